From an optimization exercise on the open Yosys and OpenROAD flow, aimed at small area; shortcuts taken in it are not production practice.
Where RTL was checked, it was by simulation tests only, not by an equivalence proof against the original.
The runs stand in the order in which they began. Some may have run side by side, so a run need not build on the results above it, and the first need not be the original design.
Not every run is shown, and edits may drop behaviour that the tests do not exercise.
The RTL of runs 2 and 3 was laid out without a check of its function.
No activity file was given, so power comes from the tool's default toggle rates.

**design.v**
```verilog
`timescale 1ns / 1ps
module hvsync_generator(clk, reset, vga_h_sync, vga_v_sync, inDisplayArea, CounterX, CounterY);
input clk;
input reset;
output vga_h_sync;
output vga_v_sync;
output inDisplayArea;
output [9:0] CounterX;
output [8:0] CounterY;
reg [9:0] CounterX;
reg [8:0] CounterY;
wire CounterXmaxed = (CounterX==10'h2FF);
reg[1:0] pxclk;
always @ (posedge clk) if (reset) pxclk <= 2'd0; else pxclk <= pxclk + 1;
wire pce;
assign pce = (pxclk == 2'b01);
always @(posedge clk)
if (reset)
	CounterX <= 0;
else if (pce) begin
if(CounterXmaxed)
	CounterX <= 0;
else
	CounterX <= CounterX + 1;
end
always @(posedge clk)
if (reset)
	CounterY <= 0;
else if (pce) begin
if(CounterXmaxed) CounterY <= CounterY + 1;
end
reg	vga_HS, vga_VS;
always @(posedge clk)
if (reset) begin
	vga_HS <= 1'b0;
	vga_VS <= 1'b0;
end
else if (pce)
begin
	vga_HS <= (CounterX[9:4]==6'h2D);  
	vga_VS <= (CounterY==500);  
end
reg inDisplayArea;
always @(posedge clk)
if (reset)
	inDisplayArea <= 1'b0;
else if (pce) begin
if(inDisplayArea==0)
	inDisplayArea <= (CounterXmaxed) && (CounterY<480);
else
	inDisplayArea <= !(CounterX==639);
end
assign vga_h_sync = ~vga_HS;
assign vga_v_sync = ~vga_VS;
endmodule 
module pong(
output vga_h_sync, vga_v_sync, 
output reg [3:0] vga_R, vga_G, vga_B,
input clk,
input btnL,
input btnR,
input reset,  
input [9:0] start_x,      
input [8:0] start_y,
input start_dir_x,
input start_dir_y,
input [8:0] start_paddle  
);
wire inDisplayArea;
wire [9:0] CounterX;
wire [8:0] CounterY;
hvsync_generator syncgen(.clk(clk), .reset(reset), .vga_h_sync(vga_h_sync), .vga_v_sync(vga_v_sync), 
  .inDisplayArea(inDisplayArea), .CounterX(CounterX), .CounterY(CounterY));
integer left;
integer right;
reg [8:0] PaddlePosition ; 
    always @(posedge clk)
    begin
            if (reset)
            begin
                left = 0;
                right = 0;
                PaddlePosition <= start_paddle;
            end
            else
            begin
                if(btnR==1) 
                begin
                right=right+1;
                        if(right>200000)
                        begin
                            PaddlePosition <= PaddlePosition + 1; 
                            right=0;
                        end
                end
                if(btnL==1) 
                begin
                left=left+1;
                        if(left>200000)
                        begin
                            PaddlePosition <= PaddlePosition - 1;
                            left=0;
                        end
                 end
            end
        end    
reg [9:0] ballX;
reg [8:0] ballY;
reg ball_inX, ball_inY;
always @(posedge clk)
if(reset) ball_inX <= 1'b0; else
if(ball_inX==0) ball_inX <= (CounterX==ballX) & ball_inY; else ball_inX <= !(CounterX==ballX+16);
always @(posedge clk)
if(reset) ball_inY <= 1'b0; else
if(ball_inY==0) ball_inY <= (CounterY==ballY); else ball_inY <= !(CounterY==ballY+16);
wire ball = ball_inX & ball_inY;
wire border = (CounterX[9:3]==0) || (CounterX[9:3]==79) || (CounterY[8:3]==0) || (CounterY[8:3]==59);
wire paddle = (CounterX>=PaddlePosition+8) && (CounterX<=PaddlePosition+120) && (CounterY[8:4]==27);
wire BouncingObject = border | paddle;  
reg ResetCollision;
always @(posedge clk) if(reset) ResetCollision <= 1'b0; else ResetCollision <= (CounterY==500) & (CounterX==0);   
reg CollisionX1, CollisionX2, CollisionY1, CollisionY2;
always @(posedge clk) if(reset | ResetCollision) CollisionX1<=0; else if(BouncingObject & (CounterX==ballX   ) & (CounterY==ballY+ 8)) CollisionX1<=1;
always @(posedge clk) if(reset | ResetCollision) CollisionX2<=0; else if(BouncingObject & (CounterX==ballX+16) & (CounterY==ballY+ 8)) CollisionX2<=1;
always @(posedge clk) if(reset | ResetCollision) CollisionY1<=0; else if(BouncingObject & (CounterX==ballX+ 8) & (CounterY==ballY   )) CollisionY1<=1;
always @(posedge clk) if(reset | ResetCollision) CollisionY2<=0; else if(BouncingObject & (CounterX==ballX+ 8) & (CounterY==ballY+16)) CollisionY2<=1;
wire UpdateBallPosition = ResetCollision;   
reg ball_dirX, ball_dirY;
always @(posedge clk)
if(reset)
begin
	ballX <= start_x;
	ballY <= start_y;
	ball_dirX <= start_dir_x;
	ball_dirY <= start_dir_y;
end
else if(UpdateBallPosition)
begin
	if(~(CollisionX1 & CollisionX2))         
	begin
		ballX <= ballX + (ball_dirX ? -1 : 1);
		if(CollisionX2) ball_dirX <= 1; else if(CollisionX1) ball_dirX <= 0;
	end
	if(~(CollisionY1 & CollisionY2))         
	begin
		ballY <= ballY + (ball_dirY ? -1 : 1);
		if(CollisionY2) ball_dirY <= 1; else if(CollisionY1) ball_dirY <= 0;
	end
end 
wire R = BouncingObject | ball | (CounterX[3] ^ CounterY[3]);
wire G = BouncingObject | ball;
wire B = BouncingObject | ball;
always @(posedge clk)
begin
	if (reset)
	begin
		vga_R <= 4'd0;
		vga_G <= 4'd0;
		vga_B <= 4'd0;
	end
	else
	begin
		vga_R [3:0] <= R & inDisplayArea;
		vga_G [3:0] <= G & inDisplayArea;
		vga_B [3:0] <= B & inDisplayArea;
	end
end
endmodule
```
**run.sh**
```bash
#!/bin/bash
# synth_recipe.tcl (not shown) runs the flow's synth.tcl, then flattens the netlist and writes it again
# the make line also repeats each setting of config.mk as NAME=value (left out here)
make -C /OpenROAD-flow-scripts/flow DESIGN_CONFIG=/design/flow/config.mk WORK_HOME=/design/flow/orfs CLKGATE_MAP_FILE= SYNTH_SCRIPT=/design/flow/synth_recipe.tcl finish
```
**config.mk**
```make
export PLATFORM = sky130hd
export DESIGN_NAME = pong
export DESIGN_NICKNAME = pong
export VERILOG_FILES = /design/flow/design.v
export SDC_FILE = /design/flow/constraint.sdc
export NUM_CORES = 4
export LEC_CHECK = 0
export CAP_MARGIN = 20
export CORE_MARGIN = 2
export CORE_UTILIZATION = 40
export SLEW_MARGIN = 20
```
**constraint.sdc**
```tcl
create_clock -name core_clock -period 10.0 [get_ports {clk}]
set_input_delay 2.0000 -clock core_clock [delete_from_list [all_inputs] [get_ports {clk}]]
set_output_delay 2.0000 -clock core_clock [all_outputs]
set_load 0.01 [all_outputs]
```
==> out/results.ini, run 1 <==
[outcome]
status = timing/DRC/antenna clean

[critical_path]
critPathCaptureType = register
crit_path_start_kind = input pin
crit_fanout = 34
critPathLaunch = btnR
crit_required_ps = 10340
r2r_start = right[0]
crit_type = in2reg
arrival_ps = 4440

[power_and_ir_drop]
pwr_density_cell_nw_per_um2 = 135
leakage_nw = 3.61
irDropWorstVdd_v = 0.000106

[die]
start_util_pct = 40.6
dieHeight_microns = 158
die_width_microns = 158
io-pin-count = 48
rows = 56
dieArea_sq_um = 25100
core_sq_um = 23500

[timing]
setup_violations = 0
period_share_pct = 41.0
slew_headroom_pct = 34.3
worst_slack_ps = 5900
holdWs_ps = 420
hold_viol_final = 0
fin_crit_ps = 4100
finalClockSkew_ps = 11.2
rsz0062_at_grt = no
setup-tns-final_ps = 0
timing.fmax_ghz = 0.244
drv_slew = 0
worst_pin_slew_ps = 982

[routing]
routed-via-count = 8901
first_iter_violations = 663
vias_per_cell = 5.76
dr.pass1.iters = 6
wl_per_cell_microns = 15.7
wl_microns = 24300
drc = 0
ant_nets = 0

[global_route]
overflow = 0
grt_antenna_before_repair = 0
grt_usage_pct = 20.0
grt_first_pass_wirelength_microns = 41000
grt_pass1_vias = 8149
grt_max_degree = 85

[clock_tree]
hold_buffers = 0
cts_tree = done
cts_made_buffers = 17
root_buffer = clkbuf_16
cts.sinks = 127
cts_setup_buffers = 0
htree_num_levels = 4
cts_buffer_depth = 2
clock_latency_ps = 430
post_cts_resized = 0
clkTransAtPathRegs_ps = 60

[job]
cap_violations = 0

[logic_synthesis]
synthFlopType = dfxtp_1
yosysWarningCount = 2
async_reset_ff_share_pct = 0
synth_top_area_cell = dfxtp_1
synth_cell_types = 83
synth-seq-cells = 127
ys_seq_area_share_pct = 28.9
synth_area_sq_um = 9540
avgSynthCellArea_sq_um = 7.70
netlist.area_leader.share_pct = 22.2
synth_area_leaders = dfxtp_1 (22%), edfxtp_1 (6.6%), ha_1 (6.0%)
syn_inst = 1238
synth_edf_count = 21

[placement]
dp.cells = 1514
dp_slack_ps = 5470
dp_hpwl_microns = 16700
gp_congestion = 0.848
io_buffers = 38

[final_layout]
area_growth_pct = 10.6
final_util_pct = 44.9
drive_gt1_share_pct = 5.22
final_nets = 1296
antennaDiodeCount = 0
stdcell_count = 1546

[min_path]
hold_class = reg2reg
min_from = syncgen.pxclk[0]

[power by group]
| part | internal [mW] | total (mW) | switching (mW) |
|---|---|---|---|
| Clock | 0.397 | 0.651 | 0.254 |
| Combinational | 0.0922 | 0.200 | 0.107 |
| Sequential | 0.542 | 0.575 | 0.0330 |
| Total | 1.03 | 1.43 | 0.395 |
[metal layers]
metal  global-route usage (%)  vias up  wire length [microns]
met5                        0        -                      0
met1                     28.3     4213                  12000
met2                     32.1      218                  10900
li1                         -     4453                      -
met4                     4.63        0                    184
met3                     3.29       17                   1190
[cell type report]
class | instances | area, sq um
timing repair buffer | 45 | 430
sequential | 127 | 2750
clock inverter | 14 | 181
inverter | 44 | 165
clock buffer | 18 | 429
tap | 319 | 399
fill | 2350 | 12900
multi-input combinational | 979 | 6190
[state kept, by name, summed over array words and instances (netlist names), 2 cells and up]
name              count
PaddlePosition        9
syncgen.CounterY      9
left                 32
ballY                 9
syncgen.pxclk         2
ballX                10
syncgen.CounterX     10
right                32
[worst max-delay path: stages]
cell,delay [ps]
clkdlybuf4s50_1,450
buf_4,310
inv_1,280
nor2_1,760
buf_4,350
nand4b_1,120
a21oi_1,160
[worst paths after layout]
kind	endpoint	slack, ps	depth (start not counted)
hold reg to reg	syncgen.pxclk[0]	420	1
setup reg to reg	right[8]	5980	12
setup / recovery	right[8]	5900	7
hold / removal	syncgen.pxclk[0]	420	1
[cell usage in the layout (no fill, tap or decap), types with 37 or more instances in the layout]
cell             count
nand2_1            135
o21ai_0             92
nand4_1             42
nor3_1              49
a21oi_1             71
inv_1               43
ha_1                46
nand3_1             47
dfxtp_1            106
nor2_1             101
clkdlybuf4s50_1     37
xnor2_1             54
[per-stage QoR]
stage / power [mW] / instance area [sq um]
after floorplan: 0.732 / 9570
after global placement: 0.781 / 9940
after detailed placement: 0.785 / 9940
after CTS: 1.44 / 10500
after global routing: 1.49 / 10500
final: 1.43 / 10500
[synth_stat cells, drive strengths merged (6+ instances only)]
cell      n
nand2   135
dfxtp   106
nor2    102
o21ai    94
a21oi    72
clkbuf   60
xnor2    54
nor3     49
nand3    47
ha       46
nand4    44
inv      43
buf      36
xor2     33
nor4     29
and3     25
nand3b   23
edfxtp   21
or3      17
a22oi    14
and2     14
a32o     12
and4     11
nand2b   11
o21a     10
or4      10
a21o      8
a31oi     8
mux2i     8
mux2      7
o211ai    7
o31ai     7
a32oi     6
nand4b    6
[logic make-up (layout without fill, tap and decap cells)]
family | count (synthesis) | after routing | share of synthesized area [%]
AO/OA/AOI/OAI | 283 | 283 | 18.8
XOR/XNOR | 87 | 87 | 7.99
adder cells (fa/ha/maj) | 48 | 48 | 6.45
buffers and inverters | 140 | 121 | 6.57
flip-flops | 127 | 127 | 28.9
multiplexers | 15 | 15 | 1.67
other | 1 | 9 | 0.0393
AND/OR/NAND/NOR | 537 | 537 | 29.6
==> run 2, diff against run 1 <==
==> design.v (replaced) <==
module hvsync_generator(clk, reset, vga_h_sync, vga_v_sync, inDisplayArea, CounterX, CounterY, pce);
input clk;
input reset;
output vga_h_sync;
output vga_v_sync;
output inDisplayArea;
output [9:0] CounterX;
output [8:0] CounterY;
output pce;
reg [9:0] CounterX;
reg [8:0] CounterY;
wire CounterXmaxed = (CounterX==10'h2FF);
reg [1:0] pxclk;
always @(posedge clk) if (reset) pxclk <= 2'd0; else pxclk <= pxclk + 2'd1;
assign pce = (pxclk == 2'b01);
always @(posedge clk)
if (reset)
	CounterX <= 10'd0;
else if (pce)
	CounterX <= CounterXmaxed ? 10'd0 : CounterX + 10'd1;
always @(posedge clk)
if (reset)
	CounterY <= 9'd0;
else if (pce & CounterXmaxed)
	CounterY <= CounterY + 9'd1;
reg vga_HS, vga_VS;
always @(posedge clk)
if (reset) begin
	vga_HS <= 1'b0;
	vga_VS <= 1'b0;
end else if (pce) begin
	vga_HS <= (CounterX[9:4]==6'h2D);
	vga_VS <= (CounterY==9'd500);
end
reg inDisplayArea;
always @(posedge clk)
if (reset)
	inDisplayArea <= 1'b0;
else if (pce) begin
	if (inDisplayArea==1'b0)
		inDisplayArea <= CounterXmaxed && (CounterY<9'd480);
	else
		inDisplayArea <= !(CounterX==10'd639);
end
assign vga_h_sync = ~vga_HS;
assign vga_v_sync = ~vga_VS;
endmodule
module pong(
output vga_h_sync, vga_v_sync,
output [3:0] vga_R, vga_G, vga_B,
input clk,
input btnL,
input btnR,
input reset,
input [9:0] start_x,      
input [8:0] start_y,
input start_dir_x,
input start_dir_y,
input [8:0] start_paddle  
);
wire inDisplayArea;
wire [9:0] CounterX;
wire [8:0] CounterY;
wire pce;
hvsync_generator syncgen(.clk(clk), .reset(reset), .vga_h_sync(vga_h_sync), .vga_v_sync(vga_v_sync),
  .inDisplayArea(inDisplayArea), .CounterX(CounterX), .CounterY(CounterY), .pce(pce));
wire moveL, moveR;
btn_counter cntL(.clk(clk), .reset(reset), .btn(btnL), .move(moveL));
btn_counter cntR(.clk(clk), .reset(reset), .btn(btnR), .move(moveR));
reg [8:0] PaddlePosition;
wire [8:0] tp;
assign tp[0] = 1'b1;
genvar gi;
generate
for (gi = 1; gi < 9; gi = gi + 1) begin : gtp
	assign tp[gi] = tp[gi-1] & (PaddlePosition[gi-1] ^ moveL);
end
endgenerate
always @(posedge clk)
if (reset)
	PaddlePosition <= start_paddle;
else if (moveL | moveR)
	PaddlePosition <= PaddlePosition ^ tp;    
reg [9:0] ballX;
reg [8:0] ballY;
reg ball_inX, ball_inY;
wire xlo = (CounterX[2:0] == ballX[2:0]);
wire ylo = (CounterY[2:0] == ballY[2:0]);
wire [7:0] ux = {1'b0, CounterX[9:3]} - {1'b0, ballX[9:3]};
wire [6:0] uy = {1'b0, CounterY[8:3]} - {1'b0, ballY[8:3]};
wire dx0  = xlo & (ux == 8'd0);
wire dx8  = xlo & (ux == 8'd1);
wire dx16 = xlo & (ux == 8'd2);
wire dy0  = ylo & (uy == 7'd0);
wire dy8  = ylo & (uy == 7'd1);
wire dy16 = ylo & (uy == 7'd2);
always @(posedge clk)
if (reset) ball_inX <= 1'b0;
else if (!ball_inX) ball_inX <= dx0 & ball_inY;
else ball_inX <= !dx16;
always @(posedge clk)
if (reset) ball_inY <= 1'b0;
else if (!ball_inY) ball_inY <= dy0;
else ball_inY <= !dy16;
wire ball = ball_inX & ball_inY;
wire border = (CounterX[9:3]==7'd0) || (CounterX[9:3]==7'd79) || (CounterY[8:3]==6'd0) || (CounterY[8:3]==6'd59);
wire [10:0] dp = {1'b0, CounterX} - {2'b0, PaddlePosition};
wire paddle = (dp[10:7] == 4'd0) && (dp[6:3] != 4'd0) && !((dp[6:3] == 4'hF) && (dp[2:0] != 3'd0)) && (CounterY[8:4]==5'd27);
wire BouncingObject = border | paddle;
reg ResetCollision;
always @(posedge clk) if (reset) ResetCollision <= 1'b0; else ResetCollision <= (CounterY==9'd500) & (CounterX==10'd0);
reg CollisionX1, CollisionX2, CollisionY1, CollisionY2;
always @(posedge clk) if (reset | ResetCollision) CollisionX1 <= 1'b0; else if (BouncingObject & dx0  & dy8 ) CollisionX1 <= 1'b1;
always @(posedge clk) if (reset | ResetCollision) CollisionX2 <= 1'b0; else if (BouncingObject & dx16 & dy8 ) CollisionX2 <= 1'b1;
always @(posedge clk) if (reset | ResetCollision) CollisionY1 <= 1'b0; else if (BouncingObject & dx8  & dy0 ) CollisionY1 <= 1'b1;
always @(posedge clk) if (reset | ResetCollision) CollisionY2 <= 1'b0; else if (BouncingObject & dx8  & dy16) CollisionY2 <= 1'b1;
reg ball_dirX, ball_dirY;
wire [9:0] tx;
wire [8:0] ty;
assign tx[0] = 1'b1;
assign ty[0] = 1'b1;
generate
for (gi = 1; gi < 10; gi = gi + 1) begin : gtx
	assign tx[gi] = tx[gi-1] & (ballX[gi-1] ^ ball_dirX);
end
for (gi = 1; gi < 9; gi = gi + 1) begin : gty
	assign ty[gi] = ty[gi-1] & (ballY[gi-1] ^ ball_dirY);
end
endgenerate
always @(posedge clk)
if (reset) begin
	ballX <= start_x;
	ballY <= start_y;
	ball_dirX <= start_dir_x;
	ball_dirY <= start_dir_y;
end else if (ResetCollision) begin
	if (~(CollisionX1 & CollisionX2)) begin
		ballX <= ballX ^ tx;
		if (CollisionX2) ball_dirX <= 1'b1; else if (CollisionX1) ball_dirX <= 1'b0;
	end
	if (~(CollisionY1 & CollisionY2)) begin
		ballY <= ballY ^ ty;
		if (CollisionY2) ball_dirY <= 1'b1; else if (CollisionY1) ball_dirY <= 1'b0;
	end
end
wire G = BouncingObject | ball;
wire R = G | (CounterX[3] ^ CounterY[3]);
reg red, grn;
always @(posedge clk)
if (reset) begin
	red <= 1'b0;
	grn <= 1'b0;
end else begin
	red <= R & inDisplayArea;
	grn <= G & inDisplayArea;
end
assign vga_R = {3'b000, red};
assign vga_G = {3'b000, grn};
assign vga_B = {3'b000, grn};
endmodule
module btn_counter(input clk, input reset, input btn, output move);
localparam [17:0] LFSR_HIT  = 18'h111c6;
localparam [17:0] LFSR_MASK = 18'h3ffdd;
reg [17:0] cnt;
assign move = btn & ((cnt & LFSR_MASK) == (LFSR_HIT & LFSR_MASK));
always @(posedge clk)
if (reset | move)
	cnt <= 18'd0;
else if (btn)
	cnt <= {cnt[16:0], ~(cnt[17] ^ cnt[10])};
endmodule
--- a/config.mk
+++ b/config.mk
@@ -7,5 +7,6 @@
 export LEC_CHECK = 0
 export CAP_MARGIN = 20
 export CORE_MARGIN = 2
-export CORE_UTILIZATION = 40
+export CORE_UTILIZATION = 60
+export CTS_BUF_LIST = sky130_fd_sc_hd__clkbuf_8
 export SLEW_MARGIN = 20
==> run 2 against run 1 <==
Fmax shrank 13%. Highest routed layer unchanged. Core utilization grew 23 points. Still clean. Combinational power shrank 42%. Synthesized area shrank 37%. Flip-flop and latch count shrank 28. Sequential share of layout area grew 8.4 points. Cell area shrank 37%. Clock-buffer cell count shrank 9. Cell count shrank 46%. Critical path depth shrank 1.
==> out/results.ini, run 2 <==
[routing]
ant_nets = 0  ; unchanged
wl_microns = 12000  ; -51%
dr.pass1.iters = 5  ; -1
routed-via-count = 4713  ; -47%
wl_per_cell_microns = 14.4  ; -8.7%
drc = 0  ; unchanged
vias_per_cell = 5.62  ; -2.3%
first_iter_violations = 216  ; -67%

[critical_path]
crit_required_ps = 10050  ; -290 ps
crit_path_start_kind = input pin
crit_fanout = 20  ; -41%
arrival_ps = 4750  ; +310 ps
critPathCaptureType = register
crit_type = in2reg

[logic_synthesis]
synth_edf_count = 30  ; +43%
async_reset_ff_share_pct = 0  ; unchanged
synthTopCellsByCount = nor2_1 (85), dfxtp_1 (69), nand2_1 (62)
synth-seq-cells = 99  ; -22%
synth_cell_types = 61  ; -27%
synth_area_leaders = dfxtp_1 (23%), edfxtp_1 (15%), mux2i_1 (7.0%)
avgSynthCellArea_sq_um = 8.84  ; +15%
yosysWarningCount = 3  ; +1
yosysMostFrequentCell = nor2_1
syn_inst = 679  ; -45%
synth_area_sq_um = 6000  ; -37%
synthFlopType = dfxtp_1
ys_seq_area_share_pct = 38.0  ; +9.2 points
netlist.area_leader.share_pct = 23.0  ; +0.76 points
synth_top_area_cell = dfxtp_1

[power_and_ir_drop]
seq_power_share_pct = 52.5  ; +12 points
power.share.switching_pct = 25.9  ; -1.7 points
p_sw_mw = 0.220  ; -44%
p_int_mw = 0.627  ; -39%
finalPower_mw = 0.847  ; -41%
clkPwrFrac_pct = 33.6  ; -12 points
comb_power_share_pct = 13.8  ; -0.2 points
pwr_density_cell_nw_per_um2 = 128  ; -5.3%
irDropWorstVdd_v = 0.000134  ; +27%
leakage_nw = 2.62  ; -28%

[min_path]
hold_class = reg2reg

[global_route]
overflow = 0  ; unchanged
grt_max_degree = 46  ; -46%
grt_usage_pct = 23.2  ; +3.1 points
met1_usage_pct = 29.0  ; +0.69 points
grt_first_pass_wirelength_microns = 20500  ; -50%
grt_antenna_before_repair = 0  ; unchanged
met3_usage_pct = 5.08  ; +1.8 points
grt_use_met2_pct = 39.6  ; +7.5 points
gr-max-usage-layer = met2
grt_pass1_vias = 4480  ; -45%

[clock_tree]
cts_setup_buffers = 0  ; unchanged
cts_buffer_depth = 2  ; unchanged
htree_num_levels = 3  ; -1
cts_tree = done
hold_buffers = 0  ; unchanged
clkTransAtPathRegs_ps = 100  ; +40 ps
cts.sinks = 99  ; -22%
cts_made_buffers = 9  ; -8
root_buffer = clkbuf_8
clock_latency_ps = 390  ; -40 ps
post_cts_resized = 0  ; unchanged

[die]
die_width_microns = 104  ; -34%
io-pin-count = 48  ; unchanged
rows = 36  ; -36%
core_sq_um = 9730  ; -59%
dieHeight_microns = 104  ; -34%
start_util_pct = 61.7  ; +21 points
dieArea_sq_um = 10800  ; -57%

[timing]
worst_pin_slew_ps = 1010  ; +25.1 ps
period_share_pct = 47.0  ; +6.0 points
fin_crit_ps = 4700  ; +598 ps
setup-tns-final_ps = 0  ; unchanged
hold_viol_final = 0  ; unchanged
slew_headroom_pct = 32.6  ; -1.6 points
drv_slew = 0  ; unchanged
setup_violations = 0  ; unchanged
rsz0062_at_grt = no
finalClockSkew_ps = 15.0  ; +3.81 ps
timing.fmax_ghz = 0.213  ; -13%

[job]
cap_violations = 0  ; unchanged

[final_layout]
final_cell_mix = nor2_1 (85), dfxtp_1 (69), nand2_1 (62)
final_nets = 764  ; -41%
antennaDiodeCount = 0  ; unchanged
layout.cells.most_common = nor2_1
drive_gt1_share_pct = 4.82  ; -0.39 points
area_growth_pct = 10.2

[placement]
io_buffers = 38  ; unchanged
dp_hpwl_microns = 8910  ; -46%
gp_congestion = 0.885  ; +4.4%

[outcome]
status = timing/DRC/antenna clean

run 2: changes by cell type in the layout (fill, tap and decap cells not counted), sizes merged, moves of 33 or more:
cell / delta
mux2i: +34
nor3: -39
nand3: -33
dfxtp: -37
o21ai: -55
nand2: -73
a21oi: -49
run 2: final timing paths:
check / startpoint / to / slack (ps) / depth (start not counted)
hold reg to reg: syncgen.pxclk[0] / syncgen.pxclk[0] / 420 / 1
setup / recovery: btnL / PaddlePosition[7] / 5300 / 6
hold / removal: syncgen.pxclk[0] / syncgen.pxclk[0] / 420 / 1
setup reg to reg: PaddlePosition[0] / CollisionX1 / 6930 / 10
run 2: layout make-up:
type | instances | area [sq um]
repair buffers | 40 | 390
clock buffers | 9 | 124
well taps | 133 | 166
clock inverters | 7 | 92.6
fillers | 817 | 3110
multi-input cells | 511 | 3410
inverters | 39 | 146
flip-flops and latches | 99 | 2280
run 2: kinds of logic after synthesis:
kind of cell             count (synthesis)  synth area share [%]
buffers and inverters                   77                  5.63
AND/OR/NAND/NOR                        255                  21.1
multiplexers                            48                  8.13
flip-flops                              99                  38.0
XOR/XNOR                                67                  9.78
AO/OA/AOI/OAI                          102                  10.7
adder cells (fa/ha/maj)                 30                  6.63
other                                    1                0.0625
run 2: critical path, stage by stage:
cell	delay, ps
clkdlybuf4s50_1	1140
nand4b_1	220
nor2_1	210
nand3_1	180
nand2b_1	520
nand2b_1	470
run 2: through the flow:
step           worst slack, ps  instance area [sq um]  utilization (%)  hold slack (ps)  instances
6_report                  5300                   6620             68.0              423        838
5_1_grt                   5070                   6620             68.0              465        838
4_1_cts                   5330                   6620             68.0              428        838
3_5_place_dp              4890                   6400             65.8              408        822
3_3_place_gp              4990                   6400             65.8              400        822
2_1_floorplan             6300                   6030                -              390        687
run 2: power groups by stage:
stage / Sequential (mW) / Combinational [mW] / Clock, mW
floorplan: 0.447 / 0.0928 / 0
global placement: 0.454 / 0.113 / 0
detailed placement: 0.454 / 0.117 / 0
CTS: 0.445 / 0.118 / 0.293
global route: 0.448 / 0.131 / 0.307
finish: 0.445 / 0.117 / 0.285
run 2: routing by layer:
metal	wire [microns]	share of wire, %
met5	0	0
met4	219	1.8
met3	503	4.2
met2	5930	49
met1	5380	45
==> run 3, diff against run 2 <==
--- a/design.v
+++ b/design.v
@@ -1,4 +1,4 @@
-module hvsync_generator(clk, reset, vga_h_sync, vga_v_sync, inDisplayArea, CounterX, CounterY, pce);
+module hvsync_generator(clk, reset, vga_h_sync, vga_v_sync, inDisplayArea, CounterX, CounterY, ResetCollision);
 input clk;
 input reset;
 output vga_h_sync;
@@ -6,44 +6,34 @@
 output inDisplayArea;
 output [9:0] CounterX;
 output [8:0] CounterY;
-output pce;
+output ResetCollision;
 reg [9:0] CounterX;
 reg [8:0] CounterY;
-wire CounterXmaxed = (CounterX==10'h2FF);
-reg [1:0] pxclk;
-always @(posedge clk) if (reset) pxclk <= 2'd0; else pxclk <= pxclk + 2'd1;
-assign pce = (pxclk == 2'b01);
+reg [1:0] ph;
+wire pce = (ph == 2'b11);
+wire CounterXmaxed = CounterX[9] & (&CounterX[7:0]);
+wire wrap = pce & CounterXmaxed;
 always @(posedge clk)
 if (reset)
-	CounterX <= 10'd0;
-else if (pce)
-	CounterX <= CounterXmaxed ? 10'd0 : CounterX + 10'd1;
+	{CounterX, ph} <= {10'd0, 2'b10};
+else if (wrap)
+	{CounterX, ph} <= 12'd0;
+else
+	{CounterX, ph} <= {CounterX, ph} + 12'd1;
 always @(posedge clk)
 if (reset)
 	CounterY <= 9'd0;
-else if (pce & CounterXmaxed)
+else if (wrap)
 	CounterY <= CounterY + 9'd1;
-reg vga_HS, vga_VS;
-always @(posedge clk)
-if (reset) begin
-	vga_HS <= 1'b0;
-	vga_VS <= 1'b0;
-end else if (pce) begin
-	vga_HS <= (CounterX[9:4]==6'h2D);
-	vga_VS <= (CounterY==9'd500);
-end
-reg inDisplayArea;
-always @(posedge clk)
-if (reset)
-	inDisplayArea <= 1'b0;
-else if (pce) begin
-	if (inDisplayArea==1'b0)
-		inDisplayArea <= CounterXmaxed && (CounterY<9'd480);
-	else
-		inDisplayArea <= !(CounterX==10'd639);
-end
-assign vga_h_sync = ~vga_HS;
-assign vga_v_sync = ~vga_VS;
+wire x0 = (CounterX[9:1] == 9'd0);        
+wire y500 = (CounterY[8:1] == 8'd250);    
+wire hs = (CounterX[9:4] == 6'h2D) ? (CounterX[3:0] != 4'd0) : (CounterX == 10'd736);
+wire vs = y500 & (CounterY[0] == (x0 & ~CounterX[0]));
+assign inDisplayArea = ~(CounterX[9] & (CounterX[8] | CounterX[7])) & (CounterY != 9'd0) &
+	~((&CounterY[8:5]) & (CounterY[4:0] != 5'd0));
+assign ResetCollision = y500 & ~CounterY[0] & x0 & (CounterX[0] ? (ph == 2'b00) : (ph != 2'b00));
+assign vga_h_sync = ~hs;
+assign vga_v_sync = ~vs;
 endmodule
 module pong(
 output vga_h_sync, vga_v_sync,
@@ -61,26 +51,26 @@
 wire inDisplayArea;
 wire [9:0] CounterX;
 wire [8:0] CounterY;
-wire pce;
+wire ResetCollision;
 hvsync_generator syncgen(.clk(clk), .reset(reset), .vga_h_sync(vga_h_sync), .vga_v_sync(vga_v_sync),
-  .inDisplayArea(inDisplayArea), .CounterX(CounterX), .CounterY(CounterY), .pce(pce));
+  .inDisplayArea(inDisplayArea), .CounterX(CounterX), .CounterY(CounterY), .ResetCollision(ResetCollision));
 wire moveL, moveR;
 btn_counter cntL(.clk(clk), .reset(reset), .btn(btnL), .move(moveL));
 btn_counter cntR(.clk(clk), .reset(reset), .btn(btnR), .move(moveR));
 reg [8:0] PaddlePosition;
 wire [8:0] tp;
-assign tp[0] = 1'b1;
+assign tp[0] = moveL | moveR;
 genvar gi;
 generate
 for (gi = 1; gi < 9; gi = gi + 1) begin : gtp
-	assign tp[gi] = tp[gi-1] & (PaddlePosition[gi-1] ^ moveL);
+	assign tp[gi] = tp[gi-1] & (PaddlePosition[gi-1] ^ moveL);    
 end
 endgenerate
 always @(posedge clk)
 if (reset)
 	PaddlePosition <= start_paddle;
-else if (moveL | moveR)
-	PaddlePosition <= PaddlePosition ^ tp;    
+else
+	PaddlePosition <= PaddlePosition ^ tp;
 reg [9:0] ballX;
 reg [8:0] ballY;
 reg ball_inX, ball_inY;
@@ -107,18 +97,18 @@
 wire [10:0] dp = {1'b0, CounterX} - {2'b0, PaddlePosition};
 wire paddle = (dp[10:7] == 4'd0) && (dp[6:3] != 4'd0) && !((dp[6:3] == 4'hF) && (dp[2:0] != 3'd0)) && (CounterY[8:4]==5'd27);
 wire BouncingObject = border | paddle;
-reg ResetCollision;
-always @(posedge clk) if (reset) ResetCollision <= 1'b0; else ResetCollision <= (CounterY==9'd500) & (CounterX==10'd0);
 reg CollisionX1, CollisionX2, CollisionY1, CollisionY2;
 always @(posedge clk) if (reset | ResetCollision) CollisionX1 <= 1'b0; else if (BouncingObject & dx0  & dy8 ) CollisionX1 <= 1'b1;
 always @(posedge clk) if (reset | ResetCollision) CollisionX2 <= 1'b0; else if (BouncingObject & dx16 & dy8 ) CollisionX2 <= 1'b1;
 always @(posedge clk) if (reset | ResetCollision) CollisionY1 <= 1'b0; else if (BouncingObject & dx8  & dy0 ) CollisionY1 <= 1'b1;
 always @(posedge clk) if (reset | ResetCollision) CollisionY2 <= 1'b0; else if (BouncingObject & dx8  & dy16) CollisionY2 <= 1'b1;
 reg ball_dirX, ball_dirY;
+wire stepX = ResetCollision & ~(CollisionX1 & CollisionX2);    
+wire stepY = ResetCollision & ~(CollisionY1 & CollisionY2);
 wire [9:0] tx;
 wire [8:0] ty;
-assign tx[0] = 1'b1;
-assign ty[0] = 1'b1;
+assign tx[0] = stepX;
+assign ty[0] = stepY;
 generate
 for (gi = 1; gi < 10; gi = gi + 1) begin : gtx
 	assign tx[gi] = tx[gi-1] & (ballX[gi-1] ^ ball_dirX);
@@ -131,15 +121,19 @@
 if (reset) begin
 	ballX <= start_x;
 	ballY <= start_y;
+end else begin
+	ballX <= ballX ^ tx;
+	ballY <= ballY ^ ty;
+end
+always @(posedge clk)
+if (reset) begin
 	ball_dirX <= start_dir_x;
 	ball_dirY <= start_dir_y;
-end else if (ResetCollision) begin
-	if (~(CollisionX1 & CollisionX2)) begin
-		ballX <= ballX ^ tx;
+end else begin
+	if (stepX) begin
 		if (CollisionX2) ball_dirX <= 1'b1; else if (CollisionX1) ball_dirX <= 1'b0;
 	end
-	if (~(CollisionY1 & CollisionY2)) begin
-		ballY <= ballY ^ ty;
+	if (stepY) begin
 		if (CollisionY2) ball_dirY <= 1'b1; else if (CollisionY1) ball_dirY <= 1'b0;
 	end
 end
==> flow/run.sh (new file) <==
#!/bin/bash
# The standard layout (standard.sh, its synthesis unchanged), with two
# changes: the port buffers are the smallest buffer, and clock tree synthesis
# adds no dummy loads.
set -euo pipefail
bash standard.sh \
  BUFFER_PORTS_ARGS="-buffer_cell sky130_fd_sc_hd__buf_1" \
  CTS_ARGS="-sink_clustering_enable -repair_clock_nets -buf_list sky130_fd_sc_hd__clkbuf_8 -dont_use_dummy_load" \
  finish > flow_make.log 2>&1
==> standard.sh (new file) <==
#!/bin/bash
# synth_recipe.tcl (not shown) runs the flow's synth.tcl, then flattens the netlist and writes it again
# the make line also repeats each setting of config.mk as NAME=value (left out here)
make -C /OpenROAD-flow-scripts/flow DESIGN_CONFIG=/design/flow/config.mk WORK_HOME=/design/flow/orfs CLKGATE_MAP_FILE= SYNTH_SCRIPT=/design/flow/synth_recipe.tcl "${@:-finish}"
removed: run.sh
==> run 3 against run 2 <==
Combinational power increased by 3%. Still clean. Core utilization shrank 4.8 points. Setup slack gained 600 ps.
==> out/results.ini, run 3 <==
[outcome]
status = timing/DRC/antenna clean

[clock_tree]
root_buffer = clkbuf_8
cts_setup_buffers = 0  ; unchanged
hold_buffers = 0  ; unchanged
cts.sinks = 95  ; -4.0%
cts_buffer_depth = 2  ; unchanged
cts_tree = done
clkTransAtPathRegs_ps = 70  ; -30 ps
post_cts_resized = 0  ; unchanged
clock_latency_ps = 370  ; -20 ps
cts_made_buffers = 9  ; unchanged
htree_num_levels = 3  ; unchanged

[logic_synthesis]
synth_top_area_cell = dfxtp_1
yosysMostFrequentCell = dfxtp_1
synth_area_sq_um = 5840  ; -2.8%
synth_area_leaders = dfxtp_1 (32%), xnor2_1 (8.0%), mux2i_1 (6.7%)
avgSynthCellArea_sq_um = 8.41  ; -4.9%
syn_inst = 694  ; +2.2%
synth_cell_types = 70  ; +15%
yosysWarningCount = 3  ; unchanged
async_reset_ff_share_pct = 0  ; unchanged
ys_seq_area_share_pct = 32.9  ; -5.1 points
synthTopCellsByCount = dfxtp_1 (93), nor2_1 (81), nand2_1 (68)
synth_edf_count = 2  ; -93%
synthFlopType = dfxtp_1
synth-seq-cells = 95  ; -4.0%
netlist.area_leader.share_pct = 31.9  ; +8.9 points

[critical_path]
r2r_end = CollisionX2
arrival_ps = 2100  ; -2650 ps
critPathLaunch = syncgen.CounterX[4]
crit_required_ps = 8000  ; -2050 ps
crit_path_start_kind = register
r2r_start = PaddlePosition[0]
critPathCaptureType = primary output
reg2reg_setup_slack_ps = 6620  ; -310 ps
endpoint = vga_v_sync
crit_type = reg2out
crit_fanout = 10  ; -50%
r2r_cells = 10  ; unchanged

[final_layout]
final_nets = 774  ; +1.3%
area_growth_pct = 3.90
fin_area_sq_um = 6070  ; -8.3%
final_cell_mix = dfxtp_1 (93), nor2_1 (81), nand2_1 (68)
layout.cells.most_common = dfxtp_1
antennaDiodeCount = 0  ; unchanged
drive_gt1_share_pct = 5.36  ; +0.54 points

[placement]
dp_hpwl_microns = 8880  ; -0.32%
postPlaceCellArea_sq_um = 5940  ; -7.1%
gp_congestion = 0.806  ; -8.9%
io_buffers = 38  ; unchanged

[global_route]
grt_first_pass_wirelength_microns = 19600  ; -4.4%
grt_usage_pct = 23.4  ; +0.28 points
overflow = 0  ; unchanged
grt_pass1_vias = 4300  ; -4.0%
grt_max_degree = 79  ; +72%
grt_antenna_before_repair = 0  ; unchanged

[timing]
hold_viol_final = 0  ; unchanged
rsz0062_at_grt = no
drv_slew = 0  ; unchanged
setup_violations = 0  ; unchanged
slew_headroom_pct = 46.0  ; +13 points
timing.fmax_ghz = 0.244  ; +15%
fin_crit_ps = 4100  ; -597 ps
worst_pin_slew_ps = 789  ; -218 ps
period_share_pct = 41.0  ; -6.0 points
finalClockSkew_ps = 20.4  ; +5.42 ps
setup-tns-final_ps = 0  ; unchanged

[power_and_ir_drop]
irDropWorstVdd_v = 0.0000902  ; -33%
pwr_density_cell_nw_per_um2 = 121  ; -5.5%
leakage_nw = 2.39  ; -8.7%

[job]
cap_violations = 0  ; unchanged

[routing]
vias_per_cell = 5.44  ; -3.2%
first_iter_violations = 168  ; -22%
ant_nets = 0  ; unchanged
dr.pass1.iters = 4  ; -1
wl_per_cell_microns = 14.0  ; -2.4%
wl_microns = 11800  ; -1.9%
drc = 0  ; unchanged
routed-via-count = 4584  ; -2.7%

[die]
dieHeight_microns = 103  ; -1.3%
start_util_pct = 60.9  ; -0.85 points
die_width_microns = 103  ; -1.3%
rows = 36  ; unchanged
core_sq_um = 9590  ; -1.4%
dieArea_sq_um = 10500  ; -2.6%
io-pin-count = 48  ; unchanged

[min_path]
hold_class = reg2reg
min_from = ball_inY

-- run 3: changes by cell type after synthesis, moves of 5 or more --
cell and delta:
edfxtp_1 -28, dfxtp_1 +24, nand2b_1 -11, a21o_1 -8
xnor2_1 +7, nand2_1 +6, o21bai_1 +5, o31ai_1 +5
-- run 3: logic make-up after synthesis --
family	after synthesis	synth area share [%]
xor+xnor	76	11.4
other cells	1	0.0642
flops	95	32.9
compound gates	104	11.4
simple gates	263	23.1
mux	44	7.65
fa+ha+maj	29	6.60
buf+inv	82	6.94
-- run 3: layout make-up --
| type | count | area [sq um] |
|---|---|---|
| Timing Repair Buffer | 41 | 166 |
| Sequential cell | 95 | 1920 |
| Clock buffer | 9 | 124 |
| Multi-Input combinational cell | 525 | 3540 |
| Inverter | 39 | 146 |
| Tap cell | 133 | 166 |
| Fill cell | 861 | 3530 |
-- run 3: how the worst min path moves through the flow --
stage	end	slack (ps)	depth (start not counted)
2_1_floorplan	syncgen.ph[0]	450	1
5_1_grt	ball_inY	520	2
3_5_place_dp	ball_inY	470	2
4_1_cts	ball_inY	490	2
3_3_place_gp	ball_inY	460	2
6_report	ball_inY	490	2
-- run 3: power breakdown --
group / switching, mW / leakage, nW / total (mW) / internal [mW]
Sequential: 0.0179 / 0.781 / 0.412 / 0.394
Clock: 0.121 / 0.0647 / 0.202 / 0.0809
Combinational: 0.0676 / 1.54 / 0.121 / 0.0535
Total: 0.206 / 2.39 / 0.734 / 0.528
-- run 3: through the flow --
stage | cells | setup slack, ps | total power, mW | utilization [%] | hold WS [ps]
3_3_place_gp | 833 | 6100 | 0.536 | 61.9 | 459
3_5_place_dp | 833 | 6070 | 0.541 | 61.9 | 474
4_1_cts | 842 | 5920 | 0.740 | 63.2 | 485
5_1_grt | 842 | 5830 | 0.775 | 63.2 | 518
2_1_floorplan | 702 | 6440 | 0.518 | - | 449
6_report | 842 | 5900 | 0.734 | 63.2 | 489
-- run 3: worst max-delay path: stages (launching register included) --
cell	delay, ps
dfxtp_1	460
or4_4	550
nor3_4	230
a21oi_1	100
o21ai_0	230
buf_1	180
-- run 3: per-layer routing --
metal  vias to the layer above  part of all wire, %  track usage, %  wire length (microns)
met2                        76                   50            41.6                   5880
met1                      2098                   45            28.6                   5360
met4                         0                  2.0            9.74                    231
li1                       2394                    -               -                      -
met5                         -                    0               0                      0
met3                        16                  2.8            2.98                    332
==> run 4, diff against run 3 <==
--- a/design.v
+++ b/design.v
@@ -13,18 +13,32 @@
 wire pce = (ph == 2'b11);
 wire CounterXmaxed = CounterX[9] & (&CounterX[7:0]);
 wire wrap = pce & CounterXmaxed;
+wire [11:0] cx = {CounterX, ph};
+wire [11:0] tc;
+wire [8:0] ty;
+assign tc[0] = 1'b1;
+assign ty[0] = wrap;
+genvar gi;
+generate
+for (gi = 1; gi < 12; gi = gi + 1) begin : gtc
+	assign tc[gi] = tc[gi-1] & cx[gi-1];
+end
+for (gi = 1; gi < 9; gi = gi + 1) begin : gty
+	assign ty[gi] = ty[gi-1] & CounterY[gi-1];
+end
+endgenerate
 always @(posedge clk)
 if (reset)
 	{CounterX, ph} <= {10'd0, 2'b10};
 else if (wrap)
 	{CounterX, ph} <= 12'd0;
 else
-	{CounterX, ph} <= {CounterX, ph} + 12'd1;
+	{CounterX, ph} <= cx ^ tc;
 always @(posedge clk)
 if (reset)
 	CounterY <= 9'd0;
-else if (wrap)
-	CounterY <= CounterY + 9'd1;
+else
+	CounterY <= CounterY ^ ty;
 wire x0 = (CounterX[9:1] == 9'd0);        
 wire y500 = (CounterY[8:1] == 8'd250);    
 wire hs = (CounterX[9:4] == 6'h2D) ? (CounterX[3:0] != 4'd0) : (CounterX == 10'd736);
@@ -76,8 +90,10 @@
 reg ball_inX, ball_inY;
 wire xlo = (CounterX[2:0] == ballX[2:0]);
 wire ylo = (CounterY[2:0] == ballY[2:0]);
-wire [7:0] ux = {1'b0, CounterX[9:3]} - {1'b0, ballX[9:3]};
-wire [6:0] uy = {1'b0, CounterY[8:3]} - {1'b0, ballY[8:3]};
+wire [7:0] ux;    
+wire [6:0] uy;    
+ripple_sub #(7) subx(.a(CounterX[9:3]), .b(ballX[9:3]), .d(ux));
+ripple_sub #(6) suby(.a(CounterY[8:3]), .b(ballY[8:3]), .d(uy));
 wire dx0  = xlo & (ux == 8'd0);
 wire dx8  = xlo & (ux == 8'd1);
 wire dx16 = xlo & (ux == 8'd2);
@@ -94,7 +110,8 @@
 else ball_inY <= !dy16;
 wire ball = ball_inX & ball_inY;
 wire border = (CounterX[9:3]==7'd0) || (CounterX[9:3]==7'd79) || (CounterY[8:3]==6'd0) || (CounterY[8:3]==6'd59);
-wire [10:0] dp = {1'b0, CounterX} - {2'b0, PaddlePosition};
+wire [10:0] dp;
+ripple_sub #(10) subp(.a(CounterX), .b({1'b0, PaddlePosition}), .d(dp));
 wire paddle = (dp[10:7] == 4'd0) && (dp[6:3] != 4'd0) && !((dp[6:3] == 4'hF) && (dp[2:0] != 3'd0)) && (CounterY[8:4]==5'd27);
 wire BouncingObject = border | paddle;
 reg CollisionX1, CollisionX2, CollisionY1, CollisionY2;
@@ -163,3 +180,15 @@
 else if (btn)
 	cnt <= {cnt[16:0], ~(cnt[17] ^ cnt[10])};
 endmodule
+module ripple_sub #(parameter N = 8) (input [N-1:0] a, input [N-1:0] b, output [N:0] d);
+wire [N:0] bw;
+assign bw[0] = 1'b0;
+genvar i;
+generate
+for (i = 0; i < N; i = i + 1) begin : g
+	assign d[i] = a[i] ^ b[i] ^ bw[i];
+	assign bw[i+1] = (~a[i] & b[i]) | (~(a[i] ^ b[i]) & bw[i]);
+end
+endgenerate
+assign d[N] = bw[N];
+endmodule
==> run.sh (new file) <==
#!/bin/bash
# synth_recipe.tcl (not shown) runs the flow's synth.tcl, then flattens the netlist and writes it again
# the make line also repeats each setting of config.mk as NAME=value (left out here)
make -C /OpenROAD-flow-scripts/flow DESIGN_CONFIG=/design/flow/config.mk WORK_HOME=/design/flow/orfs CLKGATE_MAP_FILE= SYNTH_SCRIPT=/design/flow/synth_recipe.tcl finish
removed: flow/run.sh
removed: standard.sh
==> run 4 against run 3 <==
Cell count fell by 17%. Setup slack got worse by 930 ps. Worst hold slack got worse by 30 ps. Synthesized area fell by 9.9%. Critical endpoint is now CollisionX2. Largest cell class unchanged. Flip-flop and latch count did not move. Via count fell by 17%.
==> out/results.ini, run 4 <==
[logic_synthesis]
syn_inst = 560  ; -19%
ys_seq_area_share_pct = 36.5  ; +3.6 points
synth_area_leaders = dfxtp_1 (35%), mux2i_1 (7.6%), fa_1 (7.2%)
synth_edf_count = 2  ; unchanged
avgSynthCellArea_sq_um = 9.40  ; +12%
netlist.area_leader.share_pct = 35.4  ; +3.5 points
async_reset_ff_share_pct = 0  ; unchanged
yosysMostFrequentCell = dfxtp_1
synth_area_sq_um = 5260  ; -9.9%
synthTopCellsByCount = dfxtp_1 (93), nor2_1 (64), nand2_1 (44)
yosysWarningCount = 3  ; unchanged
synth_top_area_cell = dfxtp_1
synth-seq-cells = 95  ; unchanged
synthFlopType = dfxtp_1
synth_cell_types = 59  ; -16%

[final_layout]
final_nets = 664  ; -14%
layout.cells.most_common = dfxtp_1
area_growth_pct = 11.5
fin_area_sq_um = 5870  ; -3.3%
drive_gt1_share_pct = 7.24  ; +1.9 points
final_cell_mix = dfxtp_1 (93), nor2_1 (64), nand2_1 (44)
antennaDiodeCount = 0  ; unchanged

[power_and_ir_drop]
pwr_density_cell_nw_per_um2 = 131  ; +8.5%
irDropWorstVdd_v = 0.0000848  ; -6.0%
finalPower_mw = 0.771  ; +5.0%
leakage_nw = 2.32  ; -2.9%

[die]
io-pin-count = 48  ; unchanged
dieHeight_microns = 97.7  ; -4.9%
start_util_pct = 61.2  ; +0.39 points
die_width_microns = 97.7  ; -4.9%
core_sq_um = 8590  ; -10%
dieArea_sq_um = 9540  ; -9.5%
rows = 34  ; -5.6%

[critical_path]
crit_buf_inv = 2  ; +1
arrival_ps = 5320  ; +3220 ps
crit_required_ps = 10290  ; +2290 ps
critPathMostFrequentCell = fa_1
path_cells = inv_1 -> ha_1 -> fa_1 -> fa_1 -> fa_1 -> fa_1 -> fa_1 -> inv_1 -> fa_1 -> and4b_1 -> nand3_1 -> nor4_1 -> nand2_1 -> or4_1 -> o21ai_0
crit_family = adder cells
crit_path_start_kind = register
cpPeakStageDelay_ps = 590  ; +40 ps
critPathCaptureType = register
crit_type = reg2reg
cp_slowest_cell = dfxtp_1
crit_fanout = 8  ; -2

[timing]
timing.fmax_ghz = 0.199  ; -19%
slew_headroom_pct = 30.6  ; -15 points
worst_pin_slew_ps = 1040  ; +249 ps
finalClockSkew_ps = 12.2  ; -8.21 ps
hold_viol_final = 0  ; unchanged
drv_slew = 0  ; unchanged
fin_crit_ps = 5030  ; +931 ps
rsz0062_at_grt = no
setup_violations = 0  ; unchanged
holdWs_ps = 459  ; -29.7 ps
period_share_pct = 50.3  ; +9.3 points
setup-tns-final_ps = 0  ; unchanged

[clock_tree]
hold_buffers = 0  ; unchanged
cts.sinks = 95  ; unchanged
cts_setup_buffers = 0  ; unchanged
cts_tree = done
cts_made_buffers = 9  ; unchanged
clock_latency_ps = 370  ; about the same
clkTransAtPathRegs_ps = 100  ; +30 ps
post_cts_resized = 0  ; unchanged
htree_num_levels = 3  ; unchanged
root_buffer = clkbuf_8
cts_buffer_depth = 2  ; unchanged

[routing]
vias_per_cell = 5.43  ; -0.31%
first_iter_violations = 124  ; -26%
ant_nets = 0  ; unchanged
routed-via-count = 3810  ; -17%
dr.pass1.iters = 7  ; +3
wl_per_cell_microns = 13.8  ; -1.4%
drc = 0  ; unchanged
wl_microns = 9700  ; -18%

[outcome]
status = timing/DRC/antenna clean

[global_route]
grt_antenna_before_repair = 0  ; unchanged
grt_usage_pct = 21.9  ; -1.5 points
grt_first_pass_wirelength_microns = 17300  ; -12%
overflow = 0  ; unchanged
grt_pass1_vias = 3815  ; -11%
grt_max_degree = 68  ; -14%

[min_path]
hold_class = reg2reg

[placement]
gp_congestion = 0.845  ; +4.9%
dp_hpwl_microns = 7060  ; -21%
io_buffers = 38  ; unchanged
postPlaceCellArea_sq_um = 5650  ; -4.9%

[job]
cap_violations = 0  ; unchanged

-- run 4: cell count changes after synthesis, sizes merged, moves of 14 or more --
cell,previous run,this run
nand2,68,44
xnor2,53,39
nor2,81,65
fa,3,19
xor2,23,9
o21ai,44,30
-- run 4: worst paths after layout --
path,from,endpoint,slack (ps),cells past startpoint
min,syncgen.ph[0],syncgen.ph[0],460,1
max,syncgen.CounterX[3],CollisionX2,4970,15
min reg2reg,syncgen.ph[0],syncgen.ph[0],460,1
max reg2reg,syncgen.CounterX[3],CollisionX2,4970,15
-- run 4: worst register-to-register path, stage by stage (launching register included) --
cell and delay, ps:
dfxtp_1 590, inv_1 120, ha_1 240, fa_1 380
fa_1 390, fa_1 390, fa_1 400, fa_1 370
inv_1 70, fa_1 390, and4b_1 250, nand3_1 80
nor4_1 580, nand2_1 90, or4_1 490, o21ai_0 150
-- run 4: cell families after synthesis --
kind of cell / synth area share (%)
and+or+nand+nor: 22.0
DFF: 36.5
AOI/OAI and AO/OA: 6.85
buffers and inverters: 5.16
xor gates and xnor gates: 7.99
muxes: 8.96
adders and majority gates: 12.5
other: 0.0713
-- run 4: metal layers --
metal | wire, microns | track usage (%) | up-vias
met3 | 409 | 5.90 | 10
met4 | 145 | 5.98 | 0
met2 | 4590 | 37.2 | 79
met1 | 4550 | 27.5 | 1769
met5 | 0 | 0 | -
li1 | - | - | 1952
-- run 4: per-stage QoR --
stage          cells  util [%]  setup WS [ps]
5_1_grt          702      68.3           4660
2_1_floorplan    568         -           5390
3_3_place_gp     686      65.8           5120
3_5_place_dp     686      65.8           5020
6_report         702      68.3           4970
4_1_cts          702      68.2           4960
-- run 4: layout make-up --
type / instances / area [sq um]
Timing Repair Buffer: 39 / 383
Tap cell: 108 / 135
Fill cell: 744 / 2730
Inverter: 30 / 113
Sequential cell: 95 / 1920
Multi-Input combinational cell: 414 / 3100
Clock inverter: 6 / 72.6
Clock buffer: 10 / 138
-- run 4: where the power goes --
| part | internal (mW) | switching (mW) | total [mW] |
|---|---|---|---|
| clock network | 0.107 | 0.152 | 0.258 |
| registers | 0.394 | 0.0205 | 0.414 |
| logic | 0.0505 | 0.0476 | 0.0981 |
==> run 5, diff against run 4 <==
==> flow/run.sh (new file) <==
#!/bin/bash
# The standard layout (standard.sh, its synthesis unchanged), with two
# changes: the port buffers are the smallest buffer, and clock tree synthesis
# adds no dummy loads.
set -euo pipefail
bash standard.sh \
  BUFFER_PORTS_ARGS="-buffer_cell sky130_fd_sc_hd__buf_1" \
  CTS_ARGS="-sink_clustering_enable -repair_clock_nets -buf_list sky130_fd_sc_hd__clkbuf_8 -dont_use_dummy_load" \
  finish > flow_make.log 2>&1
==> standard.sh (new file) <==
#!/bin/bash
# synth_recipe.tcl (not shown) runs the flow's synth.tcl, then flattens the netlist and writes it again
# the make line also repeats each setting of config.mk as NAME=value (left out here)
make -C /OpenROAD-flow-scripts/flow DESIGN_CONFIG=/design/flow/config.mk WORK_HOME=/design/flow/orfs CLKGATE_MAP_FILE= SYNTH_SCRIPT=/design/flow/synth_recipe.tcl "${@:-finish}"
removed: run.sh
==> run 5 against run 4 <==
Critical endpoint is now CollisionX1. Register-to-register slack better by 70 ps. Routed wire length is 0.85% higher. Highest routed layer unchanged. Sequential share of layout area is 1.8 points higher. Synthesized area stayed put. First-iteration DRC count is 25% lower. Cell count is 0.85% lower. Synthesized cell count stayed put. Flip-flop and latch count stayed put. Largest power group unchanged. Non-clock buffer count is 1 higher.
==> out/results.ini, run 5 <==
[logic_synthesis]
synthTopCellsByCount = dfxtp_1 (93), nor2_1 (64), nand2_1 (44)
synth-adder-area-share_pct = 12.5  ; unchanged
synthSimpleGateAreaFrac_pct = 22.0  ; unchanged
synth_area_leaders = dfxtp_1 (35%), mux2i_1 (7.6%), fa_1 (7.2%)
ys_seq_area_share_pct = 36.5  ; unchanged
avgSynthCellArea_sq_um = 9.40  ; unchanged
synth_top_area_cell = dfxtp_1
synth_xor_area_share_pct = 7.99  ; unchanged
netlist.area_leader.share_pct = 35.4  ; unchanged
synth_edf_count = 2  ; unchanged
yosysMostFrequentCell = dfxtp_1
synth-seq-cells = 95  ; unchanged
yosysWarningCount = 3  ; unchanged
synth_cell_types = 59  ; unchanged
async_reset_ff_share_pct = 0  ; unchanged
muxShareOfSynthArea_pct = 8.96  ; unchanged
syn_inst = 560  ; unchanged
synth_compound_area_share_pct = 6.85  ; unchanged
synthFlopType = dfxtp_1
synth_top_family_by_area = simple AND/OR/NAND/NOR gates
synth_area_sq_um = 5260  ; unchanged

[critical_path]
crit_type = reg2reg
reg2reg_setup_slack_ps = 5040  ; +70 ps
crit_buf_inv = 2  ; unchanged
r2r_end = CollisionX1
arrival_ps = 5240  ; -80 ps
crit_cells = 15  ; unchanged
crit_path_start_kind = register
crit_family = adder cells
critPathMostFrequentCell = fa_1
critPathCaptureType = register
cp_slowest_cell = dfxtp_1
cpPeakStageDelay_ps = 560  ; -30 ps
crit_required_ps = 10280  ; about the same
r2r_start = syncgen.CounterX[3]
crit_fanout = 8  ; unchanged
path_cells = inv_1 -> ha_1 -> fa_1 -> fa_1 -> fa_1 -> fa_1 -> fa_1 -> inv_1 -> fa_1 -> and4b_1 -> nand3_1 -> nor4_1 -> nand2_1 -> or4_1 -> o21ai_0
r2r_cells = 15  ; unchanged

[timing]
worst_slack_ps = 5040  ; +74.1 ps
worst_pin_slew_ps = 721  ; -317 ps
finalClockSkew_ps = 29.4  ; +17.2 ps
setup_violations = 0  ; unchanged
rsz0062_at_grt = no
drv_slew = 0  ; unchanged
slew_headroom_pct = 51.9  ; +21 points
fin_crit_ps = 4960  ; -74.1 ps
hold_viol_final = 0  ; unchanged
timing.fmax_ghz = 0.202  ; +1.5%
setup-tns-final_ps = 0  ; unchanged
period_share_pct = 49.6  ; -0.74 points

[final_layout]
multiInputGateArea_sq_um = 3100  ; unchanged
stdcell_count = 696  ; -0.85%
final_util_pct = 64.7  ; -3.6 points
layout.cells.most_common = dfxtp_1
final_nets = 665  ; +0.15%
area_growth_pct = 5.59
seq_area_sq_um = 1920  ; unchanged
drive_gt1_share_pct = 6.46  ; -0.78 points
antennaDiodeCount = 0  ; unchanged
final_cell_mix = dfxtp_1 (93), nor2_1 (64), nand2_1 (44)
fillers = 736  ; -1.1%

[min_path]
min_from = syncgen.ph[0]
hold_depth = 1  ; unchanged
hold_class = reg2reg
hold_path_end = syncgen.ph[0]

[outcome]
status = timing/DRC/antenna clean

[global_route]
grt_max_degree = 68  ; unchanged
overflow = 0  ; unchanged
grt_pass1_vias = 3667  ; -3.9%
grt_antenna_before_repair = 0  ; unchanged
grt_usage_pct = 21.6  ; -0.26 points
grt_first_pass_wirelength_microns = 17000  ; -1.3%

[clock_tree]
cts_setup_buffers = 0  ; unchanged
cts_made_buffers = 9  ; unchanged
htree_num_levels = 3  ; unchanged
cts_buffer_depth = 2  ; unchanged
hold_buffers = 0  ; unchanged
root_buffer = clkbuf_8
cts.sinks = 95  ; unchanged
post_cts_resized = 0  ; unchanged
clock_latency_ps = 370  ; about the same
clkTransAtPathRegs_ps = 80  ; -20 ps
cts_tree = done

[die]
dieArea_sq_um = 9540  ; unchanged
start_util_pct = 61.2  ; unchanged
dieHeight_microns = 97.7  ; unchanged
rows = 34  ; unchanged
core_sq_um = 8590  ; unchanged
io-pin-count = 48  ; unchanged
die_width_microns = 97.7  ; unchanged

[routing]
dr.pass1.iters = 4  ; -3
routed-via-count = 3824  ; +0.37%
first_iter_violations = 93  ; -25%
wl_per_cell_microns = 14.1  ; +1.7%
drc = 0  ; unchanged
vias_per_cell = 5.49  ; +1.2%
wl_microns = 9780  ; +0.85%
ant_nets = 0  ; unchanged

[job]
cap_violations = 0  ; unchanged

[power_and_ir_drop]
irDropWorstVdd_v = 0.000109  ; +28%
leakage_nw = 2.18  ; -5.8%
pwr_density_cell_nw_per_um2 = 127  ; -3.6%
finalPower_mw = 0.704  ; -8.7%

[placement]
gp_congestion = 0.865  ; +2.4%
dp_hpwl_microns = 7140  ; +1.2%
io_buffers = 38  ; unchanged
dp.cells = 687  ; +0.15%
dp_slack_ps = 5040  ; +12.6 ps

==> run 5: per-layer routing <==
metal | up-vias | share of wire, % | global-route usage, %
li1 | 1942 | - | -
met1 | 1782 | 48 | 28.9
met2 | 86 | 46 | 35.4
met3 | 14 | 4.5 | 4.75
met4 | 0 | 1.5 | 6.41
met5 | - | 0 | 0
==> run 5: cell type report <==
type / instances / share of cell area, %
Multi-Input combinational cell: 414 / 55.8
Sequential cell: 95 / 34.6
Timing Repair Buffer: 40 / 2.88
Tap cell: 108 / 2.43
Clock buffer: 9 / 2.23
Inverter: 30 / 2.03
==> run 5: worst max-delay path by stage <==
stage,startpoint,endpoint
global placement,syncgen.CounterX[3],CollisionX2
global route,syncgen.CounterX[3],CollisionX2
CTS,syncgen.CounterX[3],CollisionX1
finish,syncgen.CounterX[3],CollisionX1
floorplan,syncgen.CounterX[3],CollisionX1
detailed placement,syncgen.CounterX[3],CollisionX1
==> run 5: logic make-up after synthesis <==
kind of cell	count (synthesis)
AO/OA/AOI/OAI	62
other	1
buffers and inverters	59
multiplexers	46
adder cells (fa/ha/maj)	41
XOR/XNOR	48
flip-flops	95
AND/OR/NAND/NOR	208
==> run 5: through the flow <==
step / cell area, sq um / hold WS (ps)
after floorplan: 5290 / 427
after global placement: 5430 / 438
after detailed placement: 5430 / 452
after CTS: 5550 / 464
after global routing: 5560 / 485
final: 5560 / 459
==> run 5: report_power, final <==
| part | internal (mW) | switching (mW) | total, mW |
|---|---|---|---|
| clock network | 0.0809 | 0.119 | 0.200 |
| registers | 0.394 | 0.0200 | 0.414 |
| logic | 0.0424 | 0.0481 | 0.0905 |
==> run 6, diff against run 5 <==
--- a/design.v
+++ b/design.v
@@ -71,29 +71,24 @@
 wire moveL, moveR;
 btn_counter cntL(.clk(clk), .reset(reset), .btn(btnL), .move(moveL));
 btn_counter cntR(.clk(clk), .reset(reset), .btn(btnR), .move(moveR));
-reg [8:0] PaddlePosition;
-wire [8:0] tp;
-assign tp[0] = moveL | moveR;
-genvar gi;
-generate
-for (gi = 1; gi < 9; gi = gi + 1) begin : gtp
-	assign tp[gi] = tp[gi-1] & (PaddlePosition[gi-1] ^ moveL);    
-end
-endgenerate
+reg [8:0] nPaddle;
+wire [8:0] np;
+wire stepP = moveL | moveR;
+ripple_add #(9) addp(.a(nPaddle), .b({{8{moveR & ~moveL}}, stepP}), .s(np));    
 always @(posedge clk)
 if (reset)
-	PaddlePosition <= start_paddle;
+	nPaddle <= ~start_paddle;
 else
-	PaddlePosition <= PaddlePosition ^ tp;
-reg [9:0] ballX;
-reg [8:0] ballY;
+	nPaddle <= np;
+reg [9:0] nballX;
+reg [8:0] nballY;
 reg ball_inX, ball_inY;
-wire xlo = (CounterX[2:0] == ballX[2:0]);
-wire ylo = (CounterY[2:0] == ballY[2:0]);
+wire xlo = &(CounterX[2:0] ^ nballX[2:0]);
+wire ylo = &(CounterY[2:0] ^ nballY[2:0]);
 wire [7:0] ux;    
 wire [6:0] uy;    
-ripple_sub #(7) subx(.a(CounterX[9:3]), .b(ballX[9:3]), .d(ux));
-ripple_sub #(6) suby(.a(CounterY[8:3]), .b(ballY[8:3]), .d(uy));
+ripple_sub #(7) subx(.a(CounterX[9:3]), .nb(nballX[9:3]), .d(ux));
+ripple_sub #(6) suby(.a(CounterY[8:3]), .nb(nballY[8:3]), .d(uy));
 wire dx0  = xlo & (ux == 8'd0);
 wire dx8  = xlo & (ux == 8'd1);
 wire dx16 = xlo & (ux == 8'd2);
@@ -111,7 +106,7 @@
 wire ball = ball_inX & ball_inY;
 wire border = (CounterX[9:3]==7'd0) || (CounterX[9:3]==7'd79) || (CounterY[8:3]==6'd0) || (CounterY[8:3]==6'd59);
 wire [10:0] dp;
-ripple_sub #(10) subp(.a(CounterX), .b({1'b0, PaddlePosition}), .d(dp));
+ripple_sub #(10) subp(.a(CounterX), .nb({1'b1, nPaddle}), .d(dp));
 wire paddle = (dp[10:7] == 4'd0) && (dp[6:3] != 4'd0) && !((dp[6:3] == 4'hF) && (dp[2:0] != 3'd0)) && (CounterY[8:4]==5'd27);
 wire BouncingObject = border | paddle;
 reg CollisionX1, CollisionX2, CollisionY1, CollisionY2;
@@ -122,25 +117,17 @@
 reg ball_dirX, ball_dirY;
 wire stepX = ResetCollision & ~(CollisionX1 & CollisionX2);    
 wire stepY = ResetCollision & ~(CollisionY1 & CollisionY2);
-wire [9:0] tx;
-wire [8:0] ty;
-assign tx[0] = stepX;
-assign ty[0] = stepY;
-generate
-for (gi = 1; gi < 10; gi = gi + 1) begin : gtx
-	assign tx[gi] = tx[gi-1] & (ballX[gi-1] ^ ball_dirX);
-end
-for (gi = 1; gi < 9; gi = gi + 1) begin : gty
-	assign ty[gi] = ty[gi-1] & (ballY[gi-1] ^ ball_dirY);
-end
-endgenerate
+wire [9:0] nx;
+wire [8:0] ny;
+ripple_add #(10) addx(.a(nballX), .b({{9{stepX & ~ball_dirX}}, stepX}), .s(nx));
+ripple_add #(9)  addy(.a(nballY), .b({{8{stepY & ~ball_dirY}}, stepY}), .s(ny));
 always @(posedge clk)
 if (reset) begin
-	ballX <= start_x;
-	ballY <= start_y;
+	nballX <= ~start_x;
+	nballY <= ~start_y;
 end else begin
-	ballX <= ballX ^ tx;
-	ballY <= ballY ^ ty;
+	nballX <= nx;
+	nballY <= ny;
 end
 always @(posedge clk)
 if (reset) begin
@@ -180,15 +167,26 @@
 else if (btn)
 	cnt <= {cnt[16:0], ~(cnt[17] ^ cnt[10])};
 endmodule
-module ripple_sub #(parameter N = 8) (input [N-1:0] a, input [N-1:0] b, output [N:0] d);
-wire [N:0] bw;
-assign bw[0] = 1'b0;
+module ripple_sub #(parameter N = 8) (input [N-1:0] a, input [N-1:0] nb, output [N:0] d);
+wire [N:0] c;
+assign c[0] = 1'b1;
 genvar i;
 generate
 for (i = 0; i < N; i = i + 1) begin : g
-	assign d[i] = a[i] ^ b[i] ^ bw[i];
-	assign bw[i+1] = (~a[i] & b[i]) | (~(a[i] ^ b[i]) & bw[i]);
+	assign d[i] = a[i] ^ nb[i] ^ c[i];
+	assign c[i+1] = (a[i] & nb[i]) | (c[i] & (a[i] ^ nb[i]));
 end
 endgenerate
-assign d[N] = bw[N];
+assign d[N] = ~c[N];
 endmodule
+module ripple_add #(parameter N = 8) (input [N-1:0] a, input [N-1:0] b, output [N-1:0] s);
+wire [N:0] c;
+assign c[0] = 1'b0;
+genvar i;
+generate
+for (i = 0; i < N; i = i + 1) begin : g
+	assign s[i] = a[i] ^ b[i] ^ c[i];
+	assign c[i+1] = (a[i] & b[i]) | (c[i] & (a[i] ^ b[i]));
+end
+endgenerate
+endmodule
==> run 6 against run 5 <==
Still clean. First-iteration DRC count decreased by 32%. Combinational power fell by 16%. Clock power hardly changed. Register-to-register slack worse by 1100 ps. Synthesized cell count decreased by 12%. Sequential power down 2%. Largest cell class unchanged.
==> out/results.ini, run 6 <==
[die]
core_sq_um = 8220  ; -4.4%
rows = 33  ; -2.9%
dieArea_sq_um = 9200  ; -3.6%
die_width_microns = 95.9  ; -1.8%
dieHeight_microns = 95.9  ; -1.8%
io-pin-count = 48  ; unchanged
start_util_pct = 61.7  ; +0.43 points

[logic_synthesis]
synth_cell_types = 49  ; -17%
synth_area_leaders = dfxtp_1 (37%), fa_1 (16%), mux2i_1 (9.5%)
syn_inst = 492  ; -12%
synth_edf_count = 2  ; unchanged
synth-seq-cells = 95  ; unchanged
yosysWarningCount = 3  ; unchanged
netlist.area_leader.share_pct = 36.7  ; +1.4 points
yosysMostFrequentCell = dfxtp_1
async_reset_ff_share_pct = 0  ; unchanged
synth_area_sq_um = 5070  ; -3.7%
synthTopCellsByCount = dfxtp_1 (93), nor2_1 (51), mux2i_1 (48)
synth_top_area_cell = dfxtp_1
avgSynthCellArea_sq_um = 10.3  ; +9.6%
ys_seq_area_share_pct = 37.9  ; +1.4 points
synthFlopType = dfxtp_1

[power_and_ir_drop]
finalPower_mw = 0.682  ; -3.1%
seq_power_share_pct = 59.6  ; +0.8 points
power.share.switching_pct = 25.2  ; -1.3 points
pwr_density_cell_nw_per_um2 = 127  ; about the same
clkPwrFrac_pct = 29.2  ; +0.8 points
leakage_nw = 2.42  ; +11%
irDropWorstVdd_v = 0.0000838  ; -23%
p_int_mw = 0.510  ; -1.4%
comb_power_share_pct = 11.1  ; -1.8 points
p_sw_mw = 0.172  ; -7.9%

[critical_path]
crit_buf_inv = 5  ; +3
crit_type = in2reg
crit_family = adder cells
critPathMostFrequentCell = fa_1
arrival_ps = 6770  ; +1530 ps
crit_path_start_kind = input pin
cpPeakStageDelay_ps = 500  ; -60 ps
crit_required_ps = 10230  ; -50 ps
cp_slowest_cell = fa_1
path_cells = buf_1 -> buf_4 -> and4b_1 -> nand4_1 -> o211ai_1 -> inv_1 -> fa_1 -> fa_1 -> fa_1 -> fa_1 -> fa_1 -> inv_1 -> fa_1 -> inv_1 -> fa_1 -> xnor2_1 -> xnor2_1 -> mux2i_1
crit_fanout = 19  ; +11
critPathCaptureType = register

[final_layout]
drive_gt1_share_pct = 4.95  ; -1.5 points
area_growth_pct = 6.25
final_cell_mix = dfxtp_1 (93), nor2_1 (51), mux2i_1 (48)
final_nets = 627  ; -5.7%
antennaDiodeCount = 0  ; unchanged
fillers = 714  ; -3.0%
layout.cells.most_common = dfxtp_1

[timing]
fin_crit_ps = 6550  ; +1590 ps
drv_slew = 0  ; unchanged
period_share_pct = 65.5  ; +16 points
setup_violations = 0  ; unchanged
rsz0062_at_grt = no
timing.fmax_ghz = 0.153  ; -24%
slew_headroom_pct = 33.8  ; -18 points
finalClockSkew_ps = 25.4  ; -3.97 ps
setup-tns-final_ps = 0  ; unchanged
hold_viol_final = 0  ; unchanged
worst_pin_slew_ps = 992  ; +271 ps

[placement]
gp_congestion = 0.842  ; -2.7%
io_buffers = 38  ; unchanged
dp_hpwl_microns = 6760  ; -5.3%

[routing]
drc = 0  ; unchanged
routed-via-count = 3326  ; -13%
dr.pass1.iters = 4  ; unchanged
ant_nets = 0  ; unchanged
wl_microns = 8980  ; -8.2%
vias_per_cell = 5.28  ; -3.9%
wl_per_cell_microns = 14.3  ; +1.4%
first_iter_violations = 63  ; -32%

[clock_tree]
cts_setup_buffers = 0  ; unchanged
cts_made_buffers = 9  ; unchanged
cts.sinks = 95  ; unchanged
clock_latency_ps = 360  ; about the same
htree_num_levels = 3  ; unchanged
cts_buffer_depth = 2  ; unchanged
clkTransAtPathRegs_ps = 100  ; +20 ps
cts_tree = done
hold_buffers = 0  ; unchanged
root_buffer = clkbuf_8
post_cts_resized = 0  ; unchanged

[global_route]
grt_pass1_vias = 3132  ; -15%
grt_usage_pct = 20.8  ; -0.82 points
grt_max_degree = 40  ; -41%
overflow = 0  ; unchanged
grt_antenna_before_repair = 0  ; unchanged
grt_first_pass_wirelength_microns = 14500  ; -15%

[job]
cap_violations = 0  ; unchanged

[outcome]
status = timing/DRC/antenna clean

[min_path]
hold_class = reg2reg

==> run 6: changes by cell type after synthesis, moves of 4 or more <==
cell      previous run  this run
a21oi_1             15        10
nor3_1              16         9
clkbuf_1            13         8
xnor2_1             39        14
mux2i_1             40        48
o21ai_0             20        16
fa_1                19        41
nand2_1             44        28
nand2b_1             6         1
o21ai_1             10         1
inv_1               29        44
nor2_1              64        51
==> run 6: power by group through the flow <==
stage                     registers, mW  logic, mW  clock network [mW]
after global placement            0.415     0.0732                   0
final                             0.407     0.0759               0.199
after CTS                         0.407     0.0770               0.204
after global routing              0.409     0.0871               0.217
after detailed placement          0.415     0.0764                   0
after floorplan                   0.412     0.0616                   0
==> run 6: path summary, 6_finish.rpt <==
kind                                           from            end  slack [ps]  cells after the start
worst max-delay path                           btnL     nPaddle[8]        3450                     18
worst min register to register        syncgen.ph[0]  syncgen.ph[0]         450                      1
worst min-delay path                  syncgen.ph[0]  syncgen.ph[0]         450                      1
worst max register to register  syncgen.CounterY[3]      nballX[9]        3990                     17
==> run 6: per-stage QoR <==
step / worst slack (ps) / instances / util, % / hold slack [ps] / instance area, sq um
after CTS: 3470 / 630 / 65.5 / 453 / 5380
after global routing: 3150 / 630 / 65.5 / 467 / 5380
after detailed placement: 3050 / 621 / 64.0 / 443 / 5260
final: 3450 / 630 / 65.5 / 451 / 5380
after global placement: 3210 / 621 / 64.0 / 442 / 5260
after floorplan: 3310 / 500 / - / 427 / 5100
==> run 6: cell type report <==
type | count | area, sq um | share of cell area [%]
Multi-Input combinational cell | 335 | 2870 | 53.3
Sequential cell | 95 | 1920 | 35.7
Inverter | 45 | 169 | 3.14
Timing Repair Buffer | 41 | 166 | 3.09
Tap cell | 105 | 131 | 2.44
Clock buffer | 9 | 124 | 2.30
==> run 6: routing by layer <==
layer,track usage (%),vias to the layer above,part of all wire (%)
met5,0,-,0
met4,6.43,0,1.4
met3,4.23,10,3.6
met2,34.5,61,47
met1,27.6,1576,48
li1,-,1679,-
==> run 6: cell families (layout without fill, tap and decap cells) <==
kind of cell | Yosys count | after routing | synth area share, %
fa+ha+maj | 66 | 66 | 22.4
buf+inv | 70 | 95 | 6.07
simple gates | 152 | 152 | 15.7
compound gates | 36 | 36 | 4.10
xor+xnor | 22 | 22 | 3.80
flops | 95 | 95 | 37.9
other cells | 1 | 9 | 0.0740
mux | 50 | 50 | 9.93
==> run 7, diff against run 6 <==
--- a/flow/run.sh
+++ b/flow/run.sh
@@ -5,5 +5,5 @@
 set -euo pipefail
 bash standard.sh \
   BUFFER_PORTS_ARGS="-buffer_cell sky130_fd_sc_hd__buf_1" \
-  CTS_ARGS="-sink_clustering_enable -repair_clock_nets -buf_list sky130_fd_sc_hd__clkbuf_8 -dont_use_dummy_load" \
+  CTS_ARGS="-sink_clustering_enable -repair_clock_nets -buf_list sky130_fd_sc_hd__clkbuf_16 -dont_use_dummy_load" \
   finish > flow_make.log 2>&1
==> run 7 against run 6 <==
Flip-flop and latch count is the same. Worst hold slack gained 8.6 ps. Clock power grew 43%. Routed wire length shrank 0.67%.
==> out/results.ini, run 7 <==
[global_route]
grt_max_degree = 40  ; unchanged
grt_pass1_vias = 3131  ; -0.032%
gr-max-usage-layer = met2
grt_usage_pct = 20.6  ; -0.21 points
grt_antenna_before_repair = 0  ; unchanged
met1_usage_pct = 27.2  ; -0.43 points
overflow = 0  ; unchanged
grt_use_met2_pct = 34.7  ; +0.17 points
grt_first_pass_wirelength_microns = 14400  ; -0.43%
met3_usage_pct = 5.01  ; +0.78 points

[final_layout]
area_growth_pct = 8.25
final_cell_mix = dfxtp_1 (93), nor2_1 (51), mux2i_1 (48)
final_util_pct = 66.8  ; +1.2 points
layout.cells.most_common = dfxtp_1
drive_gt1_share_pct = 4.95  ; unchanged
fillers = 702  ; -1.7%
final_nets = 627  ; unchanged
antennaDiodeCount = 0  ; unchanged

[timing]
slew_headroom_pct = 33.6  ; -0.19 points
hold_viol_final = 0  ; unchanged
period_share_pct = 65.9  ; +0.42 points
timing.fmax_ghz = 0.152  ; -0.64%
finalClockSkew_ps = 17.6  ; -7.79 ps
setup-tns-final_ps = 0  ; unchanged
fin_crit_ps = 6590  ; +42.2 ps
setup_violations = 0  ; unchanged
drv_slew = 0  ; unchanged
holdWs_ps = 460  ; +8.58 ps
worst_pin_slew_ps = 995  ; +2.84 ps
rsz0062_at_grt = no

[clock_tree]
cts_buffer_depth = 2  ; unchanged
cts.sinks = 95  ; unchanged
root_buffer = clkbuf_16
cts_tree = done
post_cts_resized = 0  ; unchanged
cts_setup_buffers = 0  ; unchanged
cts_made_buffers = 9  ; unchanged
clkTransAtPathRegs_ps = 70  ; -30 ps
hold_buffers = 0  ; unchanged
clock_latency_ps = 340  ; -20 ps
htree_num_levels = 3  ; unchanged

[logic_synthesis]
yosysWarningCount = 3  ; unchanged
synth_top_area_cell = dfxtp_1
synth_area_sq_um = 5070  ; unchanged
synthTopCellsByCount = dfxtp_1 (93), nor2_1 (51), mux2i_1 (48)
synth_edf_count = 2  ; unchanged
ys_seq_area_share_pct = 37.9  ; unchanged
netlist.area_leader.share_pct = 36.7  ; unchanged
synth-seq-cells = 95  ; unchanged
avgSynthCellArea_sq_um = 10.3  ; unchanged
synth_cell_types = 49  ; unchanged
async_reset_ff_share_pct = 0  ; unchanged
yosysMostFrequentCell = dfxtp_1
synthFlopType = dfxtp_1
syn_inst = 492  ; unchanged
synth_area_leaders = dfxtp_1 (37%), fa_1 (16%), mux2i_1 (9.5%)

[power_and_ir_drop]
pwr_density_cell_nw_per_um2 = 140  ; +11%
finalPower_mw = 0.768  ; +13%
irDropWorstVdd_v = 0.0000856  ; +2.1%
leakage_nw = 2.47  ; +1.9%

[routing]
routed-via-count = 3317  ; -0.27%
dr.pass1.iters = 4  ; unchanged
wl_microns = 8920  ; -0.67%
vias_per_cell = 5.27  ; -0.27%
wl_per_cell_microns = 14.2  ; -0.67%
drc = 0  ; unchanged
ant_nets = 0  ; unchanged
first_iter_violations = 68  ; +7.9%

[job]
cap_violations = 0  ; unchanged

[placement]
gp_congestion = 0.842  ; unchanged
io_buffers = 38  ; unchanged
dp_hpwl_microns = 6760  ; unchanged

[die]
core_sq_um = 8220  ; unchanged
io-pin-count = 48  ; unchanged
dieHeight_microns = 95.9  ; unchanged
start_util_pct = 61.7  ; unchanged
dieArea_sq_um = 9200  ; unchanged
rows = 33  ; unchanged
die_width_microns = 95.9  ; unchanged

[critical_path]
arrival_ps = 6780  ; about the same
crit_type = in2reg
crit_path_start_kind = input pin
critPathCaptureType = register
crit_fanout = 19  ; unchanged
crit_required_ps = 10190  ; -40 ps

[min_path]
hold_class = reg2reg

[outcome]
status = timing/DRC/antenna clean

run 7: cell types whose count changed in the layout (fill, tap and decap cells not counted):
cell / before / now
clkbuf_16: 0 / 9
clkbuf_8: 9 / 0
run 7: critical path, cell delays in order:
cell	delay, ps
buf_1	60
buf_4	290
and4b_1	230
nand4_1	160
o211ai_1	410
inv_1	300
fa_1	500
fa_1	430
fa_1	440
fa_1	430
fa_1	390
inv_1	80
fa_1	170
inv_1	50
fa_1	400
xnor2_1	200
xnor2_1	130
mux2i_1	100
run 7: area by class of cell:
type / count / area [sq um] / area share, %
Tap cell: 105 / 131 / 2.40
Inverter: 45 / 169 / 3.08
Timing Repair Buffer: 41 / 166 / 3.03
Sequential cell: 95 / 1920 / 35.0
Clock buffer: 9 / 225 / 4.11
Multi-Input combinational cell: 335 / 2870 / 52.3
run 7: per-layer routing:
layer	part of all wire (%)	wire [microns]	vias up
met5	0	0	-
met4	0.83	74	0
met3	3.4	307	7
met2	48	4270	55
met1	48	4270	1571
li1	-	-	1684
run 7: path summary, 6_finish.rpt:
check / from / to / slack (ps) / cells past startpoint
max: btnL / nPaddle[8] / 3410 / 18
max reg2reg: syncgen.CounterY[3] / nballX[9] / 3980 / 17
min reg2reg: syncgen.ph[0] / syncgen.ph[0] / 460 / 1
min: syncgen.ph[0] / syncgen.ph[0] / 460 / 1
run 7: cells by family after synthesis:
kind of cell             Yosys count  share of synthesized area (%)
AND/OR/NAND/NOR                  152                           15.7
flip-flops                        95                           37.9
buffers and inverters             70                           6.07
adder cells (fa/ha/maj)           66                           22.4
multiplexers                      50                           9.93
AO/OA/AOI/OAI                     36                           4.10
XOR/XNOR                          22                           3.80
other                              1                         0.0740
run 7: report_power, final:
| part | internal (mW) | switching, mW |
|---|---|---|
| sequential | 0.395 | 0.0125 |
| clock | 0.158 | 0.126 |
| combinational | 0.0349 | 0.0411 |
| total | 0.588 | 0.180 |
run 7: stage by stage:
step,std cells,cell area (sq um),setup WS (ps)
final,630,5490,3410
after global routing,630,5490,3100
after CTS,630,5480,3430
after detailed placement,621,5260,3050
after global placement,621,5260,3210
after floorplan,500,5100,3310
==> run 8, diff against run 7 <==
--- a/design.v
+++ b/design.v
@@ -157,13 +157,14 @@
 assign vga_B = {3'b000, grn};
 endmodule
 module btn_counter(input clk, input reset, input btn, output move);
-localparam [17:0] LFSR_HIT  = 18'h111c6;
-localparam [17:0] LFSR_MASK = 18'h3ffdd;
+localparam [17:0] LFSR_START = 18'h1a85c;
+localparam [17:0] LFSR_HIT   = 18'h001c0;
+localparam [17:0] LFSR_MASK  = 18'h3fff8;
 reg [17:0] cnt;
 assign move = btn & ((cnt & LFSR_MASK) == (LFSR_HIT & LFSR_MASK));
 always @(posedge clk)
 if (reset | move)
-	cnt <= 18'd0;
+	cnt <= LFSR_START;
 else if (btn)
 	cnt <= {cnt[16:0], ~(cnt[17] ^ cnt[10])};
 endmodule
--- a/flow/run.sh
+++ b/flow/run.sh
@@ -5,5 +5,5 @@
 set -euo pipefail
 bash standard.sh \
   BUFFER_PORTS_ARGS="-buffer_cell sky130_fd_sc_hd__buf_1" \
-  CTS_ARGS="-sink_clustering_enable -repair_clock_nets -buf_list sky130_fd_sc_hd__clkbuf_16 -dont_use_dummy_load" \
+  CTS_ARGS="-sink_clustering_enable -repair_clock_nets -buf_list sky130_fd_sc_hd__clkbuf_8 -dont_use_dummy_load" \
   finish > flow_make.log 2>&1
--- a/config.mk
+++ b/config.mk
@@ -5,8 +5,8 @@
 export SDC_FILE = /design/flow/constraint.sdc
 export NUM_CORES = 4
 export LEC_CHECK = 0
-export CAP_MARGIN = 20
+export CAP_MARGIN = 0
 export CORE_MARGIN = 2
 export CORE_UTILIZATION = 60
 export CTS_BUF_LIST = sky130_fd_sc_hd__clkbuf_8
-export SLEW_MARGIN = 20
+export SLEW_MARGIN = 0
==> run 8 against run 7 <==
Critical path depth fell by 1. Sequential power rose by 4%. Register-to-register slack improved by 30 ps. Flip-flop and latch count did not move. Core utilization fell by 1.4 points. Still clean on timing, DRC and antenna.
==> out/results.ini, run 8 <==
[outcome]
status = timing/DRC/antenna clean

[critical_path]
critPathCaptureType = register
reg2reg_setup_slack_ps = 4010  ; +30 ps
crit_required_ps = 10260  ; +70 ps
r2r_start = syncgen.CounterY[3]
crit_type = in2reg
r2r_cells = 17  ; unchanged
arrival_ps = 6560  ; -220 ps
crit_path_start_kind = input pin
crit_fanout = 19  ; unchanged
r2r_end = nballX[9]

[placement]
dp_slack_ps = 3310  ; +263 ps
gp_congestion = 0.823  ; -2.2%
dp_hpwl_microns = 7030  ; +4.0%
io_buffers = 38  ; unchanged

[logic_synthesis]
yosysWarningCount = 3  ; unchanged
synth_cell_types = 42  ; -14%
async_reset_ff_share_pct = 0  ; unchanged
synth-seq-cells = 95  ; unchanged
synth_edf_count = 2  ; unchanged
yosysMostFrequentCell = dfxtp_1
syn_inst = 493  ; +0.20%
synthFlopType = dfxtp_1
netlist.area_leader.share_pct = 36.8  ; about the same
ys_seq_area_share_pct = 38.0  ; about the same
avgSynthCellArea_sq_um = 10.3  ; -0.28%
synth_area_sq_um = 5060  ; about the same
synth_top_area_cell = dfxtp_1
synthTopCellsByCount = dfxtp_1 (93), mux2i_1 (49), nand2_1 (48)
synth_area_leaders = dfxtp_1 (37%), fa_1 (16%), mux2i_1 (9.7%)

[die]
core_sq_um = 8220  ; unchanged
dieArea_sq_um = 9190  ; about the same
io-pin-count = 48  ; unchanged
die_width_microns = 95.9  ; about the same
dieHeight_microns = 95.9  ; about the same
rows = 33  ; unchanged
start_util_pct = 61.6  ; about the same

[global_route]
grt_max_degree = 38  ; -5.0%
grt_usage_pct = 22.6  ; +2.0 points
grt_first_pass_wirelength_microns = 15700  ; +9.1%
grt_pass1_vias = 3337  ; +6.6%
overflow = 0  ; unchanged
grt_antenna_before_repair = 0  ; unchanged

[final_layout]
seq_area_sq_um = 1920  ; unchanged
final_nets = 627  ; unchanged
fillers = 728  ; +3.7%
multiInputGateArea_sq_um = 2860  ; -0.39%
area_growth_pct = 6.10
layout.cells.most_common = dfxtp_1
antennaDiodeCount = 0  ; unchanged
final_util_pct = 65.4  ; -1.4 points
final_cell_mix = dfxtp_1 (93), mux2i_1 (49), nand2_1 (48)
drive_gt1_share_pct = 4.95  ; unchanged

[routing]
wl_met1_microns = 4610  ; +7.9%
routed-via-count = 3330  ; +0.39%
drc = 0  ; unchanged
top_layer_used = met4
first_iter_violations = 104  ; +53%
wl_microns = 9400  ; +5.4%
wl_per_cell_microns = 14.9  ; +5.4%
wl_met2_microns = 4460  ; +4.5%
dr.pass1.iters = 4  ; unchanged
wl_met3_microns = 234  ; -24%
vias_per_cell = 5.29  ; +0.39%
ant_nets = 0  ; unchanged

[min_path]
hold_path_end = syncgen.ph[0]
hold_depth = 1  ; unchanged
min_from = syncgen.ph[0]
hold_class = reg2reg

[timing]
finalClockSkew_ps = 29.6  ; +11.9 ps
slew_headroom_pct = 33.1  ; -0.50 points
period_share_pct = 63.0  ; -2.9 points
drv_slew = 0  ; unchanged
timing.fmax_ghz = 0.159  ; +4.6%
worst_pin_slew_ps = 1000  ; +6.49 ps
setup_violations = 0  ; unchanged
hold_viol_final = 0  ; unchanged
setup-tns-final_ps = 0  ; unchanged
fin_crit_ps = 6300  ; -290 ps
rsz0062_at_grt = no
worst_slack_ps = 3700  ; +290 ps

[power_and_ir_drop]
finalPower_mw = 0.708  ; -7.8%
comb_power_share_pct = 12.1  ; +2.2 points
seq_power_share_pct = 59.6  ; +6.6 points
p_int_mw = 0.524  ; -11%
pwr_density_cell_nw_per_um2 = 132  ; -5.9%
p_sw_mw = 0.184  ; +2.4%
clkPwrFrac_pct = 28.3  ; -8.8 points
power.share.switching_pct = 26.0  ; +2.6 points
leakage_nw = 2.46  ; -0.21%
irDropWorstVdd_v = 0.0000808  ; -5.5%

[clock_tree]
hold_buffers = 0  ; unchanged
cts_made_buffers = 9  ; unchanged
cts.sinks = 95  ; unchanged
cts_tree = done
clock_latency_ps = 360  ; +20 ps
cts_buffer_depth = 2  ; unchanged
clkTransAtPathRegs_ps = 70  ; about the same
htree_num_levels = 3  ; unchanged
post_cts_resized = 0  ; unchanged
root_buffer = clkbuf_8
cts_setup_buffers = 0  ; unchanged

[job]
cap_violations = 0  ; unchanged

run 8: cell types whose count changed in the layout (fill, tap and decap cells not counted), moves of 3 or more:
cell	delta
nand2_1	+20
nor2_1	-18
clkbuf_16	-9
clkbuf_8	+9
a21oi_1	-4
nand4_1	+3
nor4_1	+3
nor4b_1	+3
run 8: routing by layer:
layer  up-vias  GRT usage (%)
met5         -              0
met4         0           7.14
met3        10           3.92
met2        44           36.7
met1      1597           31.2
li1       1679              -
run 8: cells by family after synthesis:
| logic type | synth area share, % |
|---|---|
| buffers and inverters | 6.15 |
| adder cells (fa/ha/maj) | 22.4 |
| multiplexers | 10.1 |
| XOR/XNOR | 3.81 |
| flip-flops | 38.0 |
| AO/OA/AOI/OAI | 3.14 |
| other | 0.0741 |
| AND/OR/NAND/NOR | 16.4 |
run 8: how the worst max path moves through the flow:
stage | startpoint | to | slack (ps) | depth (start not counted)
after floorplan | btnL | nPaddle[8] | 3560 | 16
after global placement | btnL | nPaddle[8] | 3460 | 17
after detailed placement | btnL | nPaddle[8] | 3310 | 17
after CTS | btnL | nPaddle[8] | 3660 | 17
after global routing | btnL | nPaddle[8] | 3400 | 17
final | btnL | nPaddle[8] | 3700 | 17
run 8: metrics by stage:
| step | cell area [sq um] | hold WS, ps | std cells |
|---|---|---|---|
| 6_report | 5370 | 467 | 630 |
| 5_1_grt | 5370 | 488 | 630 |
| 4_1_cts | 5370 | 473 | 630 |
| 3_5_place_dp | 5250 | 464 | 621 |
| 3_3_place_gp | 5250 | 438 | 621 |
| 2_1_floorplan | 5090 | 427 | 501 |
run 8: power by group through the flow:
stage | clock, mW | sequential, mW | combinational, mW
2_1_floorplan | 0 | 0.423 | 0.0711
3_5_place_dp | 0 | 0.430 | 0.0860
4_1_cts | 0.205 | 0.422 | 0.0869
3_3_place_gp | 0 | 0.430 | 0.0833
6_report | 0.201 | 0.422 | 0.0856
5_1_grt | 0.222 | 0.424 | 0.0992
run 8: worst max-delay path, stage by stage:
cell and delay [ps]:
buf_1 70, buf_4 290, nor4b_1 260, nand4_1 200, nor2b_1 350, fa_1 510, fa_1 430, fa_1 430
fa_1 420, fa_1 400, inv_1 90, fa_1 170, inv_1 50, fa_1 400, xor2_1 180, xnor2_1 130
mux2i_1 180
run 8: layout make-up:
| type | instances | share of cell area [%] |
|---|---|---|
| Timing Repair Buffer | 41 | 3.10 |
| Inverter | 45 | 3.14 |
| Multi-Input combinational cell | 335 | 53.2 |
| Sequential cell | 95 | 35.8 |
| Clock buffer | 9 | 2.31 |
| Tap cell | 105 | 2.45 |
==> run 9, diff against run 8 <==
--- a/config.mk
+++ b/config.mk
@@ -5,8 +5,8 @@
 export SDC_FILE = /design/flow/constraint.sdc
 export NUM_CORES = 4
 export LEC_CHECK = 0
-export CAP_MARGIN = 0
+export CAP_MARGIN = 20
 export CORE_MARGIN = 2
 export CORE_UTILIZATION = 60
 export CTS_BUF_LIST = sky130_fd_sc_hd__clkbuf_8
-export SLEW_MARGIN = 0
+export SLEW_MARGIN = 20
==> run 9 against run 8 <==
Fmax did not move. Highest routed layer unchanged. Largest cell class unchanged. Setup slack did not move. Worst hold slack did not move. Cell area did not move.
==> out/results.ini, run 9 <==
[outcome]
status = timing/DRC/antenna clean

[job]
cap_violations = 0  ; unchanged

[timing]
worst_slack_ps = 3700  ; unchanged
fin_crit_ps = 6300  ; unchanged
rsz0062_at_grt = no
slew_headroom_pct = 33.1  ; unchanged
finalClockSkew_ps = 29.6  ; unchanged
drv_slew = 0  ; unchanged
setup-tns-final_ps = 0  ; unchanged
setup_violations = 0  ; unchanged
timing.fmax_ghz = 0.159  ; unchanged
period_share_pct = 63.0  ; unchanged
hold_viol_final = 0  ; unchanged
worst_pin_slew_ps = 1000  ; unchanged

[global_route]
grt_usage_pct = 22.6  ; unchanged
grt_antenna_before_repair = 0  ; unchanged
grt_pass1_vias = 3337  ; unchanged
grt_max_degree = 38  ; unchanged
grt_first_pass_wirelength_microns = 15700  ; unchanged
overflow = 0  ; unchanged

[power_and_ir_drop]
finalPower_mw = 0.708  ; unchanged
pwr_density_cell_nw_per_um2 = 132  ; unchanged
leakage_nw = 2.46  ; unchanged
irDropWorstVdd_v = 0.0000808  ; unchanged

[critical_path]
arrival_ps = 6560  ; about the same
crit_fanout = 19  ; unchanged
crit_type = in2reg
crit_path_start_kind = input pin
reg2reg_setup_slack_ps = 4010  ; about the same
critPathCaptureType = register
crit_required_ps = 10260  ; about the same

[routing]
wl_per_cell_microns = 14.9  ; unchanged
wl_microns = 9400  ; unchanged
dr.pass1.iters = 4  ; unchanged
routed-via-count = 3330  ; unchanged
ant_nets = 0  ; unchanged
vias_per_cell = 5.29  ; unchanged
drc = 0  ; unchanged
first_iter_violations = 104  ; unchanged

[logic_synthesis]
avgSynthCellArea_sq_um = 10.3  ; unchanged
yosysWarningCount = 3  ; unchanged
ys_seq_area_share_pct = 38.0  ; unchanged
synth_cell_types = 42  ; unchanged
syn_inst = 493  ; unchanged
synth-seq-cells = 95  ; unchanged
async_reset_ff_share_pct = 0  ; unchanged
synth_edf_count = 2  ; unchanged
synth_top_area_cell = dfxtp_1
synth_area_leaders = dfxtp_1 (37%), fa_1 (16%), mux2i_1 (9.7%)
synthTopCellsByCount = dfxtp_1 (93), mux2i_1 (49), nand2_1 (48)
yosysMostFrequentCell = dfxtp_1
netlist.area_leader.share_pct = 36.8  ; unchanged
synthFlopType = dfxtp_1
synth_area_sq_um = 5060  ; unchanged

[clock_tree]
cts_tree = done
hold_buffers = 0  ; unchanged
cts_buffer_depth = 2  ; unchanged
cts_made_buffers = 9  ; unchanged
clock_latency_ps = 360  ; about the same
root_buffer = clkbuf_8
post_cts_resized = 0  ; unchanged
cts_setup_buffers = 0  ; unchanged
cts.sinks = 95  ; unchanged
htree_num_levels = 3  ; unchanged
clkTransAtPathRegs_ps = 70  ; about the same

[die]
core_sq_um = 8220  ; unchanged
dieHeight_microns = 95.9  ; unchanged
io-pin-count = 48  ; unchanged
start_util_pct = 61.6  ; unchanged
die_width_microns = 95.9  ; unchanged
dieArea_sq_um = 9190  ; unchanged
rows = 33  ; unchanged

[min_path]
hold_class = reg2reg

[placement]
postPlaceCellArea_sq_um = 5250  ; unchanged
io_buffers = 38  ; unchanged
gp_congestion = 0.823  ; unchanged
dp_slack_ps = 3310  ; unchanged
dp_hpwl_microns = 7030  ; unchanged

[final_layout]
layout.cells.most_common = dfxtp_1
antennaDiodeCount = 0  ; unchanged
drive_gt1_share_pct = 4.95  ; unchanged
area_growth_pct = 6.10  ; unchanged
final_cell_mix = dfxtp_1 (93), mux2i_1 (49), nand2_1 (48)
final_nets = 627  ; unchanged
fin_area_sq_um = 5370  ; unchanged

run 9: final timing paths:
kind / from / end / cells after the start
max: btnL / nPaddle[8] / 17
min: syncgen.ph[0] / syncgen.ph[0] / 1
max reg2reg: syncgen.CounterY[3] / nballX[9] / 17
min reg2reg: syncgen.ph[0] / syncgen.ph[0] / 1
run 9: cell type report:
class                           instances  area [sq um]
Clock buffer                            9           124
Fill cell                             728          2840
Inverter                               45           169
Multi-Input combinational cell        335          2860
Sequential cell                        95          1920
Tap cell                              105           131
Timing Repair Buffer                   41           166
run 9: worst max-delay path, stage by stage:
cell and delay (ps):
buf_1 70, buf_4 290, nor4b_1 260, nand4_1 200, nor2b_1 350, fa_1 510
fa_1 430, fa_1 430, fa_1 420, fa_1 400, inv_1 90, fa_1 170
inv_1 50, fa_1 400, xor2_1 180, xnor2_1 130, mux2i_1 180
run 9: logic make-up (layout without fill, tap and decap cells):
group / Yosys count / after routing / share of synthesized area, %
adder cells (fa/ha/maj): 66 / 66 / 22.4
buffers and inverters: 71 / 95 / 6.15
XOR/XNOR: 22 / 22 / 3.81
other: 1 / 9 / 0.0741
AND/OR/NAND/NOR: 158 / 158 / 16.4
multiplexers: 51 / 51 / 10.1
AO/OA/AOI/OAI: 29 / 29 / 3.14
flip-flops: 95 / 95 / 38.0
run 9: through the flow:
step,utilization (%),hold slack (ps),instances
after floorplan,-,427,501
after global placement,63.9,438,621
after detailed placement,63.9,464,621
after CTS,65.4,473,630
after global routing,65.4,488,630
final,65.4,467,630
run 9: power breakdown:
part           switching (mW)  internal, mW
clock                   0.120        0.0811
sequential             0.0194         0.402
combinational          0.0454        0.0402
total                   0.184         0.524
run 9: metal layers:
| metal | global-route usage (%) | up-vias | part of all wire [%] |
|---|---|---|---|
| li1 | - | 1679 | - |
| met1 | 31.2 | 1597 | 49 |
| met2 | 36.7 | 44 | 47 |
| met3 | 3.92 | 10 | 2.5 |
| met4 | 7.14 | 0 | 1.0 |
| met5 | 0 | - | 0 |
==> run 10, diff against run 9 <==
==> flow/run.sh (replaced) <==
#!/bin/bash
# The standard layout (standard.sh, its synthesis unchanged), with
# three changes: the port buffers are the smallest buffer, clock tree
# synthesis adds no dummy loads, and the constant outputs share one tie cell.
set -euo pipefail
bash standard.sh \
  BUFFER_PORTS_ARGS="-buffer_cell sky130_fd_sc_hd__buf_1" \
  CTS_ARGS="-sink_clustering_enable -repair_clock_nets -buf_list sky130_fd_sc_hd__clkbuf_8 -dont_use_dummy_load" \
  SKIP_REPAIR_TIE_FANOUT=1 \
  finish > flow_make.log 2>&1
==> run 10 against run 9 <==
Clock power about the same. Cell area down 0.51%. Core utilization down 0.33 points.
==> out/results.ini, run 10 <==
[die]
core_sq_um = 8220  ; unchanged
io-pin-count = 48  ; unchanged
dieArea_sq_um = 9190  ; unchanged
start_util_pct = 61.6  ; unchanged
rows = 33  ; unchanged
die_width_microns = 95.9  ; unchanged
dieHeight_microns = 95.9  ; unchanged

[final_layout]
final_util_pct = 65.1  ; -0.33 points
drive_gt1_share_pct = 5.22  ; +0.27 points
stdcell_count = 622  ; -1.3%
multiInputGateArea_sq_um = 2830  ; -0.96%
final_nets = 619  ; -1.3%
final_cell_mix = dfxtp_1 (93), mux2i_1 (49), nand2_1 (48)
antennaDiodeCount = 0  ; unchanged
area_growth_pct = 5.56
seq_area_sq_um = 1920  ; unchanged
fillers = 716  ; -1.6%
layout.cells.most_common = dfxtp_1

[min_path]
hold_depth = 1  ; unchanged
hold_class = reg2reg

[routing]
wl_microns = 9510  ; +1.2%
routed-via-count = 3329  ; -0.030%
dr.pass1.iters = 4  ; unchanged
wl_per_cell_microns = 15.3  ; +2.5%
drc = 0  ; unchanged
ant_nets = 0  ; unchanged
vias_per_cell = 5.35  ; +1.3%
first_iter_violations = 137  ; +32%

[logic_synthesis]
synth-adder-area-share_pct = 22.4  ; unchanged
netlist.area_leader.share_pct = 36.8  ; unchanged
synth_edf_count = 2  ; unchanged
synth_top_family_by_area = adder cells
synth_top_area_cell = dfxtp_1
syn_inst = 493  ; unchanged
synthFlopType = dfxtp_1
synth_xor_area_share_pct = 3.81  ; unchanged
yosysMostFrequentCell = dfxtp_1
avgSynthCellArea_sq_um = 10.3  ; unchanged
muxShareOfSynthArea_pct = 10.1  ; unchanged
ys_seq_area_share_pct = 38.0  ; unchanged
synth_compound_area_share_pct = 3.14  ; unchanged
synth_area_sq_um = 5060  ; unchanged
synth-seq-cells = 95  ; unchanged
synth_area_leaders = dfxtp_1 (37%), fa_1 (16%), mux2i_1 (9.7%)
synthTopCellsByCount = dfxtp_1 (93), mux2i_1 (49), nand2_1 (48)
async_reset_ff_share_pct = 0  ; unchanged
synth_cell_types = 42  ; unchanged
synthSimpleGateAreaFrac_pct = 16.4  ; unchanged
yosysWarningCount = 3  ; unchanged

[critical_path]
crit_buf_inv = 4  ; unchanged
arrival_ps = 6390  ; -170 ps
cpPeakStageDelay_ps = 460  ; -50 ps
crit_path_start_kind = input pin
cp_slowest_cell = fa_1
crit_fanout = 19  ; unchanged
crit_required_ps = 10200  ; -60 ps
crit_type = in2reg
crit_family = adder cells
path_cells = buf_1 -> buf_4 -> nor4b_1 -> nand4_1 -> nor2b_2 -> fa_1 -> fa_1 -> fa_1 -> fa_1 -> fa_1 -> inv_1 -> fa_1 -> inv_1 -> fa_1 -> xor2_1 -> xnor2_1 -> mux2i_1
r2r_cells = 17  ; unchanged
critPathCaptureType = register
critPathMostFrequentCell = fa_1
crit_cells = 17  ; unchanged

[timing]
setup-tns-final_ps = 0  ; unchanged
slew_headroom_pct = 56.4  ; +23 points
fin_crit_ps = 6200  ; -100 ps
rsz0062_at_grt = no
worst_slack_ps = 3800  ; +100 ps
setup_violations = 0  ; unchanged
hold_viol_final = 0  ; unchanged
period_share_pct = 62.0  ; -1.0 points
finalClockSkew_ps = 32.4  ; +2.78 ps
drv_slew = 0  ; unchanged
worst_pin_slew_ps = 654  ; -348 ps
timing.fmax_ghz = 0.161  ; +1.6%
holdWs_ps = 464  ; -3.18 ps

[global_route]
grt_use_met2_pct = 38.5  ; +1.8 points
overflow = 0  ; unchanged
met3_usage_pct = 3.29  ; -0.63 points
met1_usage_pct = 31.4  ; +0.20 points
grt_max_degree = 38  ; unchanged
grt_pass1_vias = 3388  ; +1.5%
gr-max-usage-layer = met2
grt_first_pass_wirelength_microns = 16100  ; +2.6%
grt_antenna_before_repair = 0  ; unchanged
grt_usage_pct = 23.2  ; +0.57 points

[power_and_ir_drop]
p_sw_mw = 0.182  ; -1.1%
seq_power_share_pct = 59.7  ; about the same
comb_power_share_pct = 12.3  ; +0.2 points
irDropWorstVdd_v = 0.0000763  ; -5.6%
clkPwrFrac_pct = 28.0  ; -0.3 points
power.share.switching_pct = 25.8  ; -0.22 points
leakage_nw = 2.44  ; -0.97%
pwr_density_cell_nw_per_um2 = 132  ; +0.27%
p_int_mw = 0.524  ; about the same

[clock_tree]
hold_buffers = 0  ; unchanged
htree_num_levels = 3  ; unchanged
cts_made_buffers = 9  ; unchanged
cts_tree = done
post_cts_resized = 0  ; unchanged
root_buffer = clkbuf_8
clock_latency_ps = 360  ; about the same
clkTransAtPathRegs_ps = 70  ; about the same
cts_buffer_depth = 2  ; unchanged
cts_setup_buffers = 0  ; unchanged
cts.sinks = 95  ; unchanged

[placement]
dp_hpwl_microns = 7250  ; +3.1%
io_buffers = 38  ; unchanged
dp_slack_ps = 3380  ; +66.4 ps
gp_congestion = 0.754  ; -8.4%
dp.cells = 613  ; -1.3%

[outcome]
status = timing/DRC/antenna clean

[job]
cap_violations = 0  ; unchanged

## run 10: path summary, 6_finish.rpt
| path | slack [ps] | start | end |
|---|---|---|---|
| worst max-delay path | 3800 | btnL | nPaddle[8] |
| worst min-delay path | 460 | syncgen.ph[0] | syncgen.ph[0] |
| worst max register to register | 3910 | syncgen.CounterY[3] | nballX[9] |
| worst min register to register | 460 | syncgen.ph[0] | syncgen.ph[0] |
## run 10: stage by stage
step                      instance area (sq um)  total power, mW
final                                      5350            0.706
after global routing                       5350            0.745
after CTS                                  5340            0.714
after detailed placement                   5220            0.517
after global placement                     5220            0.513
after floorplan                            5060            0.494
## run 10: logic make-up after synthesis
kind of cell    Yosys count
mux                      51
compound gates           29
other cells               1
simple gates            158
xor+xnor                 22
flops                    95
buf+inv                  71
fa+ha+maj                66
## run 10: worst register-to-register path, cell delays in order (launching register included)
cell and delay, ps:
dfxtp_1 370, or3_1 400, or4_4 520, nor4_2 510, inv_1 390, fa_1 530
fa_1 440, fa_1 440, fa_1 430, fa_1 390, inv_1 80, fa_1 160
inv_1 50, fa_1 410, fa_1 410, xnor2_1 180, xnor2_1 140, mux2i_1 90
## run 10: area by class of cell
cell class,instances,share of cell area [%]
multi-input cells,327,53.0
inverters,45,3.16
flip-flops and latches,95,36.0
clock buffers,9,2.32
repair buffers,41,3.11
well taps,105,2.46
## run 10: metal layers
| metal | share of wire [%] | routed length (microns) | up-vias |
|---|---|---|---|
| met5 | 0 | 0 | - |
| met4 | 1.5 | 146 | 0 |
| met3 | 3.6 | 345 | 10 |
| met2 | 48 | 4550 | 63 |
| met1 | 47 | 4470 | 1586 |
| li1 | - | - | 1670 |
## run 10: power by group through the flow
| stage | logic (mW) | clock network [mW] | registers, mW |
|---|---|---|---|
| finish | 0.0867 | 0.198 | 0.422 |
| global route | 0.100 | 0.220 | 0.425 |
| CTS | 0.0878 | 0.204 | 0.422 |
| detailed placement | 0.0873 | 0 | 0.430 |
| global placement | 0.0832 | 0 | 0.430 |
| floorplan | 0.0711 | 0 | 0.423 |
==> run 11, diff against run 10 <==
==> run.sh (new file) <==
#!/bin/bash
# synth_recipe.tcl (not shown) runs the flow's synth.tcl, then flattens the netlist and writes it again
# the make line also repeats each setting of config.mk as NAME=value (left out here)
make -C /OpenROAD-flow-scripts/flow DESIGN_CONFIG=/design/flow/config.mk WORK_HOME=/design/flow/orfs CLKGATE_MAP_FILE= SYNTH_SCRIPT=/design/flow/synth_recipe.tcl finish
removed: flow/run.sh
removed: standard.sh
==> run 11 against run 10 <==
Still clean. Sequential power about the same. Synthesized area is the same. Synthesized cell count stayed put. Clock-buffer cell count did not move. Register-to-register slack improved by 60 ps. First-iteration DRC count is 6.6% lower. Routed wire length fell by 1.4%. Critical path type unchanged. Largest cell class unchanged.
==> out/results.ini, run 11 <==
[placement]
dp.cells = 619  ; +0.98%
io_buffers = 38  ; unchanged
gp_congestion = 0.839  ; +11%
dp_hpwl_microns = 7120  ; -1.8%

[critical_path]
critPathCaptureType = register
crit_path_start_kind = input pin
crit_required_ps = 10220  ; +20 ps
reg2reg_setup_slack_ps = 3970  ; +60 ps
arrival_ps = 7350  ; +960 ps
crit_type = in2reg
r2r_cells = 17  ; unchanged
crit_fanout = 19  ; unchanged
r2r_start = syncgen.CounterY[3]
r2r_end = nballX[9]

[logic_synthesis]
synth-seq-cells = 95  ; unchanged
yosysMostFrequentCell = dfxtp_1
avgSynthCellArea_sq_um = 10.3  ; unchanged
yosysWarningCount = 3  ; unchanged
ys_seq_area_share_pct = 38.0  ; unchanged
synthFlopType = dfxtp_1
synthTopCellsByCount = dfxtp_1 (93), mux2i_1 (49), nand2_1 (48)
synth_area_sq_um = 5060  ; unchanged
synth_top_area_cell = dfxtp_1
synth_cell_types = 42  ; unchanged
syn_inst = 493  ; unchanged
async_reset_ff_share_pct = 0  ; unchanged
synth_edf_count = 2  ; unchanged
synth_area_leaders = dfxtp_1 (37%), fa_1 (16%), mux2i_1 (9.7%)
netlist.area_leader.share_pct = 36.8  ; unchanged

[clock_tree]
hold_buffers = 0  ; unchanged
cts_setup_buffers = 0  ; unchanged
post_cts_resized = 0  ; unchanged
cts_buffer_depth = 2  ; unchanged
cts.sinks = 95  ; unchanged
clkTransAtPathRegs_ps = 90  ; +20 ps
clock_latency_ps = 360  ; about the same
root_buffer = clkbuf_8
cts_made_buffers = 9  ; unchanged
cts_tree = done
htree_num_levels = 3  ; unchanged

[die]
io-pin-count = 48  ; unchanged
dieHeight_microns = 95.9  ; unchanged
die_width_microns = 95.9  ; unchanged
start_util_pct = 61.6  ; unchanged
rows = 33  ; unchanged
core_sq_um = 8220  ; unchanged
dieArea_sq_um = 9190  ; unchanged

[global_route]
grt_pass1_vias = 3321  ; -2.0%
overflow = 0  ; unchanged
grt_usage_pct = 22.2  ; -0.97 points
grt_antenna_before_repair = 0  ; unchanged
grt_first_pass_wirelength_microns = 15400  ; -4.2%
grt_max_degree = 38  ; unchanged

[final_layout]
final_cell_mix = dfxtp_1 (93), mux2i_1 (49), nand2_1 (48)
antennaDiodeCount = 0  ; unchanged
multiInputGateArea_sq_um = 2860  ; +0.97%
fillers = 663  ; -7.4%
drive_gt1_share_pct = 5.47  ; +0.25 points
seq_area_sq_um = 1920  ; unchanged
layout.cells.most_common = dfxtp_1
stdcell_count = 635  ; +2.1%
area_growth_pct = 12.3
final_nets = 625  ; +0.97%

[routing]
wl_met2_microns = 4460  ; -2.0%
first_iter_violations = 128  ; -6.6%
wl_microns = 9380  ; -1.4%
wl_met1_microns = 4450  ; -0.49%
ant_nets = 0  ; unchanged
wl_met3_microns = 303  ; -12%
drc = 0  ; unchanged
top_layer_used = met4
wl_per_cell_microns = 14.8  ; -3.4%
routed-via-count = 3376  ; +1.4%
vias_per_cell = 5.32  ; -0.66%
dr.pass1.iters = 4  ; unchanged

[timing]
slew_headroom_pct = 32.2  ; -24 points
worst_pin_slew_ps = 1010  ; +361 ps
setup-tns-final_ps = 0  ; unchanged
drv_slew = 0  ; unchanged
rsz0062_at_grt = no
hold_viol_final = 0  ; unchanged
period_share_pct = 71.3  ; +9.3 points
finalClockSkew_ps = 17.2  ; -15.1 ps
fin_crit_ps = 7130  ; +933 ps
timing.fmax_ghz = 0.140  ; -13%
setup_violations = 0  ; unchanged

[power_and_ir_drop]
finalPower_mw = 0.795  ; +13%
leakage_nw = 2.60  ; +6.6%
irDropWorstVdd_v = 0.0000805  ; +5.5%
pwr_density_cell_nw_per_um2 = 140  ; +5.8%

[min_path]
hold_path_end = syncgen.ph[0]
min_from = syncgen.ph[0]
hold_class = reg2reg
hold_depth = 1  ; unchanged

[outcome]
status = timing/DRC/antenna clean

[job]
cap_violations = 0  ; unchanged

==> run 11: through the flow <==
stage,instance area [sq um],util [%],setup WS [ps],hold slack (ps)
after floorplan,5090,-,3560,427
after global placement,5470,66.6,2630,439
after detailed placement,5470,66.6,2470,474
after CTS,5690,69.2,2840,489
after global routing,5690,69.2,2530,517
final,5690,69.2,2870,481
==> run 11: where the power goes <==
group          internal [mW]  switching, mW
clock                  0.141          0.138
combinational         0.0485         0.0455
sequential             0.402         0.0192
==> run 11: worst max-delay path by stage <==
stage / start / endpoint / slack (ps)
floorplan: btnL / nPaddle[8] / 3560
global placement: btnL / nPaddle[8] / 2630
detailed placement: btnL / nPaddle[8] / 2470
CTS: btnL / nPaddle[8] / 2840
global route: btnL / nPaddle[8] / 2530
finish: btnL / nPaddle[8] / 2870
==> run 11: critical path: stages <==
cell,delay (ps)
clkdlybuf4s50_1,1140
nor4b_1,340
nand4_1,190
nor2b_1,350
fa_1,500
fa_1,430
fa_1,430
fa_1,430
fa_1,400
inv_1,90
fa_1,160
inv_1,50
fa_1,400
xor2_1,190
xnor2_1,140
mux2i_1,90
==> run 11: kinds of logic after synthesis <==
group | Yosys count | synth area share (%)
AND/OR/NAND/NOR | 158 | 16.4
flip-flops | 95 | 38.0
buffers and inverters | 71 | 6.15
adder cells (fa/ha/maj) | 66 | 22.4
multiplexers | 51 | 10.1
AO/OA/AOI/OAI | 29 | 3.14
XOR/XNOR | 22 | 3.81
other | 1 | 0.0741
==> run 11: area by class of cell <==
type	count	share of cell area, %
multi-input combinational	335	50.3
sequential	95	33.8
timing repair buffer	39	6.82
inverter	45	2.97
tap	105	2.31
clock buffer	9	2.18
clock inverter	7	1.65
==> run 11: layer usage <==
layer,track usage [%],vias to the layer above
li1,-,1680
met1,30.0,1618
met2,36.1,64
met3,3.92,14
met4,7.98,0
met5,0,-

==> port drivers added, routing unchanged <==
The results above use ideal ports. As a check the final layouts listed here were re-extracted and re-timed, cells and wires unchanged.
Step 1 sets driving cells, clkbuf_16 on the clock port and buf_2 on the other inputs (assumed; they add their load-dependent delay and slew).
Step 2 adds t to the input delays and takes it off the output delays; t is the mean of the earliest and latest rising clock arrival at the registers after step 1. Input paths then give back, and output paths get back, about the clock's delay inside the block.
Three values: ideal ports, drivers, drivers and shift; two values: the first two.
| run | shift t [ns] | slack for setup (ns) | hold slack, ns | clock arrival spread, ns |
|---|---|---|---|---|
| run 1 | 0.462 | 5.899 / 5.919 / 5.457 | 0.420 / 0.420 / 0.420 | 0.011 / 0.012 |
| run 2 | 0.416 | 5.301 / 5.316 / 4.899 | 0.423 / 0.423 / 0.423 | 0.015 / 0.015 |
| run 3 | 0.389 | 5.898 / 5.866 / 6.083 | 0.489 / 0.489 / 0.489 | 0.021 / 0.021 |
| run 4 | 0.392 | 4.966 / 4.966 / 4.966 | 0.459 / 0.459 / 0.459 | 0.014 / 0.014 |
| run 5 | 0.392 | 5.040 / 5.040 / 5.040 | 0.459 / 0.459 / 0.459 | 0.031 / 0.032 |
| run 6 | 0.391 | 3.454 / 3.466 / 3.075 | 0.451 / 0.451 / 0.451 | 0.035 / 0.036 |
| run 7 | 0.369 | 3.412 / 3.427 / 3.057 | 0.460 / 0.460 / 0.460 | 0.020 / 0.021 |
| run 8 | 0.380 | 3.702 / 3.715 / 3.335 | 0.467 / 0.467 / 0.467 | 0.030 / 0.030 |
| run 9 | 0.380 | 3.702 / 3.715 / 3.335 | 0.467 / 0.467 / 0.467 | 0.030 / 0.030 |
| run 10 | 0.380 | 3.802 / 3.814 / 3.435 | 0.464 / 0.464 / 0.464 | 0.032 / 0.033 |
| run 11 | 0.386 | 2.870 / 2.876 / 2.490 | 0.481 / 0.481 / 0.481 | 0.017 / 0.018 |
After both steps setup and hold are still met in every run listed. For run 1, which loses most, drivers alone change the setup slack by +0.020 ns; drivers and shift together by -0.442 ns.
